From an optimization exercise on the open Yosys and OpenROAD flow, aimed at small area; shortcuts taken in it are not production practice. In this exercise RTL edits were held to simulation tests only and were not proved equivalent to the original. The runs stand in the order in which they began. Some may have run side by side, so a run need not build on the results above it, and the first need not be the original design. Some runs may be left out. An edit can pass the tests and still lose a function that they never use. Power is estimated from default activity; no workload was simulated.

### run.sh
#!/bin/bash
# synth_recipe.tcl (not shown) runs the flow's synth.tcl, then flattens the netlist and writes it again
# the make line also repeats each setting of config.mk as NAME=value (left out here)
make -C /OpenROAD-flow-scripts/flow DESIGN_CONFIG=/design/flow/config.mk WORK_HOME=/design/flow/orfs CLKGATE_MAP_FILE= SYNTH_SCRIPT=/design/flow/synth_recipe.tcl finish
### config.mk
export PLATFORM = sky130hd
export DESIGN_NAME = median
export DESIGN_NICKNAME = median
export VERILOG_FILES = /design/flow/design.v
export SDC_FILE = /design/flow/constraint.sdc
export NUM_CORES = 4
export LEC_CHECK = 0
export CAP_MARGIN = 20
export CORE_MARGIN = 2
export CORE_UTILIZATION = 40
export SLEW_MARGIN = 20
### constraint.sdc
create_clock -name core_clock -period 30.0 [get_ports {clk}]
set_input_delay 6.0000 -clock core_clock [delete_from_list [all_inputs] [get_ports {clk}]]
set_output_delay 6.0000 -clock core_clock [all_outputs]
set_load 0.01 [all_outputs]
### design.v
module median
#(
    parameter MEM_DATA_WIDTH = 32,
    parameter LUT_ADDR_WIDTH = 10,  
    parameter MEM_ADDR_WIDTH = 10,  
    parameter PIXEL_DATA_WIDTH = 8,
    parameter IMG_WIDTH  = 320,
    parameter IMG_HEIGHT = 320
)(
    input clk,  
    input rst_n,  
    input [31:0] word0,
    input [31:0] word1,
    input [31:0] word2,
    output [PIXEL_DATA_WIDTH-1:0] pixel1,
    output [PIXEL_DATA_WIDTH-1:0] pixel2,
    output [PIXEL_DATA_WIDTH-1:0] pixel3,
    output [PIXEL_DATA_WIDTH-1:0] pixel4,
    output [LUT_ADDR_WIDTH-1:0] raddr_a,
    output [LUT_ADDR_WIDTH-1:0] raddr_b,
    output [LUT_ADDR_WIDTH-1:0] raddr_c,
    output [MEM_ADDR_WIDTH-1:0] waddr
);
    wire [PIXEL_DATA_WIDTH-1:0] x2_y1;
    wire [PIXEL_DATA_WIDTH-1:0] x2_y0;
    wire [PIXEL_DATA_WIDTH-1:0] x2_ym1;
    wire [PIXEL_DATA_WIDTH-1:0] x1_y1;
    wire [PIXEL_DATA_WIDTH-1:0] x1_y0;
    wire [PIXEL_DATA_WIDTH-1:0] x1_ym1;
    wire [PIXEL_DATA_WIDTH-1:0] x0_y1;
    wire [PIXEL_DATA_WIDTH-1:0] x0_y0;
    wire [PIXEL_DATA_WIDTH-1:0] x0_ym1;
    wire [PIXEL_DATA_WIDTH-1:0] xm1_y1;
    wire [PIXEL_DATA_WIDTH-1:0] xm1_y0;
    wire [PIXEL_DATA_WIDTH-1:0] xm1_ym1;
    assign x2_y1   = word0[PIXEL_DATA_WIDTH-1:0];
    assign x2_y0   = word1[PIXEL_DATA_WIDTH-1:0];
    assign x2_ym1  = word2[PIXEL_DATA_WIDTH-1:0];
    assign x1_y1   = word0[(PIXEL_DATA_WIDTH*2)-1:PIXEL_DATA_WIDTH];
    assign x1_y0   = word1[(PIXEL_DATA_WIDTH*2)-1:PIXEL_DATA_WIDTH];
    assign x1_ym1  = word2[(PIXEL_DATA_WIDTH*2)-1:PIXEL_DATA_WIDTH];
    assign x0_y1   = word0[(PIXEL_DATA_WIDTH*3)-1:(PIXEL_DATA_WIDTH*2)];
    assign x0_y0   = word1[(PIXEL_DATA_WIDTH*3)-1:(PIXEL_DATA_WIDTH*2)];
    assign x0_ym1  = word2[(PIXEL_DATA_WIDTH*3)-1:(PIXEL_DATA_WIDTH*2)];
    assign xm1_y1  = word0[(PIXEL_DATA_WIDTH*4)-1:(PIXEL_DATA_WIDTH*3)];
    assign xm1_y0  = word1[(PIXEL_DATA_WIDTH*4)-1:(PIXEL_DATA_WIDTH*3)];
    assign xm1_ym1 = word2[(PIXEL_DATA_WIDTH*4)-1:(PIXEL_DATA_WIDTH*3)];
    wire [PIXEL_DATA_WIDTH-1:0] c3l;
    wire [PIXEL_DATA_WIDTH-1:0] c3h;
    wire [PIXEL_DATA_WIDTH-1:0] c3m;
    wire [PIXEL_DATA_WIDTH-1:0] c3l_reg;
    wire [PIXEL_DATA_WIDTH-1:0] c3h_reg;
    wire [PIXEL_DATA_WIDTH-1:0] c3m_reg;
    wire [PIXEL_DATA_WIDTH-1:0] c2l;
    wire [PIXEL_DATA_WIDTH-1:0] c2h;
    wire [PIXEL_DATA_WIDTH-1:0] c2m;
    wire [PIXEL_DATA_WIDTH-1:0] c2l_reg;
    wire [PIXEL_DATA_WIDTH-1:0] c2h_reg;
    wire [PIXEL_DATA_WIDTH-1:0] c2m_reg;
    wire [PIXEL_DATA_WIDTH-1:0] c1l;
    wire [PIXEL_DATA_WIDTH-1:0] c1h;
    wire [PIXEL_DATA_WIDTH-1:0] c1m;
    wire [PIXEL_DATA_WIDTH-1:0] c0h;
    wire [PIXEL_DATA_WIDTH-1:0] c0m;
    wire [PIXEL_DATA_WIDTH-1:0] c0l;
    wire [PIXEL_DATA_WIDTH-1:0] p1_sig;
    wire [PIXEL_DATA_WIDTH-1:0] p2_sig;
    wire [PIXEL_DATA_WIDTH-1:0] p3_sig;
    state_machine
    #(
        .LUT_ADDR_WIDTH(LUT_ADDR_WIDTH),
        .IMG_WIDTH(IMG_WIDTH),
        .IMG_HEIGHT(IMG_HEIGHT)
    ) window_contol (
        .clk(clk),  
        .rst_n(rst_n),  
        .raddr_a(raddr_a),
        .raddr_b(raddr_b),
        .raddr_c(raddr_c),
        .waddr(waddr)
    );
    common_network
    #(
        .DATA_WIDTH(PIXEL_DATA_WIDTH)
    ) common_network_u0 (
        .x2_y1(x2_y1),
        .x2_y0(x2_y0),
        .x2_ym1(x2_ym1),
        .x1_y1(x1_y1),
        .x1_y0(x1_y0),
        .x1_ym1(x1_ym1),
        .x0_y1(x0_y1),
        .x0_y0(x0_y0),
        .x0_ym1(x0_ym1),
        .xm1_y1(xm1_y1),
        .xm1_y0(xm1_y0),
        .xm1_ym1(xm1_ym1),
        .c3l(c3l),
        .c3h(c3h),
        .c3m(c3m),
        .c2l(c2l),
        .c2h(c2h),
        .c2m(c2m),
        .c1l(c1l),
        .c1h(c1h),
        .c1m(c1m),
        .c0h(c0h),
        .c0m(c0m),
        .c0l(c0l)
    );
    dff_3_pipe
    #(
        .DATA_WIDTH(PIXEL_DATA_WIDTH)
    ) dff_c3_pipe (
        .clk(clk),
        .rst_n(rst_n),
        .d0(c3h),
        .d1(c3m),
        .d2(c3l),
        .q0(c3h_reg),
        .q1(c3m_reg),
        .q2(c3l_reg)
    );
    dff_3_pipe
    #(
        .DATA_WIDTH(PIXEL_DATA_WIDTH)
    ) dff_c2_pipe (
        .clk(clk),
        .rst_n(rst_n),
        .d0(c2h),
        .d1(c2m),
        .d2(c2l),
        .q0(c2h_reg),
        .q1(c2m_reg),
        .q2(c2l_reg)
    );
    dff_3_pipe
    #(
        .DATA_WIDTH(PIXEL_DATA_WIDTH)
    ) dff_out_pipe (
        .clk(clk),
        .rst_n(rst_n),
        .d0(p1_sig),
        .d1(p2_sig),
        .d2(p3_sig),
        .q0(pixel1),
        .q1(pixel2),
        .q2(pixel3)
    );
    pixel_network
    #(
        .DATA_WIDTH(PIXEL_DATA_WIDTH)
    ) pixel_network_u0 (
        .c3h(c1h),
        .c3m(c1m),
        .c3l(c1l),
        .c2h(c0h),
        .c2m(c0m),
        .c2l(c0l),
        .c1h(c3h_reg),
        .c1m(c3m_reg),
        .c1l(c3l_reg),
        .median(p1_sig)
    );
    pixel_network
    #(
        .DATA_WIDTH(PIXEL_DATA_WIDTH)
    ) pixel_network_u1 (
        .c3h(c2h),
        .c3m(c2m),
        .c3l(c2l),
        .c2h(c1h),
        .c2m(c1m),
        .c2l(c1l),
        .c1h(c0h),
        .c1m(c0m),
        .c1l(c0l),
        .median(p2_sig)
    );
    pixel_network
    #(
        .DATA_WIDTH(PIXEL_DATA_WIDTH)
    ) pixel_network_u2 (
        .c3h(c3h),
        .c3m(c3m),
        .c3l(c3l),
        .c2h(c2h),
        .c2m(c2m),
        .c2l(c2l),
        .c1h(c1h),
        .c1m(c1m),
        .c1l(c1l),
        .median(p3_sig)
    );
    pixel_network
    #(
        .DATA_WIDTH(PIXEL_DATA_WIDTH)
    ) pixel_network_u3 (
        .c3h(c0h),
        .c3m(c0m),
        .c3l(c0l),
        .c2h(c3h_reg),
        .c2m(c3m_reg),
        .c2l(c3l_reg),
        .c1h(c2h_reg),
        .c1m(c2m_reg),
        .c1l(c2l_reg),
        .median(pixel4)
    );
endmodule
module node
#(
    parameter DATA_WIDTH = 8,
    parameter LOW_MUX = 1,  
    parameter HI_MUX = 1  
)(
    input [DATA_WIDTH-1:0] data_a,
    input [DATA_WIDTH-1:0] data_b,
    output reg [DATA_WIDTH-1:0] data_hi,
    output reg [DATA_WIDTH-1:0] data_lo
);
    reg sel0;
    always @(*)
    begin : comparator
        if( data_b > data_a) begin
            sel0 = 1'b0;  
        end else begin
            sel0 = 1'b1;  
        end
    end
    always @(*)
    begin : mux_lo_hi
        case (sel0)
            1'b0 :
            begin
                if(LOW_MUX == 1)
                    data_lo = data_a;
                if(HI_MUX == 1)
                    data_hi = data_b;
            end
            1'b1 :
            begin
                if(LOW_MUX == 1)
                    data_lo = data_b;
                if(HI_MUX == 1)
                    data_hi = data_a;
            end
            default :
            begin
                data_lo = {DATA_WIDTH{1'b0}};
                data_hi = {DATA_WIDTH{1'b0}};
            end
        endcase
    end
endmodule
module pixel_network
#(
    parameter DATA_WIDTH = 8
)(
    input [DATA_WIDTH-1:0] c3h,
    input [DATA_WIDTH-1:0] c3m,
    input [DATA_WIDTH-1:0] c3l,
    input [DATA_WIDTH-1:0] c2h,
    input [DATA_WIDTH-1:0] c2m,
    input [DATA_WIDTH-1:0] c2l,
    input [DATA_WIDTH-1:0] c1h,
    input [DATA_WIDTH-1:0] c1m,
    input [DATA_WIDTH-1:0] c1l,
    output [DATA_WIDTH-1:0] median
);
    wire [DATA_WIDTH-1:0] node_u0_lo;
    wire [DATA_WIDTH-1:0] node_u1_hi;
    wire [DATA_WIDTH-1:0] node_u1_lo;
    wire [DATA_WIDTH-1:0] node_u2_hi;
    wire [DATA_WIDTH-1:0] node_u3_lo;
    wire [DATA_WIDTH-1:0] node_u4_hi;
    wire [DATA_WIDTH-1:0] node_u5_hi;
    wire [DATA_WIDTH-1:0] node_u6_lo;
    wire [DATA_WIDTH-1:0] node_u7_hi;
    wire [DATA_WIDTH-1:0] node_u7_lo;
    wire [DATA_WIDTH-1:0] node_u8_hi;
    node
    #(
        .DATA_WIDTH(DATA_WIDTH),
        .LOW_MUX(1),  
        .HI_MUX(0)  
    ) node_u0 (
        .data_a(c3h),
        .data_b(c2h),
        .data_lo(node_u0_lo)
    );
    node
    #(
        .DATA_WIDTH(DATA_WIDTH),
        .LOW_MUX(1),  
        .HI_MUX(1)  
    ) node_u1 (
        .data_a(c3m),
        .data_b(c2m),
        .data_hi(node_u1_hi),
        .data_lo(node_u1_lo)
    );
    node
    #(
        .DATA_WIDTH(DATA_WIDTH),
        .LOW_MUX(0),  
        .HI_MUX(1)  
    ) node_u2 (
        .data_a(c2l),
        .data_b(c1l),
        .data_hi(node_u2_hi)
    );
    node
    #(
        .DATA_WIDTH(DATA_WIDTH),
        .LOW_MUX(1),  
        .HI_MUX(0)  
    ) node_u3 (
        .data_a(node_u0_lo),
        .data_b(c1h),
        .data_lo(node_u3_lo)
    );
    node
    #(
        .DATA_WIDTH(DATA_WIDTH),
        .LOW_MUX(0),  
        .HI_MUX(1)  
    ) node_u4 (
        .data_a(node_u1_lo),
        .data_b(c1m),
        .data_hi(node_u4_hi)
    );
    node
    #(
        .DATA_WIDTH(DATA_WIDTH),
        .LOW_MUX(0),  
        .HI_MUX(1)  
    ) node_u5 (
        .data_a(c3l),
        .data_b(node_u2_hi),
        .data_hi(node_u5_hi)
    );
    node
    #(
        .DATA_WIDTH(DATA_WIDTH),
        .LOW_MUX(1),  
        .HI_MUX(0)  
    ) node_u6 (
        .data_a(node_u1_hi),
        .data_b(node_u4_hi),
        .data_lo(node_u6_lo)
    );
    node
    #(
        .DATA_WIDTH(DATA_WIDTH),
        .LOW_MUX(1),  
        .HI_MUX(1)  
    ) node_u7 (
        .data_a(node_u3_lo),
        .data_b(node_u6_lo),
        .data_hi(node_u7_hi),
        .data_lo(node_u7_lo)
    );
    node
    #(
        .DATA_WIDTH(DATA_WIDTH),
        .LOW_MUX(0),  
        .HI_MUX(1)  
    ) node_u8 (
        .data_a(node_u7_lo),
        .data_b(node_u5_hi),
        .data_hi(node_u8_hi)
    );
    node
    #(
        .DATA_WIDTH(DATA_WIDTH),
        .LOW_MUX(1),  
        .HI_MUX(0)  
    ) node_u9 (
        .data_a(node_u7_hi),
        .data_b(node_u8_hi),
        .data_lo(median)
    );
endmodule
module state_machine
#(
    parameter LUT_ADDR_WIDTH = 10,
    parameter IMG_WIDTH = 234,
    parameter IMG_HEIGHT = 234
)(
    input clk,  
    input rst_n,  
    output reg [LUT_ADDR_WIDTH-1:0] raddr_a,
    output reg [LUT_ADDR_WIDTH-1:0] raddr_b,
    output reg [LUT_ADDR_WIDTH-1:0] raddr_c,
    output reg [LUT_ADDR_WIDTH-1:0] waddr,
    output reg [1:0] window_line_counter,
    output reg [9:0] window_column_counter,
    output reg [9:0] memory_shift
);
    reg valid;
    always @(posedge clk or negedge rst_n)
    begin : out_memory_counter
        if(~rst_n) begin
            waddr <= {LUT_ADDR_WIDTH{1'b0}};
        end else if(valid) begin
            waddr <= waddr + 1'b1;
        end
    end
    always @(posedge clk or negedge rst_n)
    begin : addr_counter
        if(~rst_n) begin
            window_column_counter <= 10'd0;
            window_line_counter <= 2'b00;
            valid <= 1'b0;
            raddr_a <= {LUT_ADDR_WIDTH{1'b0}};
            raddr_b <= {LUT_ADDR_WIDTH{1'b0}};
            raddr_c <= {LUT_ADDR_WIDTH{1'b0}};
        end else begin
            if(window_column_counter != ((IMG_WIDTH/4)-1)) begin
                window_column_counter <= window_column_counter + 1'b1;
                valid <= 1'b1;
                raddr_a <= raddr_a + 1'b1;
                raddr_b <= raddr_b + 1'b1;
                raddr_c <= raddr_c + 1'b1;
            end else begin
                window_column_counter <= 10'd0;
                case (window_line_counter)
                    2'b00 :
                    begin
                        raddr_a <= raddr_a + 1'b1;
                        raddr_b <= raddr_b - window_column_counter;
                        raddr_c <= raddr_c - window_column_counter;
                        window_line_counter = window_line_counter + 1'b1;
                    end
                    2'b01 :
                    begin
                        raddr_b <= raddr_b + 1'b1;
                        raddr_a <= raddr_a - window_column_counter;
                        raddr_c <= raddr_c - window_column_counter;
                        window_line_counter = window_line_counter + 1'b1;
                    end
                    2'b10 :
                    begin
                        raddr_b <= raddr_b - window_column_counter;
                        raddr_a <= raddr_a - window_column_counter;
                        raddr_c <= raddr_c + 1'b1;
                        window_line_counter = 2'b00;
                    end
                    default :
                    begin
                        raddr_a <= {LUT_ADDR_WIDTH{1'b0}};
                        raddr_b <= {LUT_ADDR_WIDTH{1'b0}};
                        raddr_c <= {LUT_ADDR_WIDTH{1'b0}};
                    end
                endcase
            end
        end
    end
endmodule
module dff_3_pipe
#(
    parameter DATA_WIDTH = 8
)(
    input clk,
    input rst_n,
    input [DATA_WIDTH-1:0] d0,
    input [DATA_WIDTH-1:0] d1,
    input [DATA_WIDTH-1:0] d2,
    output reg [DATA_WIDTH-1:0] q0,
    output reg [DATA_WIDTH-1:0] q1,
    output reg [DATA_WIDTH-1:0] q2
);
always @(posedge clk or negedge rst_n)
begin : register_bank_3u
    if(~rst_n) begin
        q0 <= {DATA_WIDTH{1'b0}};
        q1 <= {DATA_WIDTH{1'b0}};
        q2 <= {DATA_WIDTH{1'b0}};
    end else begin
        q0 <= d0;
        q1 <= d1;
        q2 <= d2;
    end
end
endmodule
module common_network
#(
    parameter DATA_WIDTH = 8
)(
    input [DATA_WIDTH-1:0] x2_y1,
    input [DATA_WIDTH-1:0] x2_y0,
    input [DATA_WIDTH-1:0] x2_ym1,
    input [DATA_WIDTH-1:0] x1_y1,
    input [DATA_WIDTH-1:0] x1_y0,
    input [DATA_WIDTH-1:0] x1_ym1,
    input [DATA_WIDTH-1:0] x0_y1,
    input [DATA_WIDTH-1:0] x0_y0,
    input [DATA_WIDTH-1:0] x0_ym1,
    input [DATA_WIDTH-1:0] xm1_y1,
    input [DATA_WIDTH-1:0] xm1_y0,
    input [DATA_WIDTH-1:0] xm1_ym1,
    output [DATA_WIDTH-1:0] c3l,
    output [DATA_WIDTH-1:0] c3h,
    output [DATA_WIDTH-1:0] c3m,
    output [DATA_WIDTH-1:0] c2l,
    output [DATA_WIDTH-1:0] c2h,
    output [DATA_WIDTH-1:0] c2m,
    output [DATA_WIDTH-1:0] c1l,
    output [DATA_WIDTH-1:0] c1h,
    output [DATA_WIDTH-1:0] c1m,
    output [DATA_WIDTH-1:0] c0h,
    output [DATA_WIDTH-1:0] c0m,
    output [DATA_WIDTH-1:0] c0l
);
    wire [DATA_WIDTH-1:0] node_u0_hi;
    wire [DATA_WIDTH-1:0] node_u0_lo;
    wire [DATA_WIDTH-1:0] node_u1_hi;
    wire [DATA_WIDTH-1:0] node_u1_lo;
    wire [DATA_WIDTH-1:0] node_u2_hi;
    wire [DATA_WIDTH-1:0] node_u2_lo;
    wire [DATA_WIDTH-1:0] node_u3_hi;
    wire [DATA_WIDTH-1:0] node_u3_lo;
    wire [DATA_WIDTH-1:0] node_u4_hi;
    wire [DATA_WIDTH-1:0] node_u4_lo;
    wire [DATA_WIDTH-1:0] node_u5_hi;
    wire [DATA_WIDTH-1:0] node_u5_lo;
    wire [DATA_WIDTH-1:0] node_u6_hi;
    wire [DATA_WIDTH-1:0] node_u6_lo;
    wire [DATA_WIDTH-1:0] node_u7_hi;
    wire [DATA_WIDTH-1:0] node_u7_lo;
    wire [DATA_WIDTH-1:0] node_u8_hi;
    wire [DATA_WIDTH-1:0] node_u8_lo;
    wire [DATA_WIDTH-1:0] node_u9_hi;
    wire [DATA_WIDTH-1:0] node_u9_lo;
    wire [DATA_WIDTH-1:0] node_u10_hi;
    wire [DATA_WIDTH-1:0] node_u10_lo;
    wire [DATA_WIDTH-1:0] node_u11_hi;
    wire [DATA_WIDTH-1:0] node_u11_lo;
    wire [DATA_WIDTH-1:0] node_u12_hi;
    wire [DATA_WIDTH-1:0] node_u12_lo;
    assign c3l = node_u4_lo;
    assign c3h = node_u8_hi;
    assign c3m = node_u8_lo;
    assign c2l = node_u5_lo;
    assign c2h = node_u9_hi;
    assign c2m = node_u9_lo;
    assign c1l = node_u6_lo;
    assign c1h = node_u10_hi;
    assign c1m = node_u10_lo;
    assign c0h = node_u11_hi;
    assign c0m = node_u11_lo;
    assign c0l = node_u7_lo;
    node
    #(
        .DATA_WIDTH(DATA_WIDTH),
        .LOW_MUX(1),  
        .HI_MUX(1)  
    ) node_u0 (
        .data_a(x2_y1),
        .data_b(x2_y0),
        .data_hi(node_u0_hi),
        .data_lo(node_u0_lo)
    );
    node
    #(
        .DATA_WIDTH(DATA_WIDTH),
        .LOW_MUX(1),  
        .HI_MUX(1)  
    ) node_u1 (
        .data_a(x1_y1),
        .data_b(x1_y0),
        .data_hi(node_u1_hi),
        .data_lo(node_u1_lo)
    );
    node
    #(
        .DATA_WIDTH(DATA_WIDTH),
        .LOW_MUX(1),  
        .HI_MUX(1)  
    ) node_u2 (
        .data_a(x0_y1),
        .data_b(x0_y0),
        .data_hi(node_u2_hi),
        .data_lo(node_u2_lo)
    );
    node
    #(
        .DATA_WIDTH(DATA_WIDTH),
        .LOW_MUX(1),  
        .HI_MUX(1)  
    ) node_u3 (
        .data_a(xm1_y1),
        .data_b(xm1_y0),
        .data_hi(node_u3_hi),
        .data_lo(node_u3_lo)
    );
    node
    #(
        .DATA_WIDTH(DATA_WIDTH),
        .LOW_MUX(1),  
        .HI_MUX(1)  
    ) node_u4 (
        .data_a(node_u0_lo),
        .data_b(x2_ym1),
        .data_hi(node_u4_hi),
        .data_lo(node_u4_lo)
    );
    node
    #(
        .DATA_WIDTH(DATA_WIDTH),
        .LOW_MUX(1),  
        .HI_MUX(1)  
    ) node_u5 (
        .data_a(node_u1_lo),
        .data_b(x1_ym1),
        .data_hi(node_u5_hi),
        .data_lo(node_u5_lo)
    );
    node
    #(
        .DATA_WIDTH(DATA_WIDTH),
        .LOW_MUX(1),  
        .HI_MUX(1)  
    ) node_u6 (
        .data_a(node_u2_lo),
        .data_b(x0_ym1),
        .data_hi(node_u6_hi),
        .data_lo(node_u6_lo)
    );
    node
    #(
        .DATA_WIDTH(DATA_WIDTH),
        .LOW_MUX(1),  
        .HI_MUX(1)  
    ) node_u7 (
        .data_a(node_u3_lo),
        .data_b(xm1_ym1),
        .data_hi(node_u7_hi),
        .data_lo(node_u7_lo)
    );
    node
    #(
        .DATA_WIDTH(DATA_WIDTH),
        .LOW_MUX(1),  
        .HI_MUX(1)  
    ) node_u8 (
        .data_a(node_u0_hi),
        .data_b(node_u4_hi),
        .data_hi(node_u8_hi),
        .data_lo(node_u8_lo)
    );
    node
    #(
        .DATA_WIDTH(DATA_WIDTH),
        .LOW_MUX(1),  
        .HI_MUX(1)  
    ) node_u9 (
        .data_a(node_u1_hi),
        .data_b(node_u5_hi),
        .data_hi(node_u9_hi),
        .data_lo(node_u9_lo)
    );
    node
    #(
        .DATA_WIDTH(DATA_WIDTH),
        .LOW_MUX(1),  
        .HI_MUX(1)  
    ) node_u10 (
        .data_a(node_u2_hi),
        .data_b(node_u6_hi),
        .data_hi(node_u10_hi),
        .data_lo(node_u10_lo)
    );
    node
    #(
        .DATA_WIDTH(DATA_WIDTH),
        .LOW_MUX(1),  
        .HI_MUX(1)  
    ) node_u11 (
        .data_a(node_u3_hi),
        .data_b(node_u7_hi),
        .data_hi(node_u11_hi),
        .data_lo(node_u11_lo)
    );
endmodule
==> metrics.cfg, run 1 <==
[drt]
drt_first_pass_iters = 8
detail_route.drc_violations = 0
vias = 23990
detail_route.wl_per_cell_um = 20.7
route.antenna.remaining_nets = 0
post_drt_via_cell_ratio = 5.94
detail_route.wirelength_um = 83700
drt_first_iter_violations = 1840

[floorplanning]
coreArea_um2 = 57700
initial_utilization_pct = 40.5
io-pin-count = 170
chipWidth_um = 246
die-area_um2 = 60300
rows = 88
die_height_um = 246

[sta]
setup_viol = 0
final_hold_viol_count = 0
max-slew-margin-rel_pct = 24.7
timing.fmax_mhz = 34.6
worst_pin_slew_ps = 1130
setup_total_negative_slack_ps = 0
period_minus_slack_ps = 28940
finalCritPeriodShare_pct = 96.5
clock-skew-final_ps = 14.5
timing.final.max_slew_violations = 0

[final_layout]
drive_above_1_share_pct = 6.66
nets = 3792
area.growth.synth_to_final_pct = 15.7
finalNonFillerCells = 4040
diodes = 0
mostFrequentLayoutCell = ha_1
layout_common_cells = ha_1 (429), inv_1 (306), nand2_1 (276)

[worst_setup_path]
timing_worst_setup_path_type = in2out
crit_fanout = 24
endpoint_kind = output pin
critical_path_required_ps = 24000
crit_family = compound AO/OA/AOI/OAI gates
cp_slowest_cell = clkdlybuf4s50_1
cp_common_cell = a21oi_1
crit_arrival_ps = 22940
max_stage_delay_ps = 550
cp_num_buf_inv = 13
worst_setup_start_kind = primary input

[grt]
antenna_found_initial = 2
globalRouteOverflowTotal = 0
grt_pass1_wl_um = 129000
grtUsageTotal_pct = 27.2
maximum_number_of_pins_on_one_net_before_global_route_repair = 70
first_global_vias = 23087

[clock_tree]
clock_insertion_delay_at_the_later_pin_of_the_skew_report_ps = 480
clockBufferDepth = 2
h_tree_lvl_count = 4
ctsRootBufferMaster = clkbuf_16
cts_inserted_buffers = 17
cts.reportedPaths.clkPinSlew_ps = 60
cts_tree = done
cts-hold-fix-buffers = 0
numClockSinks = 125

[yosys]
register_bit_count_reported_by_yosys = 125
synth-edff-count = 0
ys_async_sr_fraction_pct = 100
synthesis.instances = 3090
post_synth.cell_area_avg_um2 = 7.56
syn-num-nets = 3620
yosys_most_used_dff = dfrtp_1
synth_warnings = 5
synthesized_area_um2 = 23400
synth.yosys.seq_area_share_pct = 13.4
ys_types = 99

[hold_path]
timing.hold.worst.class = reg2reg

[place]
placed_cells_incl_taps = 3995
placer_congestion_estimate = 0.995
place_hpwl_um = 69100
io_buffer_count = 169

[status]
status = timing/DRC/antenna clean

[run]
maxCapViolations = 0

routing by layer:
layer	vias to the layer above	routed length (um)	GRT usage, %
met2	816	37900	44.5
met4	0	4310	14.3
li1	11605	-	-
met1	11401	36600	35.2
met3	168	4900	3.15
met5	-	0	0
cell usage after synthesis (22+ instances only):
cell type	count	area share, %
xnor2_1	53	2.0
a211oi_1	23	0.74
o21ai_1	30	0.64
nand3_1	103	2.2
nand2b_1	51	1.4
nand2_1	276	4.4
nor3_1	34	0.73
nor2_1	213	3.4
o22ai_1	36	0.96
ha_1	429	23
a21o_1	92	3.0
xor2_1	22	0.83
dfrtp_1	125	13
o21a_1	70	2.3
and3_1	37	0.99
mux2_2	32	1.5
clkbuf_1	66	1.1
inv_1	307	4.9
o21ai_0	245	5.3
a21oi_1	238	5.1
mux2i_1	182	7.8
nor2b_1	45	1.2
nand4_1	41	1.1
o211ai_1	25	0.80
o221ai_1	22	0.83
cells by family (layout without fill, tap and decap cells):
logic type                 Yosys count  after routing  synth area share, %
xor gates and xnor gates            75             75                 2.81
buffers and inverters              403            588                 6.63
DFF                                125            125                 13.4
and+or+nand+nor                    875            875                 17.8
muxes                              215            215                 9.41
adders and majority gates          436            436                 23.4
AOI/OAI and AO/OA                  961            961                 26.5
sequential cells by signal, summed over array words and instances (netlist names), 8 cells and up:
register                             count
dff_out_pipe.q2                          8
dff_c2_pipe.q2                           8
dff_out_pipe.q1                          8
dff_c3_pipe.q2                           8
window_contol.waddr                     10
dff_out_pipe.q0                          8
window_contol.raddr_a                   10
dff_c2_pipe.q0                           8
window_contol.raddr_c                   10
window_contol.window_column_counter     10
dff_c2_pipe.q1                           8
dff_c3_pipe.q0                           8
dff_c3_pipe.q1                           8
window_contol.raddr_b                   10
final timing paths:
check,start,to,cells past startpoint,slack [ps]
worst max-delay path,word0[29],pixel4[1],91,1060
worst min-delay path,window_contol.waddr[9]$_DFFE_PN0P_,window_contol.waddr[9]$_DFFE_PN0P_,1,470
worst max register to register,dff_c3_pipe.q1[5]$_DFF_PN0_,dff_out_pipe.q0[0]$_DFF_PN0_,45,19250
worst min register to register,window_contol.waddr[9]$_DFFE_PN0P_,window_contol.waddr[9]$_DFFE_PN0P_,1,470
max in group asynchronous,rst_n,dff_out_pipe.q2[0]$_DFF_PN0_,2,23140
min in group asynchronous,rst_n,window_contol.raddr_b[4]$_DFF_PN0_,1,5480
stage by stage:
stage | util [%] | setup slack [ps] | area, um^2 | hold slack (ps)
final | 46.8 | 1060 | 27000 | 470
after global routing | 46.8 | -140 | 27000 | 501
after CTS | 46.4 | 21.9 | 26800 | 476
after detailed placement | 45.3 | -372 | 26100 | 463
after global placement | 45.3 | 205 | 26100 | 465
after floorplan | - | 934 | 23400 | 480
layout make-up:
cell class,count,area [um^2]
sequential,125,3130
timing repair buffer,245,2300
fill,5809,30700
tap,765,957
clock buffer,17,425
clock inverter,15,185
inverter,311,1170
multi-input combinational,2562,18900
repair_timing:
| item | CTS | global route |
|---|---|---|
| setup buffers | 0 | 12 |
| pin swaps | 0 | 5 |
| gates resized for setup | 2 | 43 |
| setup endpoints to repair | 4 | 8 |
Power of run 1 is not shown: default switching activity piles up to over one toggle a cycle in this logic, so the estimate is an artifact.
==> inputs of run 2 (changes only) <==
==> design.v (replaced) <==
module median (
    input         clk,
    input         rst_n,
    input  [31:0] word0,
    input  [31:0] word1,
    input  [31:0] word2,
    output [7:0]  pixel1,
    output [7:0]  pixel2,
    output [7:0]  pixel3,
    output [7:0]  pixel4,
    output [9:0]  raddr_a,
    output [9:0]  raddr_b,
    output [9:0]  raddr_c,
    output [9:0]  waddr
);
    function gt8;
        input [7:0] a;
        input [7:0] b;
        integer i;
        reg g;
        begin
            g = 1'b0;
            for (i = 0; i < 8; i = i + 1)
                g = (a[i] & ~b[i]) | (~(a[i] ^ b[i]) & g);
            gt8 = g;
        end
    endfunction
    wire [7:0] b0_0 = word0[7:0],   b0_1 = word1[7:0],   b0_2 = word2[7:0];
    wire [7:0] b1_0 = word0[15:8],  b1_1 = word1[15:8],  b1_2 = word2[15:8];
    wire [7:0] b2_0 = word0[23:16], b2_1 = word1[23:16], b2_2 = word2[23:16];
    wire [7:0] b3_0 = word0[31:24], b3_1 = word1[31:24], b3_2 = word2[31:24];
    wire [7:0] c0l, c0m, c0h, c1l, c1m, c1h, c2l, c2m, c2h, c3l, c3m, c3h;
    sort3 s0 (.a(b0_0), .b(b0_1), .c(b0_2), .lo(c0l), .mid(c0m), .hi(c0h));
    sort3 s1 (.a(b1_0), .b(b1_1), .c(b1_2), .lo(c1l), .mid(c1m), .hi(c1h));
    sort3 s2 (.a(b2_0), .b(b2_1), .c(b2_2), .lo(c2l), .mid(c2m), .hi(c2h));
    sort3 s3 (.a(b3_0), .b(b3_1), .c(b3_2), .lo(c3l), .mid(c3m), .hi(c3h));
    reg [7:0] r0l, r0m, r0h, r1l, r1m, r1h;
    always @(posedge clk or negedge rst_n) begin
        if (!rst_n) begin
            r0l <= 8'd0; r0m <= 8'd0; r0h <= 8'd0;
            r1l <= 8'd0; r1m <= 8'd0; r1h <= 8'd0;
        end else begin
            r0l <= c0l; r0m <= c0m; r0h <= c0h;
            r1l <= c1l; r1m <= c1m; r1h <= c1h;
        end
    end
    wire [7:0] pa_l, pa_h, pa_ml, pa_mh;    
    wire [7:0] pb_l, pb_h, pb_ml, pb_mh;    
    pair pa (.al(r0l), .am(r0m), .ah(r0h), .bl(c3l), .bm(c3m), .bh(c3h),
             .l(pa_l), .h(pa_h), .ml(pa_ml), .mh(pa_mh));
    pair pb (.al(c2l), .am(c2m), .ah(c2h), .bl(c1l), .bm(c1m), .bh(c1h),
             .l(pb_l), .h(pb_h), .ml(pb_ml), .mh(pb_mh));
    wire [7:0] m1, m2, m3;
    window w4 (.l(pa_l), .h(pa_h), .ml(pa_ml), .mh(pa_mh),
               .cl(r1l), .cm(r1m), .ch(r1h), .med(pixel4));
    window w1 (.l(pa_l), .h(pa_h), .ml(pa_ml), .mh(pa_mh),
               .cl(c2l), .cm(c2m), .ch(c2h), .med(m1));
    window w2 (.l(pb_l), .h(pb_h), .ml(pb_ml), .mh(pb_mh),
               .cl(c3l), .cm(c3m), .ch(c3h), .med(m2));
    window w3 (.l(pb_l), .h(pb_h), .ml(pb_ml), .mh(pb_mh),
               .cl(c0l), .cm(c0m), .ch(c0h), .med(m3));
    reg [7:0] p1_q, p2_q, p3_q;
    always @(posedge clk or negedge rst_n) begin
        if (!rst_n) begin
            p1_q <= 8'd0; p2_q <= 8'd0; p3_q <= 8'd0;
        end else begin
            p1_q <= m1; p2_q <= m2; p3_q <= m3;
        end
    end
    assign pixel1 = p1_q;
    assign pixel2 = p2_q;
    assign pixel3 = p3_q;
    reg [9:0] rc;
    reg [2:0] col_hi;
    reg       sa, sb;
    reg [9:0] wa;
    wire nib  = &rc[3:0];
    wire wrap = nib & col_hi[2];           
    wire valid = wa[0] ^ rc[0];
    always @(posedge clk or negedge rst_n) begin
        if (!rst_n) begin
            rc     <= 10'd0;
            col_hi <= 3'd0;
            sa     <= 1'b0;
            sb     <= 1'b0;
            wa     <= 10'd0;
        end else begin
            rc[3:0] <= rc[3:0] + 4'd1;
            if (nib)
                rc[9:4] <= rc[9:4] + ((wrap & ~sb) ? 6'd60 : 6'd1);
            if (nib)
                col_hi <= wrap ? 3'd0 : col_hi + 3'd1;
            if (wrap) begin
                sa <= ~sb;
                sb <= sa & ~sb;
            end
            if (valid)
                wa <= wa + 10'd1;
        end
    end
    assign raddr_c = rc;
    assign raddr_a = {rc[9:4] + {3'b000, sa, 1'b0, sa}, rc[3:0]};
    assign raddr_b = {rc[9:4] + {3'b000, sb, 1'b0, sb}, rc[3:0]};
    assign waddr   = wa;
endmodule
module sort3 (
    input  [7:0] a,
    input  [7:0] b,
    input  [7:0] c,
    output [7:0] lo,
    output [7:0] mid,
    output [7:0] hi
);
    function gt8;
        input [7:0] x;
        input [7:0] y;
        integer i;
        reg g;
        begin
            g = 1'b0;
            for (i = 0; i < 8; i = i + 1)
                g = (x[i] & ~y[i]) | (~(x[i] ^ y[i]) & g);
            gt8 = g;
        end
    endfunction
    wire ab = gt8(a, b);
    wire bc = gt8(b, c);
    wire ac = gt8(a, c);
    assign mid = (ab == bc) ? b : ((ab == ac) ? c : a);
    assign lo  = ab ? (bc ? c : b) : (ac ? c : a);
    assign hi  = ab ? (ac ? a : c) : (bc ? b : c);
endmodule
module pair (
    input  [7:0] al, am, ah,
    input  [7:0] bl, bm, bh,
    output [7:0] l,       
    output [7:0] h,       
    output [7:0] ml,      
    output [7:0] mh       
);
    function gt8;
        input [7:0] x;
        input [7:0] y;
        integer i;
        reg g;
        begin
            g = 1'b0;
            for (i = 0; i < 8; i = i + 1)
                g = (x[i] & ~y[i]) | (~(x[i] ^ y[i]) & g);
            gt8 = g;
        end
    endfunction
    wire gl = gt8(al, bl);
    wire gh = gt8(ah, bh);
    wire gm = gt8(am, bm);
    assign l  = gl ? al : bl;
    assign h  = gh ? bh : ah;
    assign ml = gm ? bm : am;
    assign mh = gm ? am : bm;
endmodule
module window (
    input  [7:0] l, h, ml, mh,
    input  [7:0] cl, cm, ch,
    output [7:0] med
);
    function gt8;
        input [7:0] x;
        input [7:0] y;
        integer i;
        reg g;
        begin
            g = 1'b0;
            for (i = 0; i < 8; i = i + 1)
                g = (x[i] & ~y[i]) | (~(x[i] ^ y[i]) & g);
            gt8 = g;
        end
    endfunction
    wire [7:0] lo  = gt8(cl, l) ? cl : l;
    wire [7:0] hi  = gt8(ch, h) ? h : ch;
    wire [7:0] mid = gt8(ml, cm) ? ml : (gt8(cm, mh) ? mh : cm);
    wire ab = gt8(lo, mid);
    wire bc = gt8(mid, hi);
    wire ac = gt8(lo, hi);
    assign med = (ab == bc) ? mid : ((ab == ac) ? hi : lo);
endmodule
==> run 2 against run 1 <==
Net effect:
- maximum frequency up 30%
- non-clock buffer count down 64
- first-iteration DRC count down 31%
- highest routed layer unchanged
- synthesized area down 30%
- critical endpoint is now pixel4[6]
- critical path type unchanged
==> metrics.cfg, run 2 <==
[drt]
detail_route.drc_violations = 0  ; unchanged
detail_route.wirelength_um = 55800  ; -33%
route.antenna.remaining_nets = 0  ; unchanged
post_drt_via_cell_ratio = 5.90  ; -0.58%
vias = 15858  ; -34%
drt_first_iter_violations = 1262  ; -31%
detail_route.wl_per_cell_um = 20.8  ; +0.31%
drt_first_pass_iters = 6  ; -2

[clock_tree]
ctsRootBufferMaster = clkbuf_16
cts.reportedPaths.clkPinSlew_ps = 70  ; about the same
postCtsSetupBuffers = 0  ; unchanged
cts.repair.resized = 0  ; -2
cts_tree = done
h_tree_lvl_count = 3  ; -1
numClockSinks = 97  ; -22%
cts-hold-fix-buffers = 0  ; unchanged
clock_insertion_delay_at_the_later_pin_of_the_skew_report_ps = 390  ; -90 ps
cts_inserted_buffers = 9  ; -8
clockBufferDepth = 2  ; unchanged

[sta]
period_minus_slack_ps = 22250  ; -6690 ps
rsz0062_at_grt = false
timing.fmax_mhz = 44.9  ; +30%
max-slew-margin-rel_pct = 23.3  ; -1.4 points
final_hold_viol_count = 0  ; unchanged
setup_viol = 0  ; unchanged
setup_total_negative_slack_ps = 0  ; unchanged
finalCritPeriodShare_pct = 74.2  ; -22 points
timing.final.max_slew_violations = 0  ; unchanged
final.setup.worst_slack_ps = 7750  ; +6690 ps
clock-skew-final_ps = 11.8  ; -2.76 ps
worst_pin_slew_ps = 1140  ; +12.5 ps

[grt]
grt_pass1_wl_um = 87100  ; -32%
maximum_number_of_pins_on_one_net_before_global_route_repair = 67  ; -4.3%
grtUsageTotal_pct = 26.5  ; -0.75 points
antenna_found_initial = 0  ; -2
globalRouteOverflowTotal = 0  ; unchanged
first_global_vias = 15342  ; -34%

[worst_setup_path]
cp_common_cell = nor2_1
cp_slowest_cell = o32ai_4
endpoint_kind = output pin
critical_path_required_ps = 24000  ; about the same
max_stage_delay_ps = 630  ; +80 ps
crit_fanout = 17  ; -29%
worst-r2r-cell-count = 29  ; -36%
timing_worst_setup_path_type = in2out
worst_setup_start_kind = primary input
worst_r2r_startpoint = r0m[2]$_DFF_PN0_
crit_arrival_ps = 16250  ; -6690 ps
worstSetupStartpoint = word1[26]

[yosys]
syn-num-nets = 2485  ; -31%
register_bit_count_reported_by_yosys = 97  ; -22%
synth_warnings = 4  ; -1
ys_types = 99  ; unchanged
synth-edff-count = 0  ; unchanged
synth.yosys.seq_area_share_pct = 14.9  ; +1.5 points
synthesis.instances = 2016  ; -35%
synth_area_leader_cell = ha_1
ys_async_sr_fraction_pct = 100  ; unchanged
synthTopCellsByCount = ha_1 (371), inv_1 (255), nor2_1 (173)
synthesized_area_um2 = 16300  ; -30%
yosys.area.top_type_share_pct = 28.5  ; +5.5 points
synth.most_common_cell = ha_1
post_synth.cell_area_avg_um2 = 8.09  ; +7.0%
netlist_top_cells_area = ha_1 (28%), dfrtp_1 (15%), inv_1 (5.9%)
yosys_most_used_dff = dfrtp_1

[final_layout]
drive_above_1_share_pct = 4.95  ; -1.7 points
diodes = 0  ; unchanged
num-fill-cells = 3919  ; -33%
mostFrequentLayoutCell = ha_1
fin_util_pct = 47.1  ; +0.25 points
nets = 2626  ; -31%
finalNonFillerCells = 2686  ; -34%
area.growth.synth_to_final_pct = 15.6
registers_with_the_highest_flip_flop_counts = rc x10, wa x10
layout_common_cells = ha_1 (371), inv_1 (255), nor2_1 (173)

[floorplanning]
die-area_um2 = 42400  ; -30%
chipWidth_um = 206  ; -16%
die_height_um = 206  ; -16%
rows = 73  ; -17%
initial_utilization_pct = 40.7  ; +0.27 points
io-pin-count = 170  ; unchanged
coreArea_um2 = 40000  ; -31%

[place]
placed_cells_incl_taps = 2671  ; -33%
io_buffer_count = 169  ; unchanged
dp_worst_setup_slack_ps = 7800  ; +8170 ps
place_hpwl_um = 47200  ; -32%
placer_congestion_estimate = 0.952  ; -4.3%

[hold_path]
worstHoldPathCells = 1  ; unchanged
worst_hold_startpoint = wa[9]$_DFFE_PN0P_
timing.hold.worst.class = reg2reg

[status]
status = timing/DRC/antenna clean

[run]
maxCapViolations = 0  ; unchanged

run 2: cell types whose count changed after synthesis, sizes merged, moves of 38 or more:
cell	before	now
o21a	70	32
o21ai	275	90
nand3	104	45
ha	429	371
inv	308	255
a21o	93	45
mux2i	182	87
nand2	277	130
nor2b	45	5
a21oi	241	163
nor2	213	174
run 2: metrics by stage:
stage	hold slack, ps	cell area (um^2)
6_report	471	18800
5_1_grt	497	18800
4_1_cts	479	18800
3_5_place_dp	465	18500
3_3_place_gp	462	18500
2_1_floorplan	454	16300
run 2: logic make-up (layout without fill, tap and decap cells):
family	after synthesis	count (layout)	share of synthesized area (%)
AOI/OAI and AO/OA	610	610	26.2
and+or+nand+nor	487	487	14.0
adders and majority gates	371	371	28.5
buffers and inverters	306	451	7.25
muxes	111	111	7.20
DFF	97	97	14.9
xor gates and xnor gates	34	34	1.99
run 2: critical path: cells and delay by family:
| kind | cells | cell delay (ps) |
|---|---|---|
| adders and majority gates | 4 | 1220 |
| buffers and inverters | 6 | 1850 |
| AOI/OAI and AO/OA | 19 | 4910 |
| muxes | 2 | 510 |
| and+or+nand+nor | 7 | 1480 |
| xor gates and xnor gates | 1 | 250 |
run 2: path summary, 6_finish.rpt:
| path | end | slack, ps |
|---|---|---|
| setup / recovery | pixel4[6] | 7750 |
| max in group asynchronous | p2_q[0]$_DFF_PN0_ | 23160 |
| hold reg to reg | wa[9]$_DFFE_PN0P_ | 470 |
| setup reg to reg | p1_q[2]$_DFF_PN0_ | 22740 |
| min in group asynchronous | p1_q[2]$_DFF_PN0_ | 5550 |
| hold / removal | wa[9]$_DFFE_PN0P_ | 470 |
run 2: routing by layer:
metal  global-route usage (%)  wire length, um  vias to the layer above
met5                        0                0                        -
met3                     2.40             3350                       70
li1                         -                -                     7693
met4                     7.78             1450                        0
met2                     44.3            25800                      597
met1                     36.3            25200                     7498
run 2: layout make-up:
type | instances | area (um^2) | share of cell area, %
Clock inverter | 6 | 91.3 | 0.485
Timing Repair Buffer | 181 | 1780 | 9.44
Clock buffer | 9 | 225 | 1.20
Inverter | 255 | 957 | 5.08
Sequential cell | 97 | 2430 | 12.9
Tap cell | 525 | 657 | 3.49
Multi-Input combinational cell | 1613 | 12700 | 67.4
Power of run 2 is not shown: the default activity estimate is doubtful for this run.
==> inputs of run 3 (changes only) <==
==> design.v (replaced) <==
module median (
    input         clk,
    input         rst_n,
    input  [31:0] word0,
    input  [31:0] word1,
    input  [31:0] word2,
    output [7:0]  pixel1,
    output [7:0]  pixel2,
    output [7:0]  pixel3,
    output [7:0]  pixel4,
    output [9:0]  raddr_a,
    output [9:0]  raddr_b,
    output [9:0]  raddr_c,
    output [9:0]  waddr
);
    function gt;
        input [7:0] a;
        input [7:0] b;
        integer i;
        reg g;
        begin
            g = 1'b0;
            for (i = 0; i < 8; i = i + 1)
                g = (a[i] & ~b[i]) | (g & (a[i] | ~b[i]));
            gt = g;
        end
    endfunction
    function [7:0] med3;
        input [7:0] x;
        input [7:0] y;
        input [7:0] z;
        input xy;
        input yz;
        input xz;
        begin
            med3 = (xy == yz) ? y : ((xy == xz) ? z : x);
        end
    endfunction
    wire [7:0] l0, m0, h0, l1, m1, h1, l2, m2, h2, l3, m3, h3;
    sort3 s0 (.a(word0[7:0]),   .b(word1[7:0]),   .c(word2[7:0]),   .lo(l0), .mid(m0), .hi(h0));
    sort3 s1 (.a(word0[15:8]),  .b(word1[15:8]),  .c(word2[15:8]),  .lo(l1), .mid(m1), .hi(h1));
    sort3 s2 (.a(word0[23:16]), .b(word1[23:16]), .c(word2[23:16]), .lo(l2), .mid(m2), .hi(h2));
    sort3 s3 (.a(word0[31:24]), .b(word1[31:24]), .c(word2[31:24]), .lo(l3), .mid(m3), .hi(h3));
    wire [7:0] lo10 = gt(l1, l0) ? l1 : l0;      
    wire [7:0] lo32 = gt(l3, l2) ? l3 : l2;
    wire [7:0] hi10 = gt(h1, h0) ? h0 : h1;      
    wire [7:0] hi32 = gt(h3, h2) ? h2 : h3;
    wire g10 = gt(m1, m0);
    wire g21 = gt(m2, m1);
    wire g20 = gt(m2, m0);
    wire g32 = gt(m3, m2);
    wire g31 = gt(m3, m1);
    reg [7:0] r0l, r0m, r0h, r1m, rlo, rhi;
    reg       rg10;
    always @(posedge clk or negedge rst_n) begin
        if (!rst_n) begin
            r0l <= 8'd0; r0m <= 8'd0; r0h <= 8'd0; r1m <= 8'd0;
            rlo <= 8'd0; rhi <= 8'd0; rg10 <= 1'b0;
        end else begin
            r0l <= l0; r0m <= m0; r0h <= h0; r1m <= m1;
            rlo <= lo10; rhi <= hi10; rg10 <= g10;
        end
    end
    wire g03 = gt(r0m, m3);      
    wire g02 = gt(r0m, m2);
    wire g13 = gt(r1m, m3);      
    wire [7:0] w4l = gt(l3, rlo) ? l3 : rlo;
    wire [7:0] w4h = gt(h3, rhi) ? rhi : h3;
    wire [7:0] w4m = med3(r1m, r0m, m3, rg10, g03, g13);
    wire [7:0] w1l = gt(r0l, lo32) ? r0l : lo32;
    wire [7:0] w1h = gt(r0h, hi32) ? hi32 : r0h;
    wire [7:0] w1m = med3(r0m, m3, m2, g03, g32, g02);
    wire [7:0] w2l = gt(l1, lo32) ? l1 : lo32;
    wire [7:0] w2h = gt(h1, hi32) ? hi32 : h1;
    wire [7:0] w2m = med3(m3, m2, m1, g32, g21, g31);
    wire [7:0] w3l = gt(l2, lo10) ? l2 : lo10;
    wire [7:0] w3h = gt(h2, hi10) ? hi10 : h2;
    wire [7:0] w3m = med3(m2, m1, m0, g21, g10, g20);
    wire [7:0] o4 = med3(w4l, w4m, w4h, gt(w4l, w4m), gt(w4m, w4h), gt(w4l, w4h));
    wire [7:0] o1 = med3(w1l, w1m, w1h, gt(w1l, w1m), gt(w1m, w1h), gt(w1l, w1h));
    wire [7:0] o2 = med3(w2l, w2m, w2h, gt(w2l, w2m), gt(w2m, w2h), gt(w2l, w2h));
    wire [7:0] o3 = med3(w3l, w3m, w3h, gt(w3l, w3m), gt(w3m, w3h), gt(w3l, w3h));
    reg [7:0] p1_q, p2_q, p3_q;
    always @(posedge clk or negedge rst_n) begin
        if (!rst_n) begin
            p1_q <= 8'd0; p2_q <= 8'd0; p3_q <= 8'd0;
        end else begin
            p1_q <= o1; p2_q <= o2; p3_q <= o3;
        end
    end
    assign pixel1 = p1_q;
    assign pixel2 = p2_q;
    assign pixel3 = p3_q;
    assign pixel4 = o4;
    reg [9:0] rc;
    reg [2:0] col_hi;
    reg       sa, sb;
    reg [9:0] wa;
    wire nib  = &rc[3:0];
    wire wrap = nib & col_hi[2];           
    wire valid = wa[0] ^ rc[0];
    always @(posedge clk or negedge rst_n) begin
        if (!rst_n) begin
            rc     <= 10'd0;
            col_hi <= 3'd0;
            sa     <= 1'b0;
            sb     <= 1'b0;
            wa     <= 10'd0;
        end else begin
            rc[3:0] <= rc[3:0] + 4'd1;
            if (nib)
                rc[9:4] <= rc[9:4] + ((wrap & ~sb) ? 6'd60 : 6'd1);
            if (nib)
                col_hi <= wrap ? 3'd0 : col_hi + 3'd1;
            if (wrap) begin
                sa <= ~sb;
                sb <= sa & ~sb;
            end
            if (valid)
                wa <= wa + 10'd1;
        end
    end
    assign raddr_c = rc;
    assign raddr_a = {rc[9:4] + {3'b000, sa, 1'b0, sa}, rc[3:0]};
    assign raddr_b = {rc[9:4] + {3'b000, sb, 1'b0, sb}, rc[3:0]};
    assign waddr   = wa;
endmodule
module sort3 (
    input  [7:0] a,
    input  [7:0] b,
    input  [7:0] c,
    output [7:0] lo,
    output [7:0] mid,
    output [7:0] hi
);
    function gt;
        input [7:0] x;
        input [7:0] y;
        integer i;
        reg g;
        begin
            g = 1'b0;
            for (i = 0; i < 8; i = i + 1)
                g = (x[i] & ~y[i]) | (g & (x[i] | ~y[i]));
            gt = g;
        end
    endfunction
    wire ab = gt(a, b);
    wire bc = gt(b, c);
    wire ac = gt(a, c);
    assign mid = (ab == bc) ? b : ((ab == ac) ? c : a);
    assign lo  = ab ? (bc ? c : b) : (ac ? c : a);
    assign hi  = ab ? (ac ? a : c) : (bc ? b : c);
endmodule
==> flow/run.sh (new file) <==
#!/bin/bash
# Own layout flow: the standard flow (standard.sh), with two changes:
#  - ABC maps for area (flow/abc.script) instead of ORFS's speed script with
#    gate up-sizing; ORFS reads that script from SCRIPTS_DIR, so the flow
#    runs on a copy of ORFS's scripts folder with only that file replaced;
#  - the port buffers are sky130_fd_sc_hd__buf_1.
# Everything else (synthesis passes, flattening, register names, floorplan,
# power grid, CTS, routing) is the standard flow.
set -euo pipefail
W=$(pwd)
rm -rf "$W/orfs_scripts"
cp -r "$FLOW_HOME/scripts" "$W/orfs_scripts"
cp "$W/flow/abc.script" "$W/orfs_scripts/abc_speed.script"
bash "$W/standard.sh" "SCRIPTS_DIR=$W/orfs_scripts" \
    "BUFFER_PORTS_ARGS=-buffer_cell sky130_fd_sc_hd__buf_1" finish \
    > "$W/standard.log" 2>&1
==> flow/abc.script (new file) <==
&get -n
&st
&syn2
&synch2
&dch
&nf -R 1000
&put
==> standard.sh (new file) <==
#!/bin/bash
# synth_recipe.tcl (not shown) runs the flow's synth.tcl, then flattens the netlist and writes it again
# the make line also repeats each setting of config.mk as NAME=value (left out here)
make -C /OpenROAD-flow-scripts/flow DESIGN_CONFIG=/design/flow/config.mk WORK_HOME=/design/flow/orfs CLKGATE_MAP_FILE= SYNTH_SCRIPT=/design/flow/synth_recipe.tcl "${@:-finish}"
removed: run.sh
==> run 3 against run 2 <==
Net effect:
- core utilization is 0.73 points lower
- non-clock buffer count is 24 higher
- clock skew is 2.6 ps higher
- synthesized cell count is 24% lower
- global-route usage is 0.53 points higher
- highest routed layer unchanged
==> metrics.cfg, run 3 <==
[place]
place_hpwl_um = 31200  ; -34%
io_buffer_count = 169  ; unchanged
placer_congestion_estimate = 0.975  ; +2.4%
placed_cells_incl_taps = 2074  ; -22%

[clock_tree]
clockBufferDepth = 2  ; unchanged
ctsRootBufferMaster = clkbuf_16
cts_inserted_buffers = 9  ; unchanged
cts_tree = done
cts-hold-fix-buffers = 0  ; unchanged
cts.reportedPaths.clkPinSlew_ps = 80  ; about the same
postCtsSetupBuffers = 0  ; unchanged
clock_insertion_delay_at_the_later_pin_of_the_skew_report_ps = 360  ; -30 ps
numClockSinks = 98  ; +1.0%
cts.repair.resized = 0  ; unchanged
h_tree_lvl_count = 3  ; unchanged

[yosys]
ys_types = 47  ; -53%
netlist_top_cells_area = dfrtp_1 (23%), o21ai_0 (7.6%), maj3_1 (7.6%)
yosys_most_used_dff = dfrtp_1
synthesized_area_um2 = 10800  ; -34%
synthTopCellsByCount = nand2_1 (205), nor2_1 (174), o21ai_0 (165)
synth_area_leader_cell = dfrtp_1
synth.most_common_cell = nand2_1
synthesis.instances = 1537  ; -24%
syn-num-nets = 1649  ; -34%
synth.yosys.seq_area_share_pct = 22.7  ; +7.8 points
register_bit_count_reported_by_yosys = 98  ; +1.0%
synth-edff-count = 0  ; unchanged
synth_warnings = 2  ; -2
ys_async_sr_fraction_pct = 100  ; unchanged
yosys.area.top_type_share_pct = 22.7  ; -5.8 points
post_synth.cell_area_avg_um2 = 7.04  ; -13%

[drt]
drt_first_iter_violations = 1320  ; +4.6%
detail_route.wirelength_um = 38700  ; -31%
post_drt_via_cell_ratio = 6.07  ; +2.7%
vias = 12678  ; -20%
route.antenna.remaining_nets = 0  ; unchanged
detail_route.drc_violations = 0  ; unchanged
drt_first_pass_iters = 5  ; -1
detail_route.wl_per_cell_um = 18.5  ; -11%

[worst_setup_path]
worst_setup_start_kind = primary input
endpoint_kind = output pin
cp_slowest_cell = xnor2_1
critical_path_required_ps = 24000  ; about the same
cp_common_cell = maj3_1
reg2reg_to = p1_q[6]$_DFF_PN0_
crit_fanout = 13  ; -4
crit_arrival_ps = 15620  ; -630 ps
timing_worst_setup_path_type = in2out
max_stage_delay_ps = 620  ; about the same
worst_r2r_startpoint = r0m[0]$_DFF_PN0_
worst-r2r-setup-slack_ps = 23870  ; +1130 ps
worst-r2r-cell-count = 21  ; -28%

[power]
vdd_ir_max_mv = 0.0718
power_density_nw_per_um2 = 104
leakage_nw = 4.50

[sta]
timing.fmax_mhz = 46.3  ; +2.9%
max-slew-margin-rel_pct = 25.7  ; +2.4 points
setup_viol = 0  ; unchanged
rsz0062_at_grt = false
final_hold_viol_count = 0  ; unchanged
setup_total_negative_slack_ps = 0  ; unchanged
clock-skew-final_ps = 14.4  ; +2.64 ps
timing.final.max_slew_violations = 0  ; unchanged
period_minus_slack_ps = 21620  ; -631 ps
worst_pin_slew_ps = 1110  ; -27.0 ps
finalCritPeriodShare_pct = 72.1  ; -2.1 points

[final_layout]
layout_common_cells = nand2_1 (205), nor2_1 (174), buf_1 (168)
mostFrequentLayoutCell = nand2_1
registers_with_the_highest_flip_flop_counts = rc x10, wa x10
drive_above_1_share_pct = 3.14  ; -1.8 points
area.growth.synth_to_final_pct = 14.6
finalNonFillerCells = 2090  ; -22%
diodes = 0  ; unchanged
nets = 1856  ; -29%

[floorplanning]
die_height_um = 168  ; -18%
coreArea_um2 = 26700  ; -33%
initial_utilization_pct = 40.5  ; -0.28 points
io-pin-count = 170  ; unchanged
chipWidth_um = 168  ; -18%
rows = 60  ; -18%
die-area_um2 = 28400  ; -33%

[grt]
grtUsageTotal_pct = 27.0  ; +0.53 points
grt_util_met2_pct = 41.7  ; -2.5 points
grt_util_met3_pct = 3.27  ; +0.87 points
first_global_vias = 11125  ; -27%
maximum_number_of_pins_on_one_net_before_global_route_repair = 79  ; +18%
grt.met1_usage_pct = 38.4  ; +2.2 points
grt-busiest-layer = met2
globalRouteOverflowTotal = 0  ; unchanged
antenna_found_initial = 0  ; unchanged
grt_pass1_wl_um = 60900  ; -30%

[status]
status = timing/DRC/antenna clean

[hold_path]
worst_hold_startpoint = wa[9]$_DFFE_PN0P_
timing.hold.worst.class = reg2reg
worst_hold_endpoint = wa[9]$_DFFE_PN0P_
worstHoldPathCells = 1  ; unchanged

[run]
maxCapViolations = 0  ; unchanged

## run 3: changes by cell type in the layout (fill, tap and decap cells not counted), moves of 41 or more
cell,before,now
a21o_1,45,4
buf_1,0,168
clkdlybuf4s50_1,168,0
clkinv_1,0,135
ha_1,371,14
inv_1,255,0
maj3_1,0,82
mux2i_1,83,18
nand2_1,130,205
o21ai_0,78,165
o22ai_1,36,89
## run 3: power by group
group	switching, mW	leakage, nW	internal [mW]
combinational	0.619	3.21	0.361
sequential	0.0252	1.16	0.171
clock	0.0538	0.140	0.0595
## run 3: final cells by class
class / instances / area (um^2)
fillers: 2797 / 14300
multi-input cells: 1295 / 7800
flip-flops and latches: 98 / 2450
repair buffers: 205 / 912
inverters: 135 / 507
well taps: 341 / 427
clock buffers: 10 / 239
clock inverters: 6 / 47.5
## run 3: critical path: cells and delay by family
kind	cells	cell delay (ps)
compound gates	6	1070
xor+xnor	1	620
fa+ha+maj	16	5940
buf+inv	4	680
mux	2	680
simple gates	3	630
## run 3: through the flow
stage / total power, mW / util [%] / setup slack, ps / hold slack (ps) / instance area, um^2
finish: 1.29 / 46.4 / 8380 / 476 / 12400
global route: 1.42 / 46.4 / 7590 / 511 / 12400
CTS: 1.28 / 46.3 / 8460 / 485 / 12400
floorplan: 0.896 / - / 9270 / 469 / 10800
global placement: 1.15 / 45.2 / 8570 / 467 / 12100
detailed placement: 1.16 / 45.2 / 8460 / 475 / 12100
## run 3: per-layer routing
| layer | vias to the layer above | wire length [um] |
|---|---|---|
| met3 | 72 | 2970 |
| li1 | 6183 | - |
| met4 | 0 | 1490 |
| met5 | - | 0 |
| met2 | 558 | 17100 |
| met1 | 5865 | 17200 |
## run 3: kinds of logic (layout without fill, tap and decap cells)
group	after synthesis	count (layout)	share of synthesized area, %
AO/OA/AOI/OAI	630	630	36.8
flip-flops	98	98	22.7
adder cells (fa/ha/maj)	96	96	9.21
XOR/XNOR	37	37	3.00
AND/OR/NAND/NOR	495	495	19.4
buffers and inverters	144	356	5.28
multiplexers	37	37	3.64
## run 3: how the worst max path moves through the flow
stage | slack [ps] | to | depth (start not counted) | startpoint
2_1_floorplan | 9270 | pixel4[0] | 29 | word0[24]
3_3_place_gp | 8570 | pixel4[1] | 33 | word1[24]
3_5_place_dp | 8460 | pixel4[0] | 32 | word1[24]
4_1_cts | 8460 | pixel4[1] | 33 | word1[24]
5_1_grt | 7590 | pixel4[0] | 35 | word2[25]
6_report | 8380 | pixel4[0] | 32 | word1[25]
==> inputs of run 4 (changes only) <==
==> flow/abc.script (replaced) <==
&get -n
&st
&syn2
&synch2
&deepsyn -T 60
&dch
&nf -R 1000
&put
--- a/config.mk
+++ b/config.mk
@@ -9,3 +9,4 @@
 export CORE_MARGIN = 2
 export CORE_UTILIZATION = 40
+export GPL_TIMING_DRIVEN = 0
 export SLEW_MARGIN = 20
==> run 4 against run 3 <==
Net effect:
- clock power about the same
- power decreased by 18%
- largest cell class unchanged
- combinational power decreased by 23%
- sequential share of layout area increased by 1.3 points
- sequential power decreased by 4%
- still clean
- clock skew decreased by 2.6 ps
- maximum frequency decreased by 2.0%
- wire length decreased by 5.3%
- synthesized area decreased by 5.6%
- die area decreased by 5.5%
- core utilization decreased by 0.080 points
- via count decreased by 8.4%
==> metrics.cfg, run 4 <==
[status]
status = timing/DRC/antenna clean

[final_layout]
layout_common_cells = nand2_1 (182), buf_1 (169), nor2_1 (150)
nets = 1689  ; -9.0%
diodes = 0  ; unchanged
area.growth.synth_to_final_pct = 13.8
mostFrequentLayoutCell = nand2_1
finalInstanceArea_um2 = 11600  ; -6.2%
registers_with_the_highest_flip_flop_counts = rc x10, wa x10
drive_above_1_share_pct = 1.83  ; -1.3 points

[yosys]
post_synth.cell_area_avg_um2 = 7.32  ; +4.1%
synth_warnings = 2  ; unchanged
post_synth_xor_area_fraction_pct = 3.17  ; +0.18 points
synth_top_family_by_area = compound AO/OA/AOI/OAI gates
synth-edff-count = 0  ; unchanged
netlist_top_cells_area = dfrtp_1 (24%), maj3_1 (11%), nand2_1 (6.7%)
register_bit_count_reported_by_yosys = 98  ; unchanged
yosys_most_used_dff = dfrtp_1
synthesized_area_um2 = 10200  ; -5.6%
post_synth_mux_area_share_pct = 2.82  ; -0.83 points
synth.most_common_cell = nand2_1
post_synth_fa_ha_maj_area_fraction_pct = 13.0  ; +3.8 points
yosys.area_share.simple_pct = 17.7  ; -1.7 points
synthTopCellsByCount = nand2_1 (182), nor2_1 (150), a21oi_1 (125)
synth_area_leader_cell = dfrtp_1
synth_compound_area_share_pct = 34.4  ; -2.4 points
ys_types = 43  ; -8.5%
synthesis.instances = 1394  ; -9.3%
ys_async_sr_fraction_pct = 100  ; unchanged
synth.yosys.seq_area_share_pct = 24.0  ; +1.3 points
yosys.area.top_type_share_pct = 24.0  ; +1.3 points
syn-num-nets = 1506  ; -8.7%

[power]
vdd_ir_max_mv = 0.0604  ; -16%
power.internal_uw = 497  ; -16%
power.net_switching_uw = 557  ; -20%
power_density_nw_per_um2 = 90.8  ; -13%
clock_power_share_pct = 10.7  ; +1.9 points
power.sequential.fraction_pct = 17.9  ; +2.7 points
leakage_nw = 4.28  ; -4.8%
share_comb_of_total_power_pct = 71.4  ; -4.6 points
power.switching_fraction_pct = 52.8  ; -1.3 points

[place]
place_hpwl_um = 30100  ; -3.6%
io_buffer_count = 169  ; unchanged
placed_cell_area_um2 = 11300  ; -6.3%
placer_congestion_estimate = 0.967  ; -0.89%

[sta]
clock-skew-final_ps = 11.8  ; -2.59 ps
period_minus_slack_ps = 22060  ; +441 ps
finalCritPeriodShare_pct = 73.5  ; +1.5 points
final_hold_viol_count = 0  ; unchanged
setup_viol = 0  ; unchanged
rsz0062_at_grt = false
max-slew-margin-rel_pct = 25.5  ; -0.25 points
worst_pin_slew_ps = 1110  ; -7.97 ps
setup_total_negative_slack_ps = 0  ; unchanged
timing.final.max_slew_violations = 0  ; unchanged
timing.fmax_mhz = 45.3  ; -2.0%

[worst_setup_path]
critical_path_required_ps = 24000  ; about the same
endpoint_kind = output pin
worst_r2r_startpoint = r0h[1]$_DFF_PN0_
reg2reg_to = p1_q[2]$_DFF_PN0_
worst-r2r-cell-count = 21  ; unchanged
worstSetupStartpoint = word2[26]
timing_worst_setup_path_type = in2out
cp_common_cell = maj3_1
worst_setup_start_kind = primary input
cp_num_buf_inv = 3  ; -1
crit_family = compound AO/OA/AOI/OAI gates
cp_slowest_cell = o211ai_1
worst-r2r-setup-slack_ps = 23750  ; -120 ps
crit_fanout = 16  ; +3
max_stage_delay_ps = 700  ; +80 ps
crit_arrival_ps = 16060  ; +440 ps

[floorplanning]
coreArea_um2 = 25100  ; -6.0%
io-pin-count = 170  ; unchanged
chipWidth_um = 164  ; -2.8%
rows = 58  ; -3.3%
die_height_um = 164  ; -2.8%
initial_utilization_pct = 40.7  ; +0.20 points
die-area_um2 = 26800  ; -5.5%

[hold_path]
timing.hold.worst.class = reg2reg
worstHoldPathCells = 1  ; unchanged
worst_hold_startpoint = col_hi[0]$_DFFE_PN0P_
worst_hold_endpoint = col_hi[0]$_DFFE_PN0P_

[clock_tree]
cts_tree = done
clock_insertion_delay_at_the_later_pin_of_the_skew_report_ps = 360  ; about the same
h_tree_lvl_count = 3  ; unchanged
postCtsSetupBuffers = 0  ; unchanged
clockBufferDepth = 2  ; unchanged
cts.repair.resized = 0  ; unchanged
cts-hold-fix-buffers = 0  ; unchanged
cts_inserted_buffers = 9  ; unchanged
numClockSinks = 98  ; unchanged
ctsRootBufferMaster = clkbuf_16
cts.reportedPaths.clkPinSlew_ps = 80  ; about the same

[drt]
drt_first_pass_iters = 7  ; +2
detail_route.drc_violations = 0  ; unchanged
route.antenna.remaining_nets = 0  ; unchanged
post_drt_via_cell_ratio = 6.08  ; +0.22%
detail_route.wirelength_um = 36700  ; -5.3%
detail_route.wl_per_cell_um = 19.2  ; +3.6%
drt_first_iter_violations = 1099  ; -17%
vias = 11618  ; -8.4%

[grt]
antenna_found_initial = 0  ; unchanged
maximum_number_of_pins_on_one_net_before_global_route_repair = 33  ; -58%
first_global_vias = 10330  ; -7.1%
grt_pass1_wl_um = 56700  ; -7.0%
globalRouteOverflowTotal = 0  ; unchanged
grtUsageTotal_pct = 27.2  ; +0.16 points

[run]
maxCapViolations = 0  ; unchanged

## run 4: cell types whose count changed in the layout (fill, tap and decap cells not counted), sizes merged, moves of 15 or more
cell,change
o21ai,-45
maj3,+33
nor2,-24
buf,-23
nand2,-23
nand2b,-23
a21oi,-20
clkinv,-17
a211oi,-16
o22ai,+16
a31oi,-15
o211ai,-15
## run 4: cell families (layout without fill, tap and decap cells)
| family | count (synthesis) | after routing |
|---|---|---|
| AO/OA/AOI/OAI | 547 | 547 |
| AND/OR/NAND/NOR | 428 | 428 |
| adder cells (fa/ha/maj) | 129 | 129 |
| buffers and inverters | 127 | 314 |
| flip-flops | 98 | 98 |
| XOR/XNOR | 37 | 37 |
| multiplexers | 28 | 28 |
## run 4: area by class of cell
class                      count  area (um^2)
fill                        2622        13500
multi-input combinational   1169         7260
sequential                    98         2450
timing repair buffer         172          703
inverter                     118          443
tap                          330          413
clock buffer                   9          225
buffer                         9         63.8
clock inverter                 6         57.6
## run 4: through the flow
step / setup slack, ps / util [%] / cells / total power, mW / hold slack, ps
after global routing: 7230 / 46.3 / 1911 / 1.15 / 505
after global placement: 7970 / 44.8 / 1893 / 0.921 / 452
after floorplan: 9580 / - / 1394 / 0.724 / 446
final: 7940 / 46.3 / 1911 / 1.05 / 480
after detailed placement: 7870 / 45.1 / 1896 / 0.928 / 473
after CTS: 7850 / 46.2 / 1911 / 1.05 / 485
## run 4: layer usage
metal | vias up | track usage (%) | routed length, um
met3 | 72 | 4.87 | 3130
met5 | - | 0 | 0
met2 | 518 | 44.1 | 16600
met1 | 5408 | 36.4 | 15800
li1 | 5620 | - | -
met4 | 0 | 9.45 | 1180
## run 4: worst max-delay path by stage
stage / to / slack (ps) / cells past startpoint
global route: pixel4[0] / 7230 / 33
floorplan: pixel4[4] / 9580 / 33
global placement: pixel4[0] / 7970 / 32
detailed placement: pixel4[0] / 7870 / 32
finish: pixel4[0] / 7940 / 32
CTS: pixel4[0] / 7850 / 32
## run 4: power by group through the flow
stage / clock network [mW] / logic [mW] / registers, mW
finish: 0.113 / 0.753 / 0.189
global route: 0.121 / 0.833 / 0.191
CTS: 0.116 / 0.743 / 0.187
detailed placement: 0 / 0.739 / 0.190
global placement: 0 / 0.731 / 0.190
floorplan: 0 / 0.534 / 0.190
==> inputs of run 5 (changes only) <==
--- a/design.v
+++ b/design.v
@@ -96,8 +96,8 @@
     reg [2:0] col_hi;
     reg       sa, sb;
-    reg [9:0] wa;
+    reg       first;
+    reg [5:0] wa_hi;
     wire nib  = &rc[3:0];
     wire wrap = nib & col_hi[2];           
-    wire valid = wa[0] ^ rc[0];
     always @(posedge clk or negedge rst_n) begin
         if (!rst_n) begin
@@ -106,5 +106,6 @@
             sa     <= 1'b0;
             sb     <= 1'b0;
-            wa     <= 10'd0;
+            first  <= 1'b0;
+            wa_hi  <= 6'd0;
         end else begin
             rc[3:0] <= rc[3:0] + 4'd1;
@@ -117,12 +118,13 @@
                 sb <= sa & ~sb;
             end
-            if (valid)
-                wa <= wa + 10'd1;
+            first <= 1'b1;
+            if (first && rc[3:0] == 4'd0)
+                wa_hi <= wa_hi + 6'd1;
         end
     end
     assign raddr_c = rc;
     assign raddr_a = {rc[9:4] + {3'b000, sa, 1'b0, sa}, rc[3:0]};
-    assign raddr_b = {rc[9:4] + {3'b000, sb, 1'b0, sb}, rc[3:0]};
-    assign waddr   = wa;
+    assign raddr_b = sb ? raddr_a : rc;    
+    assign waddr   = {wa_hi, rc[3:0] - {3'b000, first}};
 endmodule
 module sort3 (
--- a/config.mk
+++ b/config.mk
@@ -9,4 +9,5 @@
 export CORE_MARGIN = 2
 export CORE_UTILIZATION = 40
+export CTS_BUF_LIST = sky130_fd_sc_hd__clkbuf_8
 export GPL_TIMING_DRIVEN = 0
 export SLEW_MARGIN = 20
==> run 5 against run 4 <==
Net effect:
- synthesized cell count rose by 0.22%
- core utilization barely moved
- largest power group unchanged
- setup slack improved by 1100 ps
- cell area fell by 2.8%
- non-clock buffer count rose by 5
- largest cell class unchanged
- still clean
- hold slack got worse by 3.3 ps
- global-route usage rose by 1.5 points
==> metrics.cfg, run 5 <==
[worst_setup_path]
max_stage_delay_ps = 820  ; +120 ps
endpoint_kind = output pin
worst_r2r_startpoint = r0m[1]$_DFF_PN0_
timing_worst_setup_path_type = in2out
cp_slowest_cell = o21ai_0
worstSetupStartpoint = word2[24]
reg2reg_to = p1_q[3]$_DFF_PN0_
cp_num_buf_inv = 5  ; +2
worst-r2r-setup-slack_ps = 24120  ; +370 ps
critical_path_required_ps = 24000  ; about the same
worst_setup_start_kind = primary input
worst-r2r-cell-count = 23  ; +9.5%
crit_family = compound AO/OA/AOI/OAI gates
crit_arrival_ps = 14940  ; -1120 ps
cp_num_cells = 34  ; +6.3%
critical_path.endpoint = pixel4[0]
cp_common_cell = o21ai_0
crit_fanout = 11  ; -5

[clock_tree]
h_tree_lvl_count = 3  ; unchanged
postCtsSetupBuffers = 0  ; unchanged
cts_tree = done
ctsRootBufferMaster = clkbuf_8
cts_inserted_buffers = 9  ; unchanged
cts-hold-fix-buffers = 0  ; unchanged
clockBufferDepth = 2  ; unchanged
cts.repair.resized = 0  ; unchanged
cts.reportedPaths.clkPinSlew_ps = 100  ; +20 ps
numClockSinks = 95  ; -3.1%
clock_insertion_delay_at_the_later_pin_of_the_skew_report_ps = 380  ; +20 ps

[sta]
rsz0062_at_grt = false
max-slew-margin-rel_pct = 17.4  ; -8.0 points
worst_pin_slew_ps = 1230  ; +121 ps
finalCritPeriodShare_pct = 69.8  ; -3.7 points
clock-skew-final_ps = 6.13  ; -5.68 ps
setup_viol = 0  ; unchanged
setup_total_negative_slack_ps = 0  ; unchanged
final_hold_viol_count = 0  ; unchanged
timing.fmax_mhz = 47.8  ; +5.4%
hold_slack_ps = 477  ; -3.27 ps
period_minus_slack_ps = 20940  ; -1120 ps
timing.final.max_slew_violations = 0  ; unchanged

[hold_path]
timing.hold.worst.class = reg2reg

[power]
leakage_nw = 4.09  ; -4.6%
power.switching_fraction_pct = 55.7  ; +2.9 points
vdd_ir_max_mv = 0.0636  ; +5.2%
power.sequential.fraction_pct = 17.1  ; -0.8 points
power.net_switching_uw = 600  ; +7.6%
power_density_nw_per_um2 = 95.2  ; +4.9%
design_power_total_mw = 1.08  ; +2.0%
clock_power_share_pct = 7.2  ; -3.5 points
share_comb_of_total_power_pct = 75.6  ; +4.2 points
power.internal_uw = 476  ; -4.2%

[yosys]
synth-edff-count = 0  ; unchanged
synth_warnings = 2  ; unchanged
yosys.area.top_type_share_pct = 23.8  ; -0.19 points
syn-num-nets = 1509  ; +0.20%
synthesis.instances = 1397  ; +0.22%
netlist_top_cells_area = dfrtp_1 (24%), o22ai_1 (9.0%), a21oi_1 (7.1%)
synthesized_area_um2 = 9980  ; -2.3%
register_bit_count_reported_by_yosys = 95  ; -3.1%
synthTopCellsByCount = nor2_1 (160), clkinv_1 (149), o22ai_1 (144)
post_synth.cell_area_avg_um2 = 7.14  ; -2.5%
synth.most_common_cell = nor2_1
synth.yosys.seq_area_share_pct = 23.8  ; -0.19 points
ys_async_sr_fraction_pct = 100  ; unchanged
ys_types = 45  ; +4.7%
yosys_most_used_dff = dfrtp_1
synth_area_leader_cell = dfrtp_1

[floorplanning]
io-pin-count = 170  ; unchanged
die_height_um = 162  ; -1.1%
coreArea_um2 = 24400  ; -2.9%
initial_utilization_pct = 40.9  ; +0.24 points
chipWidth_um = 162  ; -1.1%
rows = 57  ; -1.7%
die-area_um2 = 26200  ; -2.2%

[drt]
detail_route.drc_violations = 0  ; unchanged
drt_first_iter_violations = 1408  ; +28%
route.antenna.remaining_nets = 0  ; unchanged
vias = 12165  ; +4.7%
drt_first_pass_iters = 6  ; -1
post_drt_via_cell_ratio = 6.35  ; +4.5%
detail_route.wl_per_cell_um = 20.2  ; +5.2%
detail_route.wirelength_um = 38700  ; +5.4%

[final_layout]
fin_util_pct = 46.3  ; +0.049 points
drive_above_1_share_pct = 2.01  ; +0.18 points
mostFrequentLayoutCell = buf_1
diodes = 0  ; unchanged
layout_common_cells = buf_1 (168), nor2_1 (160), clkinv_1 (149)
num-fill-cells = 2569  ; -2.0%
largest_register_ff_count = 10
nets = 1698  ; +0.53%
largest-register = rc
area.growth.synth_to_final_pct = 13.3

[grt]
maximum_number_of_pins_on_one_net_before_global_route_repair = 32  ; -3.0%
antenna_found_initial = 0  ; unchanged
globalRouteOverflowTotal = 0  ; unchanged
grt_pass1_wl_um = 59700  ; +5.3%
first_global_vias = 10650  ; +3.1%
grtUsageTotal_pct = 28.7  ; +1.5 points

[place]
io_buffer_count = 169  ; unchanged
place_hpwl_um = 31100  ; +3.3%
placer_congestion_estimate = 0.953  ; -1.4%

[run]
maxCapViolations = 0  ; unchanged

[status]
status = timing/DRC/antenna clean

==> run 5: cell types whose count changed after synthesis, sizes merged, moves of 10 or more <==
cell    change
nand2      -41
nor3       -16
maj3       -61
clkinv     +31
nor2       +10
a221oi     +31
o22ai      +39
and2       -14
a31oi      +17
o21ai      +21
a21oi      +17
==> run 5: routing by layer <==
metal | wire length [um] | up-vias | track usage (%)
met2 | 17400 | 624 | 45.6
met1 | 16800 | 5704 | 38.9
li1 | - | 5759 | -
met5 | 0 | - | 0
met4 | 1520 | 0 | 12.3
met3 | 2980 | 78 | 4.32
==> run 5: how the worst min path moves through the flow <==
| stage | endpoint | cells after the start | start | slack [ps] |
|---|---|---|---|---|
| 3_5_place_dp | wa_hi[5]$_DFFE_PN0P_ | 1 | wa_hi[5]$_DFFE_PN0P_ | 460 |
| 5_1_grt | wa_hi[5]$_DFFE_PN0P_ | 1 | wa_hi[5]$_DFFE_PN0P_ | 500 |
| 6_report | wa_hi[5]$_DFFE_PN0P_ | 1 | wa_hi[5]$_DFFE_PN0P_ | 480 |
| 3_3_place_gp | wa_hi[5]$_DFFE_PN0P_ | 1 | wa_hi[5]$_DFFE_PN0P_ | 460 |
| 2_1_floorplan | col_hi[0]$_DFFE_PN0P_ | 1 | col_hi[0]$_DFFE_PN0P_ | 450 |
| 4_1_cts | wa_hi[5]$_DFFE_PN0P_ | 1 | wa_hi[5]$_DFFE_PN0P_ | 480 |
==> run 5: cells by family (layout without fill, tap and decap cells) <==
logic type               Yosys count  count (layout)  share of synthesized area [%]
XOR/XNOR                          31              31                           2.72
flip-flops                        95              95                           23.8
AO/OA/AOI/OAI                    660             660                           42.4
AND/OR/NAND/NOR                  357             357                           14.6
other                              1               1                         0.0376
adder cells (fa/ha/maj)           68              68                           7.17
buffers and inverters            157             351                           6.21
multiplexers                      28              28                           3.00
==> run 5: final cells by class <==
type,count,area [um^2],share of cell area [%]
Buffer,8,60.1,0.532
Clock buffer,9,124,1.10
Clock inverter,7,48.8,0.432
Inverter,149,559,4.95
Multi-Input combinational cell,1145,6980,61.8
Sequential cell,95,2380,21.0
Tap cell,324,405,3.59
Timing Repair Buffer,178,746,6.60
==> run 5: power by group through the flow <==
stage | combinational [mW] | clock (mW) | sequential [mW]
finish | 0.814 | 0.0779 | 0.184
global route | 0.891 | 0.0865 | 0.187
CTS | 0.796 | 0.0803 | 0.184
detailed placement | 0.794 | 0 | 0.187
global placement | 0.786 | 0 | 0.186
floorplan | 0.558 | 0 | 0.189
==> run 5: worst register-to-register path, delay by kind of cell (launching register included) <==
kind                     cells  cell delay, ps
AO/OA/AOI/OAI               12            2070
XOR/XNOR                     2             920
adder cells (fa/ha/maj)      3            1070
buffers and inverters        3             640
flip-flops                   1             510
AND/OR/NAND/NOR              3             570
==> run 5: per-stage QoR <==
stage,setup slack [ps],cells,instance area (um^2)
4_1_cts,9280,1915,11300
3_3_place_gp,8940,1890,11000
6_report,9060,1915,11300
2_1_floorplan,11180,1397,9980
3_5_place_dp,9290,1899,11100
5_1_grt,8370,1915,11300
==> inputs of run 6 (changes only) <==
--- a/config.mk
+++ b/config.mk
@@ -6,8 +6,9 @@
 export NUM_CORES = 4
 export LEC_CHECK = 0
-export CAP_MARGIN = 20
+export CAP_MARGIN = 0
 export CORE_MARGIN = 2
 export CORE_UTILIZATION = 40
-export CTS_BUF_LIST = sky130_fd_sc_hd__clkbuf_8
+export CTS_BUF_LIST = sky130_fd_sc_hd__clkbuf_16
+export CTS_CLUSTER_SIZE = 50
 export GPL_TIMING_DRIVEN = 0
-export SLEW_MARGIN = 20
+export SLEW_MARGIN = 0
==> run 6 against run 5 <==
Net effect:
- the layout now fails its checks (capacitance limit)
- cell area is 0.72% higher
- synthesized cell count stayed put
- setup slack worse by 230 ps
- combinational power hardly changed
- critical path depth stayed put
- largest power group unchanged
- highest routed layer unchanged
- sequential cell count stayed put
- hold slack worse by 1.7 ps
- critical path type unchanged
==> metrics.cfg, run 6 <==
[place]
place_hpwl_um = 31100  ; +0.10%
placer_congestion_estimate = 0.953  ; unchanged
placed_cells_incl_taps = 1896  ; -0.16%
io_buffer_count = 169  ; unchanged
placed_cell_area_um2 = 11100  ; -0.36%

[clock_tree]
cts_inserted_buffers = 9  ; unchanged
cts-hold-fix-buffers = 0  ; unchanged
h_tree_lvl_count = 3  ; unchanged
cts.reportedPaths.clkPinSlew_ps = 60  ; -40 ps
cts_tree = done
cts.repair.resized = 0  ; unchanged
clock_insertion_delay_at_the_later_pin_of_the_skew_report_ps = 360  ; -20 ps
postCtsSetupBuffers = 0  ; unchanged
ctsRootBufferMaster = clkbuf_16
clockBufferDepth = 2  ; unchanged
numClockSinks = 95  ; unchanged

[final_layout]
largest_register_ff_count = 10  ; unchanged
diodes = 0  ; unchanged
finalInstanceArea_um2 = 11400  ; +0.72%
finalNonFillerCells = 1912  ; -0.16%
area.growth.synth_to_final_pct = 14.1
num-fill-cells = 2553  ; -0.62%
largest-register = rc
layout_common_cells = buf_1 (168), nor2_1 (160), clkinv_1 (150)
drive_above_1_share_pct = 1.83  ; -0.19 points
nets = 1695  ; -0.18%
mostFrequentLayoutCell = buf_1

[drt]
post_drt_via_cell_ratio = 6.33  ; -0.38%
drt_first_pass_iters = 6  ; unchanged
detail_route.wl_per_cell_um = 20.3  ; +0.33%
drt_first_iter_violations = 1403  ; -0.36%
route.antenna.remaining_nets = 0  ; unchanged
detail_route.drc_violations = 0  ; unchanged
vias = 12100  ; -0.53%
detail_route.wirelength_um = 38700  ; +0.17%

[grt]
globalRouteOverflowTotal = 0  ; unchanged
maximum_number_of_pins_on_one_net_before_global_route_repair = 41  ; +28%
grtUsageTotal_pct = 28.8  ; +0.11 points
grt_pass1_wl_um = 59700  ; about the same
antenna_found_initial = 0  ; unchanged
first_global_vias = 10616  ; -0.32%

[worst_setup_path]
endpoint_kind = output pin
cp_common_cell = o21ai_0
timing_worst_setup_path_type = in2out
worst_setup_start_kind = primary input
max_stage_delay_ps = 1000  ; +180 ps
crit_fanout = 11  ; unchanged
worstSetupStartpoint = word2[24]
crit_arrival_ps = 15170  ; +230 ps
cp_slowest_cell = o21ai_0
worst_r2r_startpoint = r0m[2]$_DFF_PN0_
worst-r2r-cell-count = 23  ; unchanged
critical_path_required_ps = 24000  ; about the same

[yosys]
synthTopCellsByCount = nor2_1 (160), clkinv_1 (149), o22ai_1 (144)
synthesized_area_um2 = 9980  ; unchanged
syn-num-nets = 1509  ; unchanged
yosys_most_used_dff = dfrtp_1
synth_area_leader_cell = dfrtp_1
yosys.area.top_type_share_pct = 23.8  ; unchanged
ys_async_sr_fraction_pct = 100  ; unchanged
ys_types = 45  ; unchanged
post_synth.cell_area_avg_um2 = 7.14  ; unchanged
synth.yosys.seq_area_share_pct = 23.8  ; unchanged
synthesis.instances = 1397  ; unchanged
synth-edff-count = 0  ; unchanged
synth.most_common_cell = nor2_1
synth_warnings = 2  ; unchanged
netlist_top_cells_area = dfrtp_1 (24%), o22ai_1 (9.0%), a21oi_1 (7.1%)
register_bit_count_reported_by_yosys = 95  ; unchanged

[floorplanning]
chipWidth_um = 162  ; unchanged
rows = 57  ; unchanged
die_height_um = 162  ; unchanged
die-area_um2 = 26200  ; unchanged
initial_utilization_pct = 40.9  ; unchanged
coreArea_um2 = 24400  ; unchanged
io-pin-count = 170  ; unchanged

[sta]
max-slew-margin-rel_pct = -3.76  ; -21 points
final_hold_viol_count = 0  ; unchanged
clock-skew-final_ps = 11.7  ; +5.53 ps
timing.fmax_mhz = 47.2  ; -1.1%
period_minus_slack_ps = 21170  ; +229 ps
worst_pin_slew_ps = 1540  ; +312 ps
timing.final.max_slew_violations = 9  ; +9
finalCritPeriodShare_pct = 70.6  ; +0.76 points
setup_viol = 0  ; unchanged
rsz0062_at_grt = false
setup_total_negative_slack_ps = 0  ; unchanged

[status]
so.violations = capacitance limit
status = failed layout checks

[power]
power_density_nw_per_um2 = 98.1  ; +3.0%
vdd_ir_max_mv = 0.0609  ; -4.3%
design_power_total_mw = 1.12  ; +3.7%
leakage_nw = 4.12  ; +0.82%

[run]
maxCapViolations = 1  ; +1

[hold_path]
worstHoldPathCells = 1  ; unchanged
worst_hold_startpoint = col_hi[0]$_DFFE_PN0P_
timing.hold.worst.class = reg2reg

run 6: changes by cell type in the layout (fill, tap and decap cells not counted), moves of 4 or more:
cell and delta:
clkbuf_8 -9, o21ai_1 -4, clkbuf_16 +9, o21ai_0 +4
run 6: routing by layer:
metal	vias to the layer above	global-route usage (%)	wire length [um]
met2	593	44.8	17000
met3	77	4.19	2950
li1	5749	-	-
met4	0	13.8	1840
met5	-	0	0
met1	5681	39.4	16900
run 6: logic make-up after synthesis:
family,count (synthesis),share of synthesized area (%)
xor+xnor,31,2.72
flops,95,23.8
buf+inv,157,6.21
simple gates,357,14.6
fa+ha+maj,68,7.17
mux,28,3.00
other cells,1,0.0376
compound gates,660,42.4
run 6: critical path: cells and delay by family:
family,cells,cell delay (ps)
buffers and inverters,5,1070
multiplexers,1,440
AO/OA/AOI/OAI,18,4310
AND/OR/NAND/NOR,6,1730
adder cells (fa/ha/maj),3,1060
XOR/XNOR,1,520
run 6: layout make-up:
| class | instances | area (um^2) | share of cell area, % |
|---|---|---|---|
| multi-input combinational | 1145 | 6980 | 61.3 |
| sequential | 95 | 2380 | 20.9 |
| timing repair buffer | 175 | 706 | 6.20 |
| inverter | 149 | 559 | 4.91 |
| tap | 324 | 405 | 3.56 |
| clock buffer | 9 | 225 | 1.98 |
| clock inverter | 7 | 68.8 | 0.605 |
| buffer | 8 | 60.1 | 0.528 |
run 6: report_power, final:
part	leakage, nW	switching (mW)	internal [mW]
Combinational	2.85	0.536	0.281
Clock	0.149	0.0505	0.0648
Sequential	1.12	0.0198	0.164
Total	4.12	0.606	0.510
run 6: worst paths after layout:
| kind | endpoint | slack [ps] |
|---|---|---|
| setup / recovery | pixel4[2] | 8830 |
| hold / removal | col_hi[0]$_DFFE_PN0P_ | 480 |
| setup reg to reg | p1_q[3]$_DFF_PN0_ | 24160 |
| hold reg to reg | col_hi[0]$_DFFE_PN0P_ | 480 |
| max in group asynchronous | col_hi[1]$_DFFE_PN0P_ | 23420 |
| min in group asynchronous | r0m[5]$_DFF_PN0_ | 5690 |
run 6: through the flow:
step	hold WS (ps)	worst slack, ps	util (%)
final	475	8830	46.7
after detailed placement	469	8830	45.5
after CTS	479	8810	46.7
after floorplan	446	11180	-
after global placement	458	8940	45.2
after global routing	498	8110	46.7
==> inputs of run 7 (changes only) <==
==> flow/run.sh (replaced) <==
#!/bin/bash
# Own layout flow: the standard flow (standard.sh), with three changes:
#  - ABC maps for area (flow/abc.script) instead of ORFS's speed script with
#    gate up-sizing; ORFS reads that script from SCRIPTS_DIR, so the flow
#    runs on a copy of ORFS's scripts folder with only that file replaced;
#  - the port buffers are sky130_fd_sc_hd__buf_1;
#  - so are the buffers synthesis puts on pass-through wires.
# Everything else (synthesis passes, flattening, register names, floorplan,
# power grid, CTS, routing) is the standard flow. All output of the flow is
# in standard.log and in ORFS's own logs under orfs/logs.
set -euo pipefail
W=$(pwd)
rm -rf "$W/orfs_scripts"
cp -r "$FLOW_HOME/scripts" "$W/orfs_scripts"
cp "$W/flow/abc.script" "$W/orfs_scripts/abc_speed.script"
bash "$W/standard.sh" "SCRIPTS_DIR=$W/orfs_scripts" \
    "BUFFER_PORTS_ARGS=-buffer_cell sky130_fd_sc_hd__buf_1" \
    "MIN_BUF_CELL_AND_PORTS=sky130_fd_sc_hd__buf_1 A X" finish \
    > "$W/standard.log" 2>&1
==> config.mk (replaced) <==
export PLATFORM = sky130hd
export DESIGN_NAME = median
export DESIGN_NICKNAME = median
export VERILOG_FILES = /design/flow/design.v
export SDC_FILE = /design/flow/constraint.sdc
export NUM_CORES = 4
export LEC_CHECK = 0
export CAP_MARGIN = 20
export CORE_MARGIN = 2
export CORE_UTILIZATION = 40
export CTS_BUF_LIST = sky130_fd_sc_hd__clkbuf_8
export GPL_TIMING_DRIVEN = 0
export SLEW_MARGIN = 20
==> run 7 against run 6 <==
Net effect:
- now clean on timing, DRC and antenna
- non-clock buffer count increased by 2
- global-route usage down 0.20 points
- via count about the same
- cell count is essentially flat
- combinational power about the same
- critical path depth unchanged
- die area shrank 0.29%
- register-to-register slack worse by 180 ps
- wire length shrank 1.2%
- sequential cell count stayed put
- sequential share of layout area is 0.19 points higher
- largest cell class unchanged
==> metrics.cfg, run 7 <==
[worst_setup_path]
worst_setup_start_kind = primary input
worst-r2r-setup-slack_ps = 23980  ; -180 ps
max_stage_delay_ps = 900  ; -100 ps
cp_slowest_cell = o21ai_0
crit_fanout = 11  ; unchanged
endpoint_kind = output pin
timing_worst_setup_path_type = in2out
crit_arrival_ps = 14950  ; -220 ps
cp_common_cell = o21ai_0
critical_path_required_ps = 24000  ; about the same

[yosys]
synthesis.instances = 1397  ; unchanged
register_bit_count_reported_by_yosys = 95  ; unchanged
ys_types = 45  ; unchanged
post_synth_mux_area_share_pct = 3.01  ; +0.0091 points
synth_warnings = 2  ; unchanged
yosys.area_share.simple_pct = 14.7  ; +0.044 points
synth-edff-count = 0  ; unchanged
synth_compound_area_share_pct = 42.5  ; +0.13 points
syn-num-nets = 1509  ; unchanged
synth.yosys.seq_area_share_pct = 23.9  ; +0.072 points
synth_area_leader_cell = dfrtp_1
netlist_top_cells_area = dfrtp_1 (24%), o22ai_1 (9.1%), a21oi_1 (7.1%)
yosys.area.top_type_share_pct = 23.9  ; +0.072 points
yosys_most_used_dff = dfrtp_1
post_synth_fa_ha_maj_area_fraction_pct = 7.20  ; +0.022 points
synthesized_area_um2 = 9950  ; -0.30%
post_synth_xor_area_fraction_pct = 2.73  ; +0.0082 points
synth.most_common_cell = nor2_1
ys_async_sr_fraction_pct = 100  ; unchanged
post_synth.cell_area_avg_um2 = 7.12  ; -0.30%
synth_top_family_by_area = compound AO/OA/AOI/OAI gates
synthTopCellsByCount = nor2_1 (160), clkinv_1 (149), o22ai_1 (144)

[sta]
max-slew-margin-rel_pct = 17.6  ; +21 points
period_minus_slack_ps = 20950  ; -220 ps
timing.fmax_mhz = 47.7  ; +1.1%
setup_total_negative_slack_ps = 0  ; unchanged
clock-skew-final_ps = 16.5  ; +4.81 ps
setup_viol = 0  ; unchanged
timing.final.max_slew_violations = 0  ; -9
rsz0062_at_grt = false
worst_pin_slew_ps = 1220  ; -317 ps
hold_slack_ps = 472  ; -2.99 ps
final_hold_viol_count = 0  ; unchanged
finalCritPeriodShare_pct = 69.8  ; -0.73 points

[final_layout]
layout_common_cells = buf_1 (176), nor2_1 (160), clkinv_1 (149)
num-fill-cells = 2546  ; -0.27%
largest_register_ff_count = 10  ; unchanged
largest-register = rc
area.growth.synth_to_final_pct = 13.4
finalNonFillerCells = 1913  ; +0.052%
nets = 1697  ; +0.12%
fin_util_pct = 46.2  ; -0.43 points
diodes = 0  ; unchanged
drive_above_1_share_pct = 1.57  ; -0.25 points
mostFrequentLayoutCell = buf_1

[clock_tree]
postCtsSetupBuffers = 0  ; unchanged
cts.reportedPaths.clkPinSlew_ps = 100  ; +40 ps
cts.repair.resized = 0  ; unchanged
cts_inserted_buffers = 9  ; unchanged
cts-hold-fix-buffers = 0  ; unchanged
cts_tree = done
numClockSinks = 95  ; unchanged
clock_insertion_delay_at_the_later_pin_of_the_skew_report_ps = 390  ; +30 ps
ctsRootBufferMaster = clkbuf_8
clockBufferDepth = 2  ; unchanged
h_tree_lvl_count = 3  ; unchanged

[drt]
detail_route.drc_violations = 0  ; unchanged
vias = 12092  ; -0.066%
drt_first_iter_violations = 1205  ; -14%
detail_route.wirelength_um = 38300  ; -1.2%
detail_route.wl_per_cell_um = 20.0  ; -1.3%
post_drt_via_cell_ratio = 6.32  ; -0.12%
route.antenna.remaining_nets = 0  ; unchanged
drt_first_pass_iters = 6  ; unchanged

[floorplanning]
die-area_um2 = 26100  ; -0.29%
die_height_um = 162  ; -0.15%
io-pin-count = 170  ; unchanged
coreArea_um2 = 24400  ; unchanged
initial_utilization_pct = 40.8  ; -0.12 points
chipWidth_um = 162  ; -0.15%
rows = 57  ; unchanged

[grt]
maximum_number_of_pins_on_one_net_before_global_route_repair = 35  ; -15%
antenna_found_initial = 0  ; unchanged
first_global_vias = 10601  ; -0.14%
grtUsageTotal_pct = 28.6  ; -0.20 points
grt_pass1_wl_um = 59100  ; -1.0%
globalRouteOverflowTotal = 0  ; unchanged

[place]
io_buffer_count = 169  ; unchanged
placed_cells_incl_taps = 1898  ; +0.11%
placer_congestion_estimate = 0.976  ; +2.4%
place_hpwl_um = 31000  ; -0.37%

[power]
vdd_ir_max_mv = 0.0502  ; -18%
leakage_nw = 4.04  ; -1.9%
power_density_nw_per_um2 = 96.4  ; -1.7%

[hold_path]
timing.hold.worst.class = reg2reg

[run]
maxCapViolations = 0  ; -1

[status]
status = timing/DRC/antenna clean

run 7: cell count changes after synthesis:
cell / delta
buf_4: -8
buf_1: +8
run 7: cell families (layout without fill, tap and decap cells):
logic type,after synthesis,after routing
AND/OR/NAND/NOR,357,357
flip-flops,95,95
multiplexers,28,28
other,1,1
adder cells (fa/ha/maj),68,68
buffers and inverters,157,349
XOR/XNOR,31,31
AO/OA/AOI/OAI,660,660
run 7: layout make-up:
type                            count  area [um^2]  share of cell area, %
Buffer                              8         30.0                  0.266
Clock buffer                       10          138                   1.22
Clock inverter                      5         41.3                  0.366
Inverter                          149          559                   4.96
Multi-Input combinational cell   1145         6990                   61.9
Sequential cell                    95         2380                   21.1
Tap cell                          324          405                   3.59
Timing Repair Buffer              177          741                   6.57
run 7: critical path: cells and delay by family:
family | cells | cell delay, ps
muxes | 1 | 440
and+or+nand+nor | 6 | 1660
adders and majority gates | 3 | 1080
xor gates and xnor gates | 1 | 500
AOI/OAI and AO/OA | 18 | 4170
buffers and inverters | 5 | 1080
run 7: path summary, 6_finish.rpt:
| check | start | endpoint | depth (start not counted) |
|---|---|---|---|
| max | word2[24] | pixel4[6] | 34 |
| min in group asynchronous | rst_n | rc[9]$_DFFE_PN0P_ | 1 |
| min reg2reg | wa_hi[5]$_DFFE_PN0P_ | wa_hi[5]$_DFFE_PN0P_ | 1 |
| max reg2reg | r0m[2]$_DFF_PN0_ | p1_q[3]$_DFF_PN0_ | 22 |
| max in group asynchronous | rst_n | rlo[2]$_DFF_PN0_ | 3 |
| min | wa_hi[5]$_DFFE_PN0P_ | wa_hi[5]$_DFFE_PN0P_ | 1 |
run 7: per-stage QoR:
step / setup WS [ps] / area [um^2] / power, mW
global route: 8190 / 11300 / 1.17
global placement: 9120 / 11000 / 0.975
floorplan: 11180 / 9950 / 0.747
CTS: 9140 / 11300 / 1.07
detailed placement: 9150 / 11100 / 0.984
finish: 9050 / 11300 / 1.09
run 7: per-layer routing:
layer	vias up	part of all wire [%]	wire (um)	global-route usage, %
li1	5749	-	-	-
met1	5659	43	16600	39.9
met2	597	43	16600	44.4
met3	87	8.4	3220	3.47
met4	0	4.7	1810	13.2
met5	-	0	0	0
run 7: report_power, final:
group / switching [mW] / leakage, nW / total [mW] / internal [mW]
Clock: 0.0499 / 0.0854 / 0.0826 / 0.0327
Sequential: 0.0206 / 1.12 / 0.185 / 0.164
Combinational: 0.538 / 2.84 / 0.819 / 0.281
Total: 0.608 / 4.04 / 1.09 / 0.478
==> inputs of run 8 (changes only) <==
--- a/config.mk
+++ b/config.mk
@@ -10,4 +10,6 @@
 export CORE_UTILIZATION = 40
 export CTS_BUF_LIST = sky130_fd_sc_hd__clkbuf_8
+export CTS_CLUSTER_DIAMETER = 150
+export CTS_CLUSTER_SIZE = 30
 export GPL_TIMING_DRIVEN = 0
 export SLEW_MARGIN = 20
==> run 8 against run 7 <==
Net effect:
- global-route usage did not move
- sequential share of layout area did not move
- via count did not move
- critical path depth did not move
- clock-buffer cell count did not move
- critical path type unchanged
- critical endpoint unchanged
- largest cell class unchanged
==> metrics.cfg, run 8 <==
[status]
status = timing/DRC/antenna clean

[sta]
finalCritPeriodShare_pct = 69.8  ; unchanged
timing.fmax_mhz = 47.7  ; unchanged
worst_pin_slew_ps = 1220  ; unchanged
clock-skew-final_ps = 16.5  ; unchanged
final_hold_viol_count = 0  ; unchanged
setup_total_negative_slack_ps = 0  ; unchanged
period_minus_slack_ps = 20950  ; unchanged
timing.final.max_slew_violations = 0  ; unchanged
hold_slack_ps = 472  ; unchanged
final.setup.worst_slack_ps = 9050  ; unchanged
rsz0062_at_grt = false
max-slew-margin-rel_pct = 17.6  ; unchanged
setup_viol = 0  ; unchanged

[grt]
globalRouteOverflowTotal = 0  ; unchanged
first_global_vias = 10601  ; unchanged
grtUsageTotal_pct = 28.6  ; unchanged
grt_pass1_wl_um = 59100  ; unchanged
antenna_found_initial = 0  ; unchanged
maximum_number_of_pins_on_one_net_before_global_route_repair = 35  ; unchanged

[hold_path]
worst_hold_startpoint = wa_hi[5]$_DFFE_PN0P_
timing.hold.worst.class = reg2reg
worstHoldPathCells = 1  ; unchanged
worst_hold_endpoint = wa_hi[5]$_DFFE_PN0P_

[final_layout]
nets = 1697  ; unchanged
layout_common_cells = buf_1 (176), nor2_1 (160), clkinv_1 (149)
area.growth.synth_to_final_pct = 13.4  ; unchanged
fin_util_pct = 46.2  ; unchanged
largest_register_ff_count = 10  ; unchanged
mostFrequentLayoutCell = buf_1
diodes = 0  ; unchanged
drive_above_1_share_pct = 1.57  ; unchanged
finalNonFillerCells = 1913  ; unchanged
finalInstanceArea_um2 = 11300  ; unchanged
num-fill-cells = 2546  ; unchanged
largest-register = rc

[worst_setup_path]
reg2reg_to = p1_q[3]$_DFF_PN0_
worst_r2r_startpoint = r0m[2]$_DFF_PN0_
cp_common_cell = o21ai_0
timing_worst_setup_path_type = in2out
max_stage_delay_ps = 900  ; about the same
critical_path_required_ps = 24000  ; about the same
worst-r2r-setup-slack_ps = 23980  ; about the same
crit_arrival_ps = 14950  ; about the same
worst_setup_start_kind = primary input
cp_num_buf_inv = 5  ; unchanged
worst-r2r-cell-count = 22  ; unchanged
crit_family = compound AO/OA/AOI/OAI gates
endpoint_kind = output pin
cp_slowest_cell = o21ai_0
crit_fanout = 11  ; unchanged

[clock_tree]
cts_tree = done
cts.reportedPaths.clkPinSlew_ps = 100  ; about the same
numClockSinks = 95  ; unchanged
clockBufferDepth = 2  ; unchanged
ctsRootBufferMaster = clkbuf_8
h_tree_lvl_count = 3  ; unchanged
postCtsSetupBuffers = 0  ; unchanged
cts-hold-fix-buffers = 0  ; unchanged
cts_inserted_buffers = 9  ; unchanged
clock_insertion_delay_at_the_later_pin_of_the_skew_report_ps = 390  ; about the same
cts.repair.resized = 0  ; unchanged

[power]
leakage_nw = 4.04  ; unchanged
power_density_nw_per_um2 = 96.4  ; unchanged
vdd_ir_max_mv = 0.0502  ; unchanged
design_power_total_mw = 1.09  ; unchanged

[yosys]
synth_area_leader_cell = dfrtp_1
ys_async_sr_fraction_pct = 100  ; unchanged
yosys.area.top_type_share_pct = 23.9  ; unchanged
synth.most_common_cell = nor2_1
synth_warnings = 2  ; unchanged
post_synth.cell_area_avg_um2 = 7.12  ; unchanged
synthesized_area_um2 = 9950  ; unchanged
synthTopCellsByCount = nor2_1 (160), clkinv_1 (149), o22ai_1 (144)
yosys_most_used_dff = dfrtp_1
synth-edff-count = 0  ; unchanged
register_bit_count_reported_by_yosys = 95  ; unchanged
synthesis.instances = 1397  ; unchanged
synth.yosys.seq_area_share_pct = 23.9  ; unchanged
ys_types = 45  ; unchanged
netlist_top_cells_area = dfrtp_1 (24%), o22ai_1 (9.1%), a21oi_1 (7.1%)
syn-num-nets = 1509  ; unchanged

[drt]
vias = 12092  ; unchanged
post_drt_via_cell_ratio = 6.32  ; unchanged
route.antenna.remaining_nets = 0  ; unchanged
detail_route.drc_violations = 0  ; unchanged
drt_first_iter_violations = 1205  ; unchanged
drt_first_pass_iters = 6  ; unchanged
detail_route.wirelength_um = 38300  ; unchanged
detail_route.wl_per_cell_um = 20.0  ; unchanged

[floorplanning]
chipWidth_um = 162  ; unchanged
io-pin-count = 170  ; unchanged
coreArea_um2 = 24400  ; unchanged
rows = 57  ; unchanged
initial_utilization_pct = 40.8  ; unchanged
die_height_um = 162  ; unchanged
die-area_um2 = 26100  ; unchanged

[run]
maxCapViolations = 0  ; unchanged

[place]
placer_congestion_estimate = 0.976  ; unchanged
place_hpwl_um = 31000  ; unchanged
dp_worst_setup_slack_ps = 9150  ; unchanged
io_buffer_count = 169  ; unchanged
placed_cells_incl_taps = 1898  ; unchanged
placed_cell_area_um2 = 11100  ; unchanged

## run 8: cell counts in the layout (fill, tap and decap cells not counted)
Identical to the previous run, type by type.
## run 8: kinds of logic after synthesis
logic type / count (synthesis) / share of synthesized area, %
and+or+nand+nor: 357 / 14.7
adders and majority gates: 68 / 7.20
muxes: 28 / 3.01
AOI/OAI and AO/OA: 660 / 42.5
DFF: 95 / 23.9
other: 1 / 0.0377
xor gates and xnor gates: 31 / 2.73
buffers and inverters: 157 / 5.93
## run 8: cell type report
cell class | instances | area [um^2] | share of cell area [%]
flip-flops and latches | 95 | 2380 | 21.1
clock buffers | 10 | 138 | 1.22
repair buffers | 177 | 741 | 6.57
multi-input cells | 1145 | 6990 | 61.9
inverters | 149 | 559 | 4.96
well taps | 324 | 405 | 3.59
clock inverters | 5 | 41.3 | 0.366
plain buffers | 8 | 30.0 | 0.266
## run 8: how the worst max path moves through the flow
stage | to | slack (ps) | start | depth (start not counted)
floorplan | pixel4[0] | 11180 | word2[25] | 32
global placement | pixel4[6] | 9120 | word0[25] | 30
detailed placement | pixel4[6] | 9150 | word0[25] | 32
CTS | pixel4[6] | 9140 | word2[24] | 34
global route | pixel4[6] | 8190 | word2[24] | 34
finish | pixel4[6] | 9050 | word2[24] | 34
## run 8: metal layers
metal	track usage (%)	wire [um]	up-vias
li1	-	-	5749
met1	39.9	16600	5659
met2	44.4	16600	597
met3	3.47	3220	87
met4	13.2	1810	0
met5	0	0	-
## run 8: report_power, final
| part | internal (mW) | switching [mW] | leakage, nW |
|---|---|---|---|
| Clock | 0.0327 | 0.0499 | 0.0854 |
| Sequential | 0.164 | 0.0206 | 1.12 |
| Combinational | 0.281 | 0.538 | 2.84 |
==> inputs of run 9 (changes only) <==
==> flow/abc.script (replaced) <==
&get -n
&st
&syn2
&synch2
&deepsyn -T 60
&dch
&nf -R 1000 -p -C 32 -F 8 -a -A 8
&put
--- a/config.mk
+++ b/config.mk
@@ -10,6 +10,4 @@
 export CORE_UTILIZATION = 40
 export CTS_BUF_LIST = sky130_fd_sc_hd__clkbuf_8
-export CTS_CLUSTER_DIAMETER = 150
-export CTS_CLUSTER_SIZE = 30
 export GPL_TIMING_DRIVEN = 0
 export SLEW_MARGIN = 20
==> run 9 against run 8 <==
Net effect:
- still clean on timing, DRC and antenna
- die area decreased by 0.27%
- setup slack gained 670 ps
- synthesized area down 0.28%
==> metrics.cfg, run 9 <==
[sta]
timing.fmax_mhz = 49.3  ; +3.3%
clock-skew-final_ps = 15.9  ; -0.554 ps
final.setup.worst_slack_ps = 9730  ; +673 ps
max-slew-margin-rel_pct = 17.5  ; -0.052 points
setup_viol = 0  ; unchanged
timing.final.max_slew_violations = 0  ; unchanged
finalCritPeriodShare_pct = 67.6  ; -2.2 points
worst_pin_slew_ps = 1220  ; +0.768 ps
period_minus_slack_ps = 20270  ; -673 ps
setup_total_negative_slack_ps = 0  ; unchanged
rsz0062_at_grt = false
final_hold_viol_count = 0  ; unchanged

[floorplanning]
initial_utilization_pct = 40.8  ; about the same
coreArea_um2 = 24300  ; -0.29%
die_height_um = 161  ; -0.14%
rows = 57  ; unchanged
chipWidth_um = 161  ; -0.14%
io-pin-count = 170  ; unchanged
die-area_um2 = 26100  ; -0.27%

[final_layout]
mostFrequentLayoutCell = buf_1
drive_above_1_share_pct = 1.46  ; -0.11 points
diodes = 0  ; unchanged
area.growth.synth_to_final_pct = 13.3  ; about the same
largest-register = rc
largest_register_ff_count = 10  ; unchanged
layout_common_cells = buf_1 (176), nor2_1 (169), clkinv_1 (154)
nets = 1678  ; -1.1%

[hold_path]
worstHoldPathCells = 1  ; unchanged
timing.hold.worst.class = reg2reg

[drt]
dr_wl_met3_um = 3250  ; +0.81%
drt_first_iter_violations = 1467  ; +22%
detail_route.wirelength_um = 38000  ; -0.66%
topRoutingLayerUsed = met4
detail_route.wl_per_cell_um = 20.1  ; +0.29%
drt_first_pass_iters = 7  ; +1
post_drt_via_cell_ratio = 6.38  ; +0.92%
detail_route.drc_violations = 0  ; unchanged
routedLengthMet1_um = 16100  ; -3.1%
vias = 12088  ; -0.033%
detailroute.wirelength.met2_um = 16900  ; +1.8%
route.antenna.remaining_nets = 0  ; unchanged

[clock_tree]
clock_insertion_delay_at_the_later_pin_of_the_skew_report_ps = 390  ; about the same
cts_inserted_buffers = 9  ; unchanged
cts.repair.resized = 0  ; unchanged
cts_tree = done
clockBufferDepth = 2  ; unchanged
cts-hold-fix-buffers = 0  ; unchanged
cts.reportedPaths.clkPinSlew_ps = 120  ; +20 ps
numClockSinks = 95  ; unchanged
ctsRootBufferMaster = clkbuf_8
postCtsSetupBuffers = 0  ; unchanged
h_tree_lvl_count = 3  ; unchanged

[power]
leakage_nw = 4.08  ; +0.90%
power_density_nw_per_um2 = 97.8  ; +1.5%
vdd_ir_max_mv = 0.0656  ; +31%

[worst_setup_path]
endpoint_kind = output pin
cp_slowest_cell = o221ai_1
crit_arrival_ps = 14270  ; -680 ps
crit_fanout = 13  ; +2
worstSetupStartpoint = word1[24]
worst_r2r_startpoint = r0m[1]$_DFF_PN0_
worst_setup_start_kind = primary input
critical_path.endpoint = pixel4[2]
max_stage_delay_ps = 790  ; -110 ps
critical_path_required_ps = 24000  ; about the same
worst-r2r-cell-count = 20  ; -9.1%
worst-r2r-setup-slack_ps = 23990  ; about the same
cp_common_cell = a21oi_1
timing_worst_setup_path_type = in2out
reg2reg_to = p1_q[4]$_DFF_PN0_

[grt]
first_global_vias = 10580  ; -0.20%
grt_pass1_wl_um = 58700  ; -0.65%
grtUsageTotal_pct = 28.5  ; -0.14 points
globalRouteOverflowTotal = 0  ; unchanged
antenna_found_initial = 0  ; unchanged
maximum_number_of_pins_on_one_net_before_global_route_repair = 35  ; unchanged

[yosys]
post_synth.cell_area_avg_um2 = 7.18  ; +0.88%
synth_area_leader_cell = dfrtp_1
syn-num-nets = 1493  ; -1.1%
synthTopCellsByCount = nor2_1 (169), clkinv_1 (154), o22ai_1 (153)
ys_async_sr_fraction_pct = 100  ; unchanged
register_bit_count_reported_by_yosys = 95  ; unchanged
yosys_most_used_dff = dfrtp_1
synth.most_common_cell = nor2_1
synth.yosys.seq_area_share_pct = 24.0  ; +0.066 points
yosys.area.top_type_share_pct = 24.0  ; +0.066 points
synth-edff-count = 0  ; unchanged
synth_warnings = 2  ; unchanged
ys_types = 46  ; +2.2%
synthesis.instances = 1381  ; -1.1%
synthesized_area_um2 = 9920  ; -0.28%
netlist_top_cells_area = dfrtp_1 (24%), o22ai_1 (9.7%), a21oi_1 (6.6%)

[place]
placer_congestion_estimate = 1.08  ; +11%
io_buffer_count = 169  ; unchanged
place_hpwl_um = 30500  ; -1.9%
dp_worst_setup_slack_ps = 9420  ; +262 ps

[status]
status = timing/DRC/antenna clean

[run]
maxCapViolations = 0  ; unchanged

-- run 9: changes by cell type after synthesis, sizes merged, moves of 10 or more --
cell	change
maj3	-10
o221ai	+12
mux2i	+12
a21oi	-11
o21ai	-28
nand2	-15
-- run 9: per-layer routing --
layer / vias up / GRT usage, %
li1: 5721 / -
met1: 5642 / 39.1
met2: 630 / 45.0
met3: 95 / 3.03
met4: 0 / 13.2
met5: - / 0
-- run 9: logic make-up (layout without fill, tap and decap cells) --
logic type                 Yosys count  count (layout)  synth area share, %
AOI/OAI and AO/OA                  633             633                 41.7
xor gates and xnor gates            32              32                 2.83
adders and majority gates           58              58                 6.21
buffers and inverters              162             352                 6.13
DFF                                 95              95                 24.0
muxes                               39              39                 4.11
other                                1               1               0.0378
and+or+nand+nor                    361             361                 15.1
-- run 9: where the power goes --
group	switching (mW)	total [mW]	leakage, nW	internal (mW)
logic	0.546	0.831	2.87	0.285
registers	0.0177	0.182	1.12	0.164
clock network	0.0539	0.0867	0.0950	0.0328
-- run 9: metrics by stage --
| step | util, % | power (mW) | hold slack, ps | instance area (um^2) | std cells |
|---|---|---|---|---|---|
| finish | 46.2 | 1.10 | 475 | 11200 | 1895 |
| detailed placement | 45.3 | 0.991 | 462 | 11000 | 1878 |
| global route | 46.2 | 1.19 | 505 | 11200 | 1895 |
| CTS | 46.2 | 1.08 | 483 | 11200 | 1894 |
| global placement | 45.1 | 0.983 | 459 | 11000 | 1874 |
| floorplan | - | 0.757 | 446 | 9920 | 1381 |
-- run 9: critical path: cells and delay by family --
family / cells / cell delay [ps]
AOI/OAI and AO/OA: 22 / 4090
adders and majority gates: 2 / 650
and+or+nand+nor: 6 / 2120
muxes: 1 / 440
buffers and inverters: 4 / 620
xor gates and xnor gates: 1 / 320
-- run 9: worst min-delay path by stage --
| stage | startpoint | endpoint | slack [ps] |
|---|---|---|---|
| detailed placement | wa_hi[5]$_DFFE_PN0P_ | wa_hi[5]$_DFFE_PN0P_ | 460 |
| finish | wa_hi[5]$_DFFE_PN0P_ | wa_hi[5]$_DFFE_PN0P_ | 470 |
| floorplan | col_hi[0]$_DFFE_PN0P_ | col_hi[0]$_DFFE_PN0P_ | 450 |
| global route | wa_hi[5]$_DFFE_PN0P_ | wa_hi[5]$_DFFE_PN0P_ | 500 |
| global placement | col_hi[0]$_DFFE_PN0P_ | col_hi[0]$_DFFE_PN0P_ | 460 |
| CTS | wa_hi[5]$_DFFE_PN0P_ | wa_hi[5]$_DFFE_PN0P_ | 480 |
-- run 9: cell type report --
cell class                 count  area (um^2)
tap                          324          405
buffer                         8         30.0
fill                        2571        13100
inverter                     154          578
sequential                    95         2380
clock inverter                 7         78.8
clock buffer                   9          124
timing repair buffer         174          711
multi-input combinational   1124         6940
==> inputs of run 10 (changes only) <==
--- a/config.mk
+++ b/config.mk
@@ -9,5 +9,5 @@
 export CORE_MARGIN = 2
 export CORE_UTILIZATION = 40
-export CTS_BUF_LIST = sky130_fd_sc_hd__clkbuf_8
+export CTS_BUF_LIST = sky130_fd_sc_hd__clkbuf_4 sky130_fd_sc_hd__clkbuf_8
 export GPL_TIMING_DRIVEN = 0
 export SLEW_MARGIN = 20
==> run 10 against run 9 <==
Net effect:
- highest routed layer unchanged
- via count did not move
- setup slack stayed put
- synthesized cell count stayed put
- sequential power about the same
- largest cell class unchanged
- die area is the same
- global-route usage stayed put
- maximum frequency did not move
- cell count did not move
- clock skew unchanged
- non-clock buffer count unchanged
- critical path depth unchanged
- register-to-register slack about the same
==> metrics.cfg, run 10 <==
[status]
status = timing/DRC/antenna clean

[yosys]
syn-num-nets = 1493  ; unchanged
synth.most_common_cell = nor2_1
yosys_most_used_dff = dfrtp_1
post_synth_mux_area_share_pct = 4.11  ; unchanged
synth_area_leader_cell = dfrtp_1
post_synth.cell_area_avg_um2 = 7.18  ; unchanged
synthesized_area_um2 = 9920  ; unchanged
synth.yosys.seq_area_share_pct = 24.0  ; unchanged
synth-edff-count = 0  ; unchanged
post_synth_fa_ha_maj_area_fraction_pct = 6.21  ; unchanged
ys_types = 46  ; unchanged
yosys.area.top_type_share_pct = 24.0  ; unchanged
synth_top_family_by_area = compound AO/OA/AOI/OAI gates
ys_async_sr_fraction_pct = 100  ; unchanged
yosys.area_share.simple_pct = 15.1  ; unchanged
synthTopCellsByCount = nor2_1 (169), clkinv_1 (154), o22ai_1 (153)
synth_warnings = 2  ; unchanged
post_synth_xor_area_fraction_pct = 2.83  ; unchanged
register_bit_count_reported_by_yosys = 95  ; unchanged
netlist_top_cells_area = dfrtp_1 (24%), o22ai_1 (9.7%), a21oi_1 (6.6%)
synthesis.instances = 1381  ; unchanged
synth_compound_area_share_pct = 41.7  ; unchanged

[final_layout]
num-fill-cells = 2571  ; unchanged
finalInstanceArea_um2 = 11200  ; unchanged
largest-register = rc
area.growth.synth_to_final_pct = 13.3  ; unchanged
ff_latch_area_um2 = 2380  ; unchanged
drive_above_1_share_pct = 1.46  ; unchanged
multiInputGateArea_um2 = 6940  ; unchanged
fin_util_pct = 46.2  ; unchanged
nets = 1678  ; unchanged
finalNonFillerCells = 1895  ; unchanged
diodes = 0  ; unchanged
mostFrequentLayoutCell = buf_1
largest_register_ff_count = 10  ; unchanged
layout_common_cells = buf_1 (176), nor2_1 (169), clkinv_1 (154)

[grt]
first_global_vias = 10580  ; unchanged
globalRouteOverflowTotal = 0  ; unchanged
maximum_number_of_pins_on_one_net_before_global_route_repair = 35  ; unchanged
grtUsageTotal_pct = 28.5  ; unchanged
antenna_found_initial = 0  ; unchanged
grt_pass1_wl_um = 58700  ; unchanged

[sta]
worst_pin_slew_ps = 1220  ; unchanged
final_hold_viol_count = 0  ; unchanged
setup_viol = 0  ; unchanged
final.setup.worst_slack_ps = 9730  ; unchanged
max-slew-margin-rel_pct = 17.5  ; unchanged
clock-skew-final_ps = 15.9  ; unchanged
timing.final.max_slew_violations = 0  ; unchanged
rsz0062_at_grt = false
period_minus_slack_ps = 20270  ; unchanged
hold_slack_ps = 475  ; unchanged
setup_total_negative_slack_ps = 0  ; unchanged
timing.fmax_mhz = 49.3  ; unchanged
finalCritPeriodShare_pct = 67.6  ; unchanged

[run]
maxCapViolations = 0  ; unchanged

[floorplanning]
die_height_um = 161  ; unchanged
io-pin-count = 170  ; unchanged
die-area_um2 = 26100  ; unchanged
initial_utilization_pct = 40.8  ; unchanged
chipWidth_um = 161  ; unchanged
rows = 57  ; unchanged
coreArea_um2 = 24300  ; unchanged

[worst_setup_path]
critical_path_required_ps = 24000  ; about the same
worst_setup_start_kind = primary input
cp_slowest_cell = o221ai_1
endpoint_kind = output pin
cp_common_cell = a21oi_1
timing_worst_setup_path_type = in2out
max_stage_delay_ps = 790  ; about the same
crit_arrival_ps = 14270  ; about the same
crit_fanout = 13  ; unchanged

[drt]
drt_first_iter_violations = 1467  ; unchanged
post_drt_via_cell_ratio = 6.38  ; unchanged
route.antenna.remaining_nets = 0  ; unchanged
drt_first_pass_iters = 7  ; unchanged
detail_route.drc_violations = 0  ; unchanged
detail_route.wirelength_um = 38000  ; unchanged
detail_route.wl_per_cell_um = 20.1  ; unchanged
vias = 12088  ; unchanged

[clock_tree]
ctsRootBufferMaster = clkbuf_8
clock_insertion_delay_at_the_later_pin_of_the_skew_report_ps = 390  ; about the same
cts_inserted_buffers = 9  ; unchanged
numClockSinks = 95  ; unchanged
h_tree_lvl_count = 3  ; unchanged
cts.repair.resized = 0  ; unchanged
clockBufferDepth = 2  ; unchanged
cts.reportedPaths.clkPinSlew_ps = 120  ; about the same
cts_tree = done
cts-hold-fix-buffers = 0  ; unchanged
postCtsSetupBuffers = 0  ; unchanged

[place]
dp_worst_setup_slack_ps = 9420  ; unchanged
placer_congestion_estimate = 1.08  ; unchanged
placed_cell_area_um2 = 11000  ; unchanged
place_hpwl_um = 30500  ; unchanged
io_buffer_count = 169  ; unchanged
placed_cells_incl_taps = 1878  ; unchanged

[power]
design_power_total_mw = 1.10  ; unchanged
power.net_switching_uw = 617  ; unchanged
power.sequential.fraction_pct = 16.5  ; about the same
clock_power_share_pct = 7.9  ; about the same
power.internal_uw = 482  ; unchanged
power.switching_fraction_pct = 56.2  ; unchanged
power_density_nw_per_um2 = 97.8  ; unchanged
vdd_ir_max_mv = 0.0656  ; unchanged
share_comb_of_total_power_pct = 75.6  ; about the same
leakage_nw = 4.08  ; unchanged

[hold_path]
timing.hold.worst.class = reg2reg

## run 10: cell counts in the layout (fill, tap and decap cells not counted)
No cell type changed its count.
## run 10: power groups by stage
stage          Sequential, mW  Combinational (mW)  Clock, mW
2_1_floorplan           0.189               0.568          0
3_3_place_gp            0.184               0.798          0
3_5_place_dp            0.184               0.806          0
4_1_cts                 0.182               0.811     0.0892
5_1_grt                 0.185               0.907     0.0949
6_report                0.182               0.831     0.0867
## run 10: logic make-up (layout without fill, tap and decap cells)
logic type / count (synthesis) / count (layout)
fa+ha+maj: 58 / 58
flops: 95 / 95
simple gates: 361 / 361
mux: 39 / 39
buf+inv: 162 / 352
compound gates: 633 / 633
xor+xnor: 32 / 32
other cells: 1 / 1
## run 10: cell type report
class / instances / share of cell area (%)
well taps: 324 / 3.61
repair buffers: 174 / 6.32
plain buffers: 8 / 0.267
multi-input cells: 1124 / 61.7
clock buffers: 9 / 1.10
inverters: 154 / 5.14
clock inverters: 7 / 0.701
flip-flops and latches: 95 / 21.1
## run 10: routing by layer
| metal | vias to the layer above | wire (um) | GRT usage, % |
|---|---|---|---|
| met5 | - | 0 | 0 |
| met4 | 0 | 1750 | 13.2 |
| met3 | 95 | 3250 | 3.03 |
| met2 | 630 | 16900 | 45.0 |
| met1 | 5642 | 16100 | 39.1 |
| li1 | 5721 | - | - |
## run 10: worst max-delay path: cells and delay by family
| kind | cells | cell delay [ps] |
|---|---|---|
| fa+ha+maj | 2 | 650 |
| xor+xnor | 1 | 320 |
| compound gates | 22 | 4090 |
| buf+inv | 4 | 620 |
| simple gates | 6 | 2120 |
| mux | 1 | 440 |
## run 10: path summary, 6_finish.rpt
| kind | startpoint | end | slack (ps) | cells past startpoint |
|---|---|---|---|---|
| max reg2reg | r0m[1]$_DFF_PN0_ | p1_q[4]$_DFF_PN0_ | 23990 | 20 |
| min in group asynchronous | rst_n | rc[8]$_DFFE_PN0P_ | 5590 | 2 |
| max | word1[24] | pixel4[2] | 9730 | 36 |
| max in group asynchronous | rst_n | r0m[6]$_DFF_PN0_ | 23960 | 3 |
| min reg2reg | wa_hi[5]$_DFFE_PN0P_ | wa_hi[5]$_DFFE_PN0P_ | 470 | 1 |
| min | wa_hi[5]$_DFFE_PN0P_ | wa_hi[5]$_DFFE_PN0P_ | 470 | 1 |
==> inputs of run 11 (changes only) <==
--- a/config.mk
+++ b/config.mk
@@ -8,6 +8,6 @@
 export CAP_MARGIN = 20
 export CORE_MARGIN = 2
-export CORE_UTILIZATION = 40
-export CTS_BUF_LIST = sky130_fd_sc_hd__clkbuf_4 sky130_fd_sc_hd__clkbuf_8
+export CORE_UTILIZATION = 55
+export CTS_BUF_LIST = sky130_fd_sc_hd__clkbuf_8
 export GPL_TIMING_DRIVEN = 0
 export SLEW_MARGIN = 20
==> run 11 against run 10 <==
Net effect:
- still clean
- critical path depth is the same
- register-to-register slack worse by 230 ps
- via count increased by 1.9%
- wire length fell by 1.4%
- core utilization rose by 16 points
- non-clock buffer count down 1
- first-iteration DRC count is 14% higher
- critical path type unchanged
- critical endpoint is now pixel4[1]
==> metrics.cfg, run 11 <==
[yosys]
ys_async_sr_fraction_pct = 100  ; unchanged
netlist_top_cells_area = dfrtp_1 (24%), o22ai_1 (9.7%), a21oi_1 (6.6%)
ys_types = 46  ; unchanged
synthesized_area_um2 = 9920  ; unchanged
post_synth.cell_area_avg_um2 = 7.18  ; unchanged
register_bit_count_reported_by_yosys = 95  ; unchanged
yosys_most_used_dff = dfrtp_1
synth.yosys.seq_area_share_pct = 24.0  ; unchanged
synth_area_leader_cell = dfrtp_1
synthesis.instances = 1381  ; unchanged
synth.most_common_cell = nor2_1
syn-num-nets = 1493  ; unchanged
yosys.area.top_type_share_pct = 24.0  ; unchanged
synthTopCellsByCount = nor2_1 (169), clkinv_1 (154), o22ai_1 (153)
synth_warnings = 2  ; unchanged
synth-edff-count = 0  ; unchanged

[grt]
grt_pass1_wl_um = 57600  ; -1.9%
globalRouteOverflowTotal = 0  ; unchanged
first_global_vias = 10429  ; -1.4%
maximum_number_of_pins_on_one_net_before_global_route_repair = 29  ; -17%
grtUsageTotal_pct = 37.4  ; +8.9 points
antenna_found_initial = 0  ; unchanged

[drt]
route.antenna.remaining_nets = 0  ; unchanged
drt_first_pass_iters = 8  ; +1
detail_route.drc_violations = 0  ; unchanged
vias = 12316  ; +1.9%
post_drt_via_cell_ratio = 6.85  ; +7.3%
detail_route.wl_per_cell_um = 20.8  ; +3.9%
detail_route.wirelength_um = 37500  ; -1.4%
drt_first_iter_violations = 1672  ; +14%

[worst_setup_path]
max_stage_delay_ps = 800  ; about the same
critical_path.endpoint = pixel4[1]
crit_fanout = 11  ; -2
reg2reg_to = p1_q[4]$_DFF_PN0_
endpoint_kind = output pin
cp_slowest_cell = o221ai_1
timing_worst_setup_path_type = in2out
worstSetupStartpoint = word2[24]
crit_arrival_ps = 14440  ; +170 ps
worst-r2r-setup-slack_ps = 23760  ; -230 ps
worst_setup_start_kind = primary input
critical_path_required_ps = 24000  ; about the same
worst_r2r_startpoint = r0m[1]$_DFF_PN0_
worst-r2r-cell-count = 22  ; +10%
cp_common_cell = a221oi_1

[sta]
final_hold_viol_count = 0  ; unchanged
timing.final.max_slew_violations = 0  ; unchanged
hold_slack_ps = 481  ; +6.51 ps
timing.fmax_mhz = 48.9  ; -0.83%
period_minus_slack_ps = 20440  ; +170 ps
clock-skew-final_ps = 9.12  ; -6.80 ps
max-slew-margin-rel_pct = 14.0  ; -3.5 points
worst_pin_slew_ps = 1280  ; +60.1 ps
finalCritPeriodShare_pct = 68.1  ; +0.57 points
rsz0062_at_grt = false
setup_viol = 0  ; unchanged
setup_total_negative_slack_ps = 0  ; unchanged

[hold_path]
timing.hold.worst.class = reg2reg

[final_layout]
multiInputGateArea_um2 = 6950  ; +0.16%
ff_latch_area_um2 = 2380  ; unchanged
drive_above_1_share_pct = 1.53  ; +0.065 points
finalInstanceArea_um2 = 11100  ; -0.83%
num-fill-cells = 1700  ; -34%
nets = 1677  ; -0.060%
diodes = 0  ; unchanged
largest_register_ff_count = 10  ; unchanged
mostFrequentLayoutCell = buf_1
largest-register = rc
area.growth.synth_to_final_pct = 12.4
layout_common_cells = buf_1 (176), nor2_1 (169), clkinv_1 (154)

[clock_tree]
clockBufferDepth = 2  ; unchanged
cts.repair.resized = 0  ; unchanged
cts.reportedPaths.clkPinSlew_ps = 110  ; about the same
postCtsSetupBuffers = 0  ; unchanged
ctsRootBufferMaster = clkbuf_8
cts-hold-fix-buffers = 0  ; unchanged
cts_tree = done
clock_insertion_delay_at_the_later_pin_of_the_skew_report_ps = 400  ; about the same
cts_inserted_buffers = 9  ; unchanged
numClockSinks = 95  ; unchanged
h_tree_lvl_count = 3  ; unchanged

[place]
placed_cell_area_um2 = 10900  ; -0.73%
place_hpwl_um = 29700  ; -2.3%
io_buffer_count = 169  ; unchanged
placer_congestion_estimate = 1.03  ; -5.0%

[power]
vdd_ir_max_mv = 0.110  ; +68%
power_density_nw_per_um2 = 97.7  ; about the same
leakage_nw = 4.09  ; +0.29%
design_power_total_mw = 1.09  ; -0.92%

[floorplanning]
rows = 49  ; -14%
coreArea_um2 = 17800  ; -27%
initial_utilization_pct = 55.6  ; +15 points
die_height_um = 138  ; -14%
io-pin-count = 170  ; unchanged
die-area_um2 = 19100  ; -27%
chipWidth_um = 138  ; -14%

[status]
status = timing/DRC/antenna clean

[run]
maxCapViolations = 0  ; unchanged

==> run 11: cell counts after synthesis <==
No cell type changed its count.
==> run 11: cell type report <==
| cell class | instances | share of cell area [%] |
|---|---|---|
| Timing Repair Buffer | 173 | 6.55 |
| Tap cell | 229 | 2.57 |
| Inverter | 154 | 5.19 |
| Buffer | 8 | 0.269 |
| Clock inverter | 6 | 0.527 |
| Multi-Input combinational cell | 1124 | 62.3 |
| Sequential cell | 95 | 21.3 |
| Clock buffer | 10 | 1.23 |
==> run 11: per-stage QoR <==
stage,setup WS [ps],utilization (%),std cells
after floorplan,11450,-,1381
after global placement,9690,60.8,1779
after detailed placement,9670,61.4,1783
after CTS,9650,62.5,1799
after global routing,8790,62.5,1799
final,9560,62.5,1799
==> run 11: worst min-delay path by stage <==
stage / from / end / slack, ps / cells after the start
after floorplan: col_hi[0]$_DFFE_PN0P_ / col_hi[0]$_DFFE_PN0P_ / 450 / 1
after global placement: wa_hi[5]$_DFFE_PN0P_ / wa_hi[5]$_DFFE_PN0P_ / 460 / 1
after detailed placement: wa_hi[5]$_DFFE_PN0P_ / wa_hi[5]$_DFFE_PN0P_ / 470 / 1
after CTS: wa_hi[5]$_DFFE_PN0P_ / wa_hi[5]$_DFFE_PN0P_ / 490 / 1
after global routing: wa_hi[5]$_DFFE_PN0P_ / wa_hi[5]$_DFFE_PN0P_ / 500 / 1
final: wa_hi[5]$_DFFE_PN0P_ / wa_hi[5]$_DFFE_PN0P_ / 480 / 1
==> run 11: logic make-up after synthesis <==
kind of cell / after synthesis / share of synthesized area, %
mux: 39 / 4.11
other cells: 1 / 0.0378
xor+xnor: 32 / 2.83
simple gates: 361 / 15.1
flops: 95 / 24.0
buf+inv: 162 / 6.13
compound gates: 633 / 41.7
fa+ha+maj: 58 / 6.21
==> run 11: power by group <==
group	total [mW]	switching [mW]	leakage [nW]	internal, mW
registers	0.187	0.0225	1.12	0.164
logic	0.813	0.529	2.88	0.284
clock network	0.0895	0.0548	0.0988	0.0347
total	1.09	0.606	4.09	0.483
==> run 11: routing by layer <==
layer  vias up  routed length (um)  global-route usage, %  share of wire, %
met1      5605               15200                   52.5                41
met3       108                4490                   7.07                12
met5         -                   0                      0                 0
met2       881               16300                   57.2                44
li1       5722                   -                      -                 -
met4         0                1460                   14.8               3.9
==> run 11: worst max-delay path, delay by kind of cell <==
family                   cells  cell delay, ps
XOR/XNOR                     1             450
multiplexers                 1             420
AND/OR/NAND/NOR              9            1830
buffers and inverters        4             920
adder cells (fa/ha/maj)      1             190
AO/OA/AOI/OAI               20            4610
==> inputs of run 12 (changes only) <==
--- a/config.mk
+++ b/config.mk
@@ -8,5 +8,5 @@
 export CAP_MARGIN = 20
 export CORE_MARGIN = 2
-export CORE_UTILIZATION = 55
+export CORE_UTILIZATION = 70
 export CTS_BUF_LIST = sky130_fd_sc_hd__clkbuf_8
 export GPL_TIMING_DRIVEN = 0
==> run 12 against run 11 <==
Net effect:
- still clean on timing, DRC and antenna
- combinational power is 1% higher
- cell count is 2.8% lower
- non-clock buffer count is 1 lower
- cell area is 0.84% lower
- wire length is 0.82% lower
- sequential power hardly changed
- clock power is 3.7% higher
- die area is 21% lower
- first-iteration DRC count is 56% higher
- register-to-register slack better by 70 ps
- synthesized cell count stayed put
- clock-buffer cell count is 1 lower
==> metrics.cfg, run 12 <==
[final_layout]
layout_common_cells = buf_1 (176), nor2_1 (169), clkinv_1 (154)
diodes = 0  ; unchanged
area.growth.synth_to_final_pct = 11.5
drive_above_1_share_pct = 1.40  ; -0.13 points
largest_register_ff_count = 10  ; unchanged
nets = 1676  ; -0.060%
largest-register = rc
mostFrequentLayoutCell = buf_1
num-fill-cells = 1049  ; -38%

[worst_setup_path]
timing_worst_setup_path_type = in2out
critical_path_required_ps = 24000  ; about the same
max_stage_delay_ps = 890  ; +90 ps
cp_common_cell = a221oi_1
cp_slowest_cell = o21ai_0
endpoint_kind = output pin
crit_family = compound AO/OA/AOI/OAI gates
crit_fanout = 11  ; unchanged
cp_num_buf_inv = 4  ; unchanged
crit_arrival_ps = 14460  ; +20 ps
worst_setup_start_kind = primary input
cp_num_cells = 36  ; unchanged
worst-r2r-cell-count = 22  ; unchanged

[power]
leakage_nw = 4.07  ; -0.39%
vdd_ir_max_mv = 0.0877  ; -20%
power.switching_fraction_pct = 55.8  ; +0.16 points
clock_power_share_pct = 8.4  ; +0.2 points
power_density_nw_per_um2 = 99.8  ; +2.2%
power.internal_uw = 487  ; +0.94%
share_comb_of_total_power_pct = 74.6  ; about the same
power.net_switching_uw = 616  ; +1.6%
power.sequential.fraction_pct = 17.0  ; about the same

[drt]
dr_wl_met3_um = 5700  ; +27%
detail_route.drc_violations = 0  ; unchanged
detail_route.wirelength_um = 37200  ; -0.82%
post_drt_via_cell_ratio = 7.35  ; +7.4%
detailroute.wirelength.met2_um = 15700  ; -3.7%
vias = 12855  ; +4.4%
detail_route.wl_per_cell_um = 21.3  ; +2.1%
topRoutingLayerUsed = met4
route.antenna.remaining_nets = 0  ; unchanged
routedLengthMet1_um = 13600  ; -10%
drt_first_pass_iters = 11  ; +3
drt_first_iter_violations = 2601  ; +56%

[clock_tree]
cts_tree = done
numClockSinks = 95  ; unchanged
cts-hold-fix-buffers = 0  ; unchanged
cts.reportedPaths.clkPinSlew_ps = 90  ; -20 ps
cts_inserted_buffers = 9  ; unchanged
cts.repair.resized = 0  ; unchanged
postCtsSetupBuffers = 0  ; unchanged
clock_insertion_delay_at_the_later_pin_of_the_skew_report_ps = 410  ; about the same
clockBufferDepth = 2  ; unchanged
h_tree_lvl_count = 3  ; unchanged
ctsRootBufferMaster = clkbuf_8

[floorplanning]
rows = 43  ; -12%
die-area_um2 = 15100  ; -21%
initial_utilization_pct = 71.5  ; +16 points
die_height_um = 123  ; -11%
io-pin-count = 170  ; unchanged
chipWidth_um = 123  ; -11%
coreArea_um2 = 13900  ; -22%

[yosys]
synth.most_common_cell = nor2_1
synth-edff-count = 0  ; unchanged
synthTopCellsByCount = nor2_1 (169), clkinv_1 (154), o22ai_1 (153)
ys_async_sr_fraction_pct = 100  ; unchanged
netlist_top_cells_area = dfrtp_1 (24%), o22ai_1 (9.7%), a21oi_1 (6.6%)
ys_types = 46  ; unchanged
post_synth.cell_area_avg_um2 = 7.18  ; unchanged
register_bit_count_reported_by_yosys = 95  ; unchanged
synthesis.instances = 1381  ; unchanged
synth_warnings = 2  ; unchanged
yosys_most_used_dff = dfrtp_1
yosys.area.top_type_share_pct = 24.0  ; unchanged
synth.yosys.seq_area_share_pct = 24.0  ; unchanged
syn-num-nets = 1493  ; unchanged
synth_area_leader_cell = dfrtp_1
synthesized_area_um2 = 9920  ; unchanged

[grt]
maximum_number_of_pins_on_one_net_before_global_route_repair = 34  ; +17%
grtUsageTotal_pct = 48.2  ; +11 points
first_global_vias = 10722  ; +2.8%
grt_pass1_wl_um = 56200  ; -2.3%
globalRouteOverflowTotal = 0  ; unchanged
antenna_found_initial = 0  ; unchanged

[sta]
finalCritPeriodShare_pct = 68.2  ; +0.074 points
max-slew-margin-rel_pct = 20.1  ; +6.1 points
worst_pin_slew_ps = 1190  ; -90.7 ps
setup_viol = 0  ; unchanged
clock-skew-final_ps = 9.25  ; +0.131 ps
period_minus_slack_ps = 20460  ; +22.3 ps
hold_slack_ps = 473  ; -8.23 ps
final.setup.worst_slack_ps = 9540  ; -22.3 ps
final_hold_viol_count = 0  ; unchanged
rsz0062_at_grt = false
timing.final.max_slew_violations = 0  ; unchanged
setup_total_negative_slack_ps = 0  ; unchanged
timing.fmax_mhz = 48.9  ; -0.11%

[status]
status = timing/DRC/antenna clean

[place]
placer_congestion_estimate = 1.14  ; +11%
io_buffer_count = 169  ; unchanged
place_hpwl_um = 28400  ; -4.4%
dp_worst_setup_slack_ps = 9780  ; +115 ps

[hold_path]
worstHoldPathCells = 1  ; unchanged
timing.hold.worst.class = reg2reg

[run]
maxCapViolations = 0  ; unchanged

==> run 12: cell counts after synthesis <==
Identical to the previous run, type by type.
==> run 12: path summary, 6_finish.rpt <==
path / startpoint / end / slack [ps]
setup / recovery: word2[24] / pixel4[0] / 9540
hold / removal: wa_hi[5]$_DFFE_PN0P_ / wa_hi[5]$_DFFE_PN0P_ / 470
setup reg to reg: r0m[1]$_DFF_PN0_ / p1_q[4]$_DFF_PN0_ / 23830
hold reg to reg: wa_hi[5]$_DFFE_PN0P_ / wa_hi[5]$_DFFE_PN0P_ / 470
max in group asynchronous: rst_n / p3_q[4]$_DFF_PN0_ / 23790
min in group asynchronous: rst_n / wa_hi[3]$_DFFE_PN0P_ / 5530
==> run 12: cell families (layout without fill, tap and decap cells) <==
logic type | count (synthesis) | in the layout | synth area share, %
simple gates | 361 | 361 | 15.1
xor+xnor | 32 | 32 | 2.83
buf+inv | 162 | 349 | 6.13
mux | 39 | 39 | 4.11
other cells | 1 | 1 | 0.0378
flops | 95 | 95 | 24.0
fa+ha+maj | 58 | 58 | 6.21
compound gates | 633 | 633 | 41.7
==> run 12: cell type report <==
type                       count  area [um^2]  area share [%]
sequential                    95         2380            21.5
timing repair buffer         172          696            6.29
inverter                     154          578            5.23
buffer                         8         30.0           0.272
clock inverter                 6         75.1           0.679
clock buffer                   9          124            1.12
tap                          180          225            2.04
multi-input combinational   1124         6950            62.9
==> run 12: metal layers <==
| metal | global-route usage, % | vias to the layer above |
|---|---|---|
| met4 | 24.6 | 0 |
| met3 | 14.9 | 230 |
| li1 | - | 5729 |
| met1 | 63.9 | 5755 |
| met2 | 71.1 | 1141 |
| met5 | 0 | - |
==> run 12: worst reg2reg max path, delay by kind of cell, from the launching register on <==
| kind | cells | cell delay [ps] |
|---|---|---|
| buf+inv | 3 | 480 |
| simple gates | 3 | 740 |
| flops | 1 | 480 |
| compound gates | 9 | 1630 |
| xor+xnor | 2 | 970 |
| fa+ha+maj | 5 | 1780 |
==> run 12: per-stage QoR <==
| step | cells | cell area, um^2 | power, mW | util (%) |
|---|---|---|---|---|
| 2_1_floorplan | 1381 | 9920 | 0.757 | - |
| 3_3_place_gp | 1730 | 10800 | 0.940 | 77.6 |
| 3_5_place_dp | 1733 | 10800 | 0.963 | 78.1 |
| 4_1_cts | 1748 | 11000 | 1.06 | 79.6 |
| 5_1_grt | 1748 | 11100 | 1.17 | 79.6 |
| 6_report | 1748 | 11100 | 1.10 | 79.6 |
==> run 12: power groups by stage <==
stage	logic (mW)	clock network, mW	registers (mW)
after floorplan	0.568	0	0.189
after global placement	0.755	0	0.185
after detailed placement	0.776	0	0.187
after CTS	0.784	0.0911	0.185
after global routing	0.883	0.0971	0.189
final	0.823	0.0928	0.187

[re-timing with driven ports]
The results above use ideal ports. As a check the final layouts listed here were re-extracted and re-timed, cells and wires unchanged.
Step 1: set_driving_cell puts a clkbuf_16 on clk and a buf_2 on each other input, an assumption about the parent block.
Step 2 times the ports against the registers' clock, not the clock port: input delays grow and output delays shrink by t, the midpoint of the rising clock arrivals with the driver on.
a / b / c = ideal ports / drivers / drivers and shift; a / b = the first two.
run	t, ns	setup slack, ns	clock arrival spread, ns	slew at the worst register clock pin (ns)
run 1	0.535	1.059 / 1.025 / 1.025	0.016 / 0.016	0.08 / 0.08
run 2	0.430	7.751 / 7.720 / 7.720	0.013 / 0.013	0.08 / 0.08
run 3	0.398	8.382 / 8.353 / 8.353	0.014 / 0.014	0.08 / 0.08
run 4	0.402	7.941 / 7.915 / 7.915	0.015 / 0.015	0.08 / 0.08
run 5	0.416	9.064 / 9.037 / 9.037	0.015 / 0.014	0.10 / 0.10
run 6	0.398	8.835 / 8.809 / 8.809	0.017 / 0.017	0.07 / 0.07
run 7	0.423	9.055 / 9.033 / 9.033	0.018 / 0.018	0.11 / 0.11
run 8	0.423	9.055 / 9.033 / 9.033	0.018 / 0.018	0.11 / 0.11
run 9	0.420	9.728 / 9.706 / 9.706	0.017 / 0.017	0.12 / 0.12
run 10	0.420	9.728 / 9.706 / 9.706	0.017 / 0.017	0.12 / 0.12
run 11	0.434	9.558 / 9.537 / 9.537	0.020 / 0.020	0.11 / 0.11
run 12	0.447	9.536 / 9.514 / 9.514	0.012 / 0.012	0.11 / 0.11
For run 1, which loses most, drivers alone change the setup slack by -0.034 ns; drivers and shift together by -0.034 ns.
